From an optimization exercise on the open Yosys and OpenROAD flow, aimed at small area, a short achievable clock period and few clock cycles per item; shortcuts taken in it are not production practice.
RTL that was checked went through simulation tests only; none was proved equivalent to the original.
The runs stand in the order in which they began. Some may have run side by side, so a run need not build on the results above it, and the first need not be the original design.
Some runs may be left out. An edit can pass the tests and still lose a function that they never use.
The RTL of runs 1, 2 and 4 was laid out without a check of its function.
Power and IR drop assume default switching activity.

### design/flow/design.v
module fac (
  input x,
  input y,
  input c_in,
  output z,
  output c_out
);
  assign z = x ^ y ^ c_in;
  assign c_out = x & y | x & c_in | y & c_in;
endmodule
module rca8 (
  input [7:0]x,
  input [7:0]y,
  input c_in,
  output [7:0]z,
  output c_out
);
  generate
    wire intern_carry[6:0];
    genvar i;
    for(i = 0 ; i < 8 ; i = i + 1) begin: instances
      if(i == 0)
        fac inst(.x(x[0]), .y(y[0]), .c_in(c_in), .z(z[0]), .c_out(intern_carry[0]));
      else if(i == 7)
        fac inst(.x(x[7]), .y(y[7]), .c_in(intern_carry[6]), .z(z[7]), .c_out(c_out));
      else
        fac inst(.x(x[i]), .y(y[i]), .c_in(intern_carry[i-1]), .z(z[i]), .c_out(intern_carry[i]));
    end
  endgenerate
endmodule
module csea_level (
  input [7:0]x,
  input [7:0]y,
  input previous_c_out,
  output [7:0]z,
  output next_c_out
);
  wire [7:0]z_0;
  wire [7:0]z_1;
  wire c_out_0;
  wire c_out_1;
  rca8 adder_0 (
    .x(x),
    .y(y),
    .c_in(1'b0),
    .z(z_0),
    .c_out(c_out_0)
  );
  rca8 adder_1 (
    .x(x),
    .y(y),
    .c_in(1'b1),
    .z(z_1),
    .c_out(c_out_1)
  );
  mux2to1 #(.w(8)) sum_mux (
    .in_0(z_0),
    .in_1(z_1),
    .sel(previous_c_out),
    .out(z)
  );
  mux2to1 #(.w(1)) carry_mux (
    .in_0(c_out_0),
    .in_1(c_out_1),
    .sel(previous_c_out),
    .out(next_c_out)
  );
endmodule
module ml_csea_8 #(parameter w = 64)(
  input [w-1:0]x,
  input [w-1:0]y,
  input c_in,
  output [w-1:0]z
);
  generate
    wire [((w-1)/8 - 1):0]intern_carry;
    genvar i;
    for(i = 0 ; i < (w-1)/8 ; i = i + 1) begin: instances
      if(i == 0)
        rca8 adder( .x(x[7:0]), .y(y[7:0]), .c_in(c_in), .z(z[7:0]), .c_out(intern_carry[0]) );
      else if(i == (w-1)/8 - 1)
      begin
        csea_level ml_adder( .x(x[w-2:w-9]), .y(y[w-2:w-9]), .previous_c_out(intern_carry[(w-1)/8 - 2]), .z(z[w-2:w-9]), .next_c_out(intern_carry[(w-1)/8 - 1]) );
        fac adder( .x(x[w-1]), .y(y[w-1]), .c_in(intern_carry[(w-1)/8 - 1]), .z(z[w-1]), .c_out() );
      end
      else
        csea_level ml_adder( .x(x[8*i+7:8*i]), .y(y[8*i+7:8*i]), .previous_c_out(intern_carry[i-1]), .z(z[8*i+7:8*i]), .next_c_out(intern_carry[i]) );
    end
  endgenerate
endmodule
module mux2to1 #(parameter w = 1)(
  input [w-1:0]in_0,
  input [w-1:0]in_1,
  input sel,
  output [w-1:0]out
);
  assign out = sel ? in_1 : in_0;
endmodule
module mux4to1 #(parameter w = 64)(
  input [w-1:0]in_0,
  input [w-1:0]in_1,
  input [w-1:0]in_2,
  input [w-1:0]in_3,
  input [1:0]sel,
  output reg [w-1:0]out
);
  always @(*) begin
    case(sel)
      2'b00: out = in_0;
      2'b01: out = in_1;
      2'b10: out = in_2;
      default: out = in_3;
    endcase
  end
endmodule
module mux8to1 #(parameter w = 64) ( 
  input [w-1:0]in_0,
  input [w-1:0]in_1,
  input [w-1:0]in_2,
  input [w-1:0]in_3,
  input [w-1:0]in_4,
  input [w-1:0]in_5,
  input [w-1:0]in_6,
  input [w-1:0]in_7,
  input [2:0]sel,
  output reg [w-1:0]out
);
  always @(*) begin
    case(sel)
      3'b000: out = in_0;
      3'b001: out = in_1;
      3'b010: out = in_2;
      3'b011: out = in_3;
      3'b100: out = in_4;
      3'b101: out = in_5;
      3'b110: out = in_6;
      default: out = in_7;
    endcase
  end
endmodule
module bitwise_and (
  input in_0,
  input in_1,
  output and_
);
  assign and_ = in_0 & in_1;
endmodule
module bitwise_nand (
  input in_0,
  input in_1,
  output nand_
);
  assign nand_ = ~(in_0 & in_1);
endmodule
module bitwise_or (
  input in_0,
  input in_1,
  output or_
);
  assign or_ = in_0 | in_1;
endmodule
module bitwise_nor (
  input in_0,
  input in_1,
  output nor_
);
  assign nor_ = ~(in_0 | in_1);
endmodule
module bitwise_xor (
  input in_0,
  input in_1,
  output xor_
);
  assign xor_ = in_0 ^ in_1;
endmodule
module bitwise_xnor (
  input in_0,
  input in_1,
  output xnor_
);
  assign xnor_ = ~(in_0 ^ in_1);
endmodule
module bitwise_not (
  input in,
  output not_
);
  assign not_ = ~in;
endmodule
module and_wordgate #(parameter w = 64)(
  input [w-1:0]in_0,
  input [w-1:0]in_1,
  output [w-1:0]AND
);
  generate
    genvar i;
    for(i = 0 ; i < w ; i = i + 1) begin: and_gates
      bitwise_and gate(.in_0(in_0[i]), .in_1(in_1[i]), .and_(AND[i]));
    end
  endgenerate
endmodule
module nand_wordgate #(parameter w = 64)(
  input [w-1:0]in_0,
  input [w-1:0]in_1,
  output [w-1:0]NAND
);
  generate
    genvar i;
    for(i = 0 ; i < w ; i = i + 1) begin: nand_gates
      bitwise_nand gate(.in_0(in_0[i]), .in_1(in_1[i]), .nand_(NAND[i]));
    end
  endgenerate
endmodule
module or_wordgate #(parameter w = 64)(
  input [w-1:0]in_0,
  input [w-1:0]in_1,
  output [w-1:0]OR
);
  generate
    genvar i;
    for(i = 0 ; i < w ; i = i + 1) begin: or_gates
      bitwise_or gate(.in_0(in_0[i]), .in_1(in_1[i]), .or_(OR[i]));
    end
  endgenerate
endmodule
module nor_wordgate #(parameter w = 64)(
  input [w-1:0]in_0,
  input [w-1:0]in_1,
  output [w-1:0]NOR
);
  generate
    genvar i;
    for(i = 0 ; i < w ; i = i + 1) begin: nor_gates
      bitwise_nor gate(.in_0(in_0[i]), .in_1(in_1[i]), .nor_(NOR[i]));
    end
  endgenerate
endmodule
module xor_wordgate #(parameter w = 64)(
  input [w-1:0]in_0,
  input [w-1:0]in_1,
  output [w-1:0]XOR
);
  generate
    genvar i;
    for(i = 0 ; i < w ; i = i + 1) begin: xor_gates
      bitwise_xor gate(.in_0(in_0[i]), .in_1(in_1[i]), .xor_(XOR[i]));
    end
  endgenerate
endmodule
module xnor_wordgate #(parameter w = 64)(
  input [w-1:0]in_0,
  input [w-1:0]in_1,
  output [w-1:0]XNOR
);
  generate
    genvar i;
    for(i = 0 ; i < w ; i = i + 1) begin: xnor_gates
      bitwise_xnor gate(.in_0(in_0[i]), .in_1(in_1[i]), .xnor_(XNOR[i]));
    end
  endgenerate
endmodule
module not_wordgate #(parameter w = 64)(
  input [w-1:0]in,
  output [w-1:0]NOT
);
  generate
    genvar i;
    for(i = 0 ; i < w ; i = i + 1) begin: not_gates
      bitwise_not gate(.in(in[i]), .not_(NOT[i]));
    end
  endgenerate
endmodule
module logic_unit (
  input [63:0]in_0,
  input [63:0]in_1,
  input [2:0]sel,
  output [63:0]out
);
  wire [63:0]and_out;
  wire [63:0]nand_out;
  wire [63:0]or_out;
  wire [63:0]nor_out;
  wire [63:0]xor_out;
  wire [63:0]xnor_out;
  wire [63:0]not_out;
  and_wordgate uut_and (
    .in_0(in_0),
    .in_1(in_1),
    .AND(and_out)
  );
  nand_wordgate uut_nand (
    .in_0(in_0),
    .in_1(in_1),
    .NAND(nand_out)
  );
  or_wordgate uut_or (
    .in_0(in_0),
    .in_1(in_1),
    .OR(or_out)
  );
  nor_wordgate uut_nor (
    .in_0(in_0),
    .in_1(in_1),
    .NOR(nor_out)
  );
  xor_wordgate uut_xor (
    .in_0(in_0),
    .in_1(in_1),
    .XOR(xor_out)
  );
  xnor_wordgate uut_xnor (
    .in_0(in_0),
    .in_1(in_1),
    .XNOR(xnor_out)
  );
  not_wordgate uut_not (
    .in(sel[0] ? in_1 : in_0),
    .NOT(not_out)
  );
  mux8to1 uut_mux (
    .in_0(and_out),
    .in_1(nand_out),
    .in_2(or_out),
    .in_3(nor_out),
    .in_4(xor_out),
    .in_5(xnor_out),
    .in_6(not_out),
    .in_7(not_out),
    .sel(sel),
    .out(out)
  );
endmodule
module sll (
  input [127:0]in,
  output [127:0]out
);
  assign out = {in[126:0], 1'b0};
endmodule
module srl (
  input [127:0]in,
  output [127:0]out
);
  assign out = {1'b0, in[127:1]};
endmodule
module sla (
  input [127:0]in,
  output [127:0]out
);
  assign out = {in[126:0], 1'b0};
endmodule
module sra (
  input [127:0]in,
  output [127:0]out
);
  assign out = {in[127], in[127:1]};
endmodule
module rotl (
  input [127:0]in,
  output [127:0]out
);
  assign out = {in[126:0], in[127]};
endmodule
module rotr (
  input [127:0]in,
  output [127:0]out
);
  assign out = {in[0], in[127:1]};
endmodule
module shift_rotate_unit (
  input [127:0]in,
  input [2:0]sel,
  output [127:0]out
);
  wire [127:0]sll_out;
  wire [127:0]srl_out;
  wire [127:0]sla_out;
  wire [127:0]sra_out;
  wire [127:0]rotl_out;
  wire [127:0]rotr_out;
  sll uut_sll (
    .in(in),
    .out(sll_out)
  );
  srl uut_srl (
    .in(in),
    .out(srl_out)
  );
  sla uut_sla (
    .in(in),
    .out(sla_out)
  );
  sra uut_sra (
    .in(in),
    .out(sra_out)
  );
  rotl uut_rotl (
    .in(in),
    .out(rotl_out)
  );
  rotr uut_rotr (
    .in(in),
    .out(rotr_out)
  );
  mux8to1 #(.w(128)) uut_mux (
    .in_0(sll_out),
    .in_1(srl_out),
    .in_2(sla_out),
    .in_3(sra_out),
    .in_4(rotl_out),
    .in_5(rotr_out),
    .in_6(128'b0),
    .in_7(128'b0),
    .sel(sel),
    .out(out)
  );
endmodule
module reg_M #(parameter w = 64)(
  input clk,
  input rst_b,
  input c0,
  input [w-1:0]inbus,
  output reg [w-1:0]q
);
  always@(posedge clk or negedge rst_b) begin
    if(!rst_b)
      q <= 0;
    else if(c0)
      q <= inbus;
  end
endmodule
module reg_A #(parameter w = 65)(
  input clk,
  input rst_b,
  input c0,
  input c2,
  input c10,
  input c5,
  input c8,
  input Q_msb,
  input [w-1:0]sum,
  output reg [w-2:0]outbus,
  output reg [w-1:0]q
);
  always@(posedge clk or negedge rst_b) begin
    if(!rst_b) 
      q <= 0;
    else if(c0)
      q <= 0;
    else if(c2)
      q <= sum;
    else if(c10)
      q <= {q[w-1], q[w-1:1]};
    else if(c8)
      q <= {q[w-2:0], Q_msb};
  end
  always @(*) begin
    if(c5) 
      outbus = q[w-2:0];
    else 
      outbus = {(w-1){1'b0}};
  end
endmodule
module reg_Q #(parameter w = 64)(
  input clk,
  input rst_b,
  input c1,
  input c10,
  input c6,
  input c8,
  input c9,
  input [w-1:0]inbus,
  input A_lsb,
  output reg [w-1:0]outbus,
  output reg [w-1:0]q
);
  always @(posedge clk or negedge rst_b) begin
    if(!rst_b)
      q <= 0;
    else if (c1)
      q <= inbus;
    else if(c10)
      q <= {A_lsb, q[w-1:1]};
    else if(c8)
      q <= {q[w-2:0], 1'b0};
    else if(c9)
      q[0] <= 1;
  end
  always @(*) begin
    if(c6) 
      outbus = q;
    else 
      outbus = {w{1'b0}};
  end
endmodule
module reg_Q_1(
  input clk,
  input rst_b,
  input c0,
  input c4,
  input Q_lsb,
  output reg q
);
  always @(posedge clk or negedge rst_b) begin
    if(!rst_b)
      q <= 0;
    else if(c0)
      q <= 0;
    else if(c4)
      q <= Q_lsb;
  end
endmodule
module counter (
  input clk,
  input rst_b,
  input c0,
  input c4,
  output count63
);
  reg [5:0]count;
  always@(posedge clk or negedge rst_b) begin
    if(!rst_b) 
      count <= 0;
    else if(c0)
      count <= 0;
    else if(c4)
      count <= count + 1;
  end
  assign count63 = count[0] & count[1] & count[2] & count[3] & count[4] & count[5];
endmodule
  module control_unit(
  input clk,
  input rst_b,
  input bgn,
  input [1:0]opcode,
  input q_1,
  input q0,
  input a64,
  input count63,
  output reg c0,
  output reg c1,
  output reg c2,
  output reg c3,
  output reg c4,
  output reg c5,
  output reg c6,
  output reg c7,
  output reg c8,
  output reg c9,
  output reg c10,
  output reg stop
);
  localparam ADDITION = 2'b00;
  localparam SUBSTRACTION = 2'b01;
  localparam MULTIPLICATION = 2'b10;
  localparam DIVISION = 2'b11;
  localparam S0 = 4'b0000;
  localparam S1_A = 4'b0001;
  localparam S2_A = 4'b0010;
  localparam S3_A = 4'b0011;
  localparam S4_A = 4'b0100;
  localparam S1_S = 4'b0001;
  localparam S2_S = 4'b0010;
  localparam S3_S = 4'b0011;
  localparam S4_S = 4'b0100;
  localparam S1_M = 4'b0001;
  localparam S2_M = 4'b0010;
  localparam S3_M = 4'b0011;
  localparam S4_M = 4'b0100;
  localparam S5_M = 4'b0101;
  localparam S6_M = 4'b0110;
  localparam S7_M = 4'b0111;
  localparam S8_M = 4'b1000;
  localparam S1_D = 4'b0001;
  localparam S2_D = 4'b0010;
  localparam S3_D = 4'b0011;
  localparam S4_D = 4'b0100;
  localparam S5_D = 4'b0101;
  localparam S7_D = 4'b0111;
  localparam S8_D = 4'b1000;
  reg [3:0] st;
  reg [3:0] st_nxt;
  always@(*) begin
    stop = 0;
    c0 = 0;
    c1 = 0;
    c2 = 0;
    c3 = 0;
    c4 = 0;
    c5 = 0;
    c6 = 0;
    c7 = 0;
    c8 = 0;
    c9 = 0;
    c10 = 0;
    st_nxt = S0;
    case(opcode)
      ADDITION:
      begin
        c7 = 1;
        case(st)
        S0: 
        begin 
          if(bgn) 
            st_nxt = S1_A;
          else 
            st_nxt = S0;
        end
        S1_A:
        begin
          c0 = 1;
          st_nxt = S2_A;
        end
        S2_A:
        begin
          c1 = 1;
          st_nxt = S3_A;
        end
        S3_A:
        begin
          c2 = 1;
          st_nxt = S4_A;
        end
        S4_A:
        begin
          c5 = 1;
          stop = 1;
          st_nxt = S0;
        end
        default:
          st_nxt = S0;
        endcase
      end
      SUBSTRACTION:
      begin
        c7 = 1;
        case(st)
        S0: 
        begin 
          if(bgn) 
            st_nxt = S1_S;
          else 
            st_nxt = S0;
        end
        S1_S:
        begin
          c0 = 1;
          st_nxt = S2_S;
        end
        S2_S:
        begin
          c1 = 1;
          st_nxt = S3_S;
        end
        S3_S:
        begin
          c2 = 1;
          c3 = 1;
          st_nxt = S4_S;
        end
        S4_S:
        begin
          c5 = 1;
          stop = 1;
          st_nxt = S0;
        end
        default:
          st_nxt = S0;
        endcase
      end
      MULTIPLICATION:
      begin
        case(st)
        S0: 
        begin 
          if(bgn) 
            st_nxt = S1_M;
          else 
            st_nxt = S0;
          end
        S1_M:
        begin
          c0 = 1;
          st_nxt = S2_M;
        end 
        S2_M: 
        begin 
          c1 = 1; 
          st_nxt = S8_M;
        end
        S8_M: 
        begin 
          if(q0 == 0 && q_1 == 1)
            st_nxt = S3_M;
          else if(q0 == 1 && q_1 == 0) 
            st_nxt = S4_M;
          else 
            st_nxt = S5_M;   
        end
        S3_M: 
        begin
          c2 = 1;
          st_nxt = S5_M;
        end
        S4_M: 
        begin
          c2 = 1;
          c3 = 1;
          st_nxt = S5_M;
        end
        S5_M:
        begin
          c4 = 1;
          c10 = 1;
          if(count63 == 0)
            st_nxt = S8_M;
          else 
            st_nxt = S6_M;
        end    
        S6_M: 
        begin
          c5 = 1;
          st_nxt = S7_M;
        end  
        S7_M:
        begin
          c6 = 1;
          stop = 1;
          st_nxt = S0;
        end
        default:
          st_nxt = S0;
        endcase
      end
      DIVISION:
      begin
        case(st)
        S0: 
        begin 
          if(bgn) 
            st_nxt = S1_D;
          else 
            st_nxt = S0;
        end
        S1_D:
        begin
          c0 = 1;
          st_nxt = S2_D;
        end
        S2_D:
        begin
          c1 = 1;
          st_nxt = S3_D;
        end
        S3_D:
        begin
          c8 = 1;
          st_nxt = S4_D;
        end
        S4_D:
        begin
          c2 = 1;
          c3 = 1;
          st_nxt = S5_D;
        end
        S5_D:
        begin
          c4 = 1;
          if(a64)
            c2 = 1;
          else
            c9 = 1;
          if(!count63)
            st_nxt = S3_D;
          else
            st_nxt = S7_D;
        end
        S7_D:
        begin
          c5 = 1;
          st_nxt = S8_D;
        end
        S8_D:
        begin
          c6 = 1;
          stop = 1;
          st_nxt = S0;
        end
        default:
          st_nxt = S0;
      endcase
    end
    endcase
  end
  always@(posedge clk or negedge rst_b) begin
    if(!rst_b)
      st <= S0;
    else 
      st <= st_nxt;
  end
endmodule
module arithmetic_unit (
  input clk,
  input bgn,
  input rst_b,
  input [1:0]opcode,  
  input [63:0]inbus,
  output stop, 
  output [63:0]outbus
);
  wire c0;
  wire c1;
  wire c2;
  wire c3;
  wire c4;
  wire c5;
  wire c6;
  wire c7;
  wire c8;
  wire c9;
  wire c10;
  wire q_1;
  wire count63;
  wire [63:0]M;
  wire [64:0]A;
  wire [63:0]Q;
  wire [64:0]M_ext;
  wire [64:0]out_parallel;
  wire [64:0]out_xor;
  wire [63:0]outbus_A;
  wire [63:0]outbus_Q;
  reg_M  uut_M (
    .clk(clk),
    .rst_b(rst_b),
    .c0(c0), 
    .inbus(inbus), 
    .q(M)
  );
  reg_A uut_A (
    .clk(clk), 
    .rst_b(rst_b), 
    .c0(c0), 
    .c2(c2), 
    .c10(c10), 
    .c5(c5), 
    .c8(c8),
    .sum(out_parallel), 
    .Q_msb(Q[63]),
    .q(A), 
    .outbus(outbus_A)
  );
  reg_Q uut_Q (
    .clk(clk), 
    .rst_b(rst_b), 
    .c1(c1), 
    .c10(c10), 
    .c6(c6), 
    .c8(c8),
    .c9(c9),
    .A_lsb(A[0]), 
    .inbus(inbus), 
    .q(Q),
    .outbus(outbus_Q)
  );
  reg_Q_1 uut_Q_1 (
    .clk(clk), 
    .rst_b(rst_b), 
    .c0(c0), 
    .c4(c4), 
    .Q_lsb(Q[0]), 
    .q(q_1)
  );
  counter uut_counter (
    .clk(clk), 
    .rst_b(rst_b), 
    .c0(c0), 
    .c4(c4), 
    .count63(count63)
  );
  control_unit uut_control_unit ( 
    .clk(clk), 
    .rst_b(rst_b), 
    .bgn(bgn), 
    .opcode(opcode),
    .q_1(q_1), 
    .q0(Q[0]), 
    .count63(count63),
    .a64(A[64]),
    .c0(c0), 
    .c1(c1), 
    .c2(c2), 
    .c3(c3), 
    .c4(c4), 
    .c5(c5), 
    .c6(c6), 
    .c7(c7),
    .c8(c8),
    .c9(c9),
    .c10(c10),
    .stop(stop)
  );
  assign M_ext = {~opcode[0] & M[63], M};
  xor_wordgate #(.w(65)) uut_xor (
    .in_0({65{c3}}), 
    .in_1(M_ext), 
    .XOR(out_xor)
  );
  ml_csea_8 #(.w(65)) uut_adder (
    .x(out_xor), 
    .y(c7 ? {1'b0, Q} : A), 
    .c_in(c3), 
    .z(out_parallel)
  );
  assign outbus = outbus_A | outbus_Q;
endmodule
module ALU_64 (
  input clk,
  input rst_b,
  input bgn,
  input [63:0]in_0,
  input [63:0]in_1,
  input [4:0]sel,
  output stop,
  output [63:0]out
);
  wire [63:0]out_arithmetic;
  wire [63:0]out_logic;
  wire [127:0]out_shift;
  arithmetic_unit uut_arithmetic (
    .clk(clk),
    .bgn(bgn),
    .rst_b(rst_b),
    .opcode(sel[1:0]),
    .inbus(in_0),
    .stop(stop),
    .outbus(out_arithmetic)
  );
  logic_unit uut_logic (
    .in_0(in_0),
    .in_1(in_1),
    .sel(sel[2:0]),
    .out(out_logic)
  );
  shift_rotate_unit uut_shift (
    .in({in_1, in_0}),
    .sel(sel[2:0]),
    .out(out_shift)
  );
  mux4to1 uut_mux (
    .in_0(out_arithmetic),
    .in_1(out_logic),
    .in_2(out_shift[63:0]),
    .in_3({64{1'b0}}),
    .sel(sel[4:3]),
    .out(out)
  );
endmodule
### design/flow/run.sh
#!/bin/bash
# synth_recipe.tcl (not shown) runs the flow's synth.tcl, then flattens the netlist and writes it again
# the make line also repeats each setting of config.mk as NAME=value (left out here)
make -C /OpenROAD-flow-scripts/flow DESIGN_CONFIG=/design/flow/config.mk WORK_HOME=/design/flow/orfs CLKGATE_MAP_FILE= SYNTH_SCRIPT=/design/flow/synth_recipe.tcl finish
### design/flow/config.mk
export PLATFORM = sky130hd
export DESIGN_NAME = ALU_64
export DESIGN_NICKNAME = ALU_64
export VERILOG_FILES = /design/flow/design.v
export SDC_FILE = /design/flow/constraint.sdc
export NUM_CORES = 4
export LEC_CHECK = 0
export CAP_MARGIN = 20
export CORE_MARGIN = 2
export CORE_UTILIZATION = 40
export PLACE_DENSITY = 0.6
export SLEW_MARGIN = 20
### design/flow/constraint.sdc
create_clock -name core_clock -period 7.0 [get_ports {clk}]
set_input_delay 1.4000 -clock core_clock [delete_from_list [all_inputs] [get_ports {clk}]]
set_output_delay 1.4000 -clock core_clock [all_outputs]
set_load 0.01 [all_outputs]
==> impl_metrics.toml, run 1 <==
[floorplanning]
design.die.area_um2 = 56400
top_level_port_count = 201
floorplan.die.height_um = 238
design.core.area_um2 = 53900
fp-row-count = 85
die_width_um = 238
start_util = 0.405

[global_route]
grt_pass1_wl_um = 109000
all_layer_global_routing_usage = 0.234
via_count_of_the_first_global_routing_pass = 20700
antenna_violations_before_repair = 0
overflow_left_after_global_routing = 0
grt_max_degree = 164

[sta]
slew-limit-headroom = 0.256
grt_setup_unrepaired = "no"
fmax_mhz = 150
fin_crit_sh = 0.954
final-setup-viol-count = 0
final_max_slew_viol_count = 0
fin_skew_ps = 13.8
timing.final.crit_period_ps = 6680
tns_ps = 0
timing_worst_slew_pin_value_ps = 1120
finalHoldViolCount = 0

[critical_path]
worst-endpoint-arrival_ps = 7110
worst_path_dominant_cell_family = "adder cells"
slowest_stage = "sky130_fd_sc_hd__fa_2"
reg2reg_from = "uut_arithmetic.uut_control_unit.st[1]"
worst-setup-path-type = "in2reg"
timing.critical_path.slowest_cell_delay_ps = 410
cp_startpoint_kind = "primary input"
critical_path_peak_fanout = 6
crit_top_cell = "sky130_fd_sc_hd__fa_2"
cp.buffers_inverters = 3
cp_data_required_time_ps = 7430
worst_setup_path_startpoint = "sel[1]"
setup_crit_end_kind = "register"

[final_layout]
finalCoreUtilization = 0.473
share_of_post_route_cells_with_drive_strength_above_1 = 0.0991
stdcell_area_um2 = 25500
final_net_count = 3124
filler_cells = 5102
syn2layout_area_growth_pct = 16.9
antenna_cells_inserted = 0
multi_input_area_um2 = 15200
sequential_cell_area_um2 = 5100

[logic_synthesis]
yosys_warnings = 10
summed_instance_area_of_the_synthesized_netlist_um2 = 21800
number_of_nets_in_the_synthesized_netlist = 3036
synth_largest_area_cell = "sky130_fd_sc_hd__dfrtp_1"
number_of_flops_mapped_to_enable_cells_by_yosys = 0
avgSynthCellArea_um2 = 8.08
ys_types = 70
yosys_most_used_dff = "sky130_fd_sc_hd__dfrtp_1"
synth_sequential_area_ratio = 0.234
synthDominantCellAreaShare = 0.234
yosys_register_bits = 204
ys_top_cells_by_area = "sky130_fd_sc_hd__dfrtp_1 23%, sky130_fd_sc_hd__ha_1 11%, sky130_fd_sc_hd__mux2i_1 7.2%"
synth_most_common_cell = "sky130_fd_sc_hd__nand2_1"
synth.top_cells.by_count = "372 x sky130_fd_sc_hd__nand2_1, 253 x sky130_fd_sc_hd__inv_1, 226 x sky130_fd_sc_hd__o21ai_0"
synthCells = 2700
postSynth.asyncResetShare = 1.00

[power_and_ir_drop]
power_mw = 8.91
combinational_group_share_of_total_power = 0.588
internal_power_mw = 4.96
power_density_nw_per_um2 = 349
sw_frac_of_total = 0.443
pwr-share-clk = 0.144
vdd.ir_drop.worst_v = 0.000209
p_leak_nw = 11.4
seqPwrFrac = 0.268
net-switching-power_mw = 3.95

[run]
max_cap_violations = 0

[drt]
ant_nets = 0
routed_vias_inst = 5.89
drt_iter0_markers = 1873
first_drt_pass_iteration_count = 10
drt-wirelength-per-cell_um = 19.4
route.detailed.drc = 0
total_length_of_routed_wires_um = 67900
dr_total_vias = 20600

[placed_design]
post-dp-hpwl_um = 46200
io_buffer_count = 200
dpl_cell_area_um2 = 24600
routabilityCongestion = 0.855

[clock_network]
cts_tree = "built"
sinks_on_clock_net = 204
clk_root_buffer_cell = "sky130_fd_sc_hd__clkbuf_16"
postCtsSetupRepairBufs = 0
quantity_of_gates_resized_following_cts = 0
post_cts_hold_buffer_count = 0
cts_htree_levels = 1
cts_inserted_buffers = 25
max-clock-path-buffers = 3
cts.reportedPaths.clkPinSlew_ps = 60
clock_latency_late_sink_ps = 550

[hold_path]
hp-class = "reg2reg"
worst_hold_startpoint = "uut_arithmetic.uut_M.q[41]"

[run_status]
outcome = "finished clean"
-- path summary, 6_finish.rpt --
kind | to | slack, ps | depth (start not counted)
min in group asynchronous | uut_arithmetic.uut_Q.q[35] | 790 | 1
hold reg to reg | uut_arithmetic.uut_M.q[41] | 530 | 1
hold / removal | uut_arithmetic.uut_M.q[41] | 530 | 1
setup reg to reg | uut_arithmetic.uut_A.q[47] | 520 | 24
max in group asynchronous | uut_arithmetic.uut_control_unit.st[2] | 4910 | 2
setup / recovery | uut_arithmetic.uut_A.q[47] | 320 | 25
-- cell usage in the layout, fill, tap and decap left out, types with 10 or more instances in the layout --
cell type,netlist,final
sky130_fd_sc_hd__nand2_1,372,372
sky130_fd_sc_hd__inv_1,253,253
sky130_fd_sc_hd__o21ai_0,226,218
sky130_fd_sc_hd__dfrtp_1,204,204
sky130_fd_sc_hd__clkdlybuf4s50_1,0,196
sky130_fd_sc_hd__ha_1,193,193
sky130_fd_sc_hd__mux2i_1,156,156
sky130_fd_sc_hd__xnor2_1,150,148
sky130_fd_sc_hd__a21oi_1,135,131
sky130_fd_sc_hd__mux2_2,103,101
sky130_fd_sc_hd__a222oi_1,90,90
sky130_fd_sc_hd__nor2_1,82,78
sky130_fd_sc_hd__nand2b_1,73,73
sky130_fd_sc_hd__o221ai_1,68,68
sky130_fd_sc_hd__a22oi_1,65,65
sky130_fd_sc_hd__and3_1,64,63
sky130_fd_sc_hd__buf_4,1,56
sky130_fd_sc_hd__xor2_1,35,35
sky130_fd_sc_hd__clkbuf_16,0,25
sky130_fd_sc_hd__a221o_1,24,24
sky130_fd_sc_hd__or2_2,20,19
sky130_fd_sc_hd__o22ai_1,19,19
sky130_fd_sc_hd__nand3_1,15,15
sky130_fd_sc_hd__clkbuf_8,0,10
-- area by class of cell --
class,count,share of cell area
Clock buffer,40,0.0303
Clock inverter,5,0.00123
Inverter,253,0.0372
Multi-Input combinational cell,2043,0.597
Sequential cell,204,0.200
Tap cell,696,0.0341
Timing Repair Buffer,261,0.0995
-- metal layers --
layer / part of all wire / vias up / global-route usage
li1: - / 9776 / -
met1: 0.45 / 10100 / 0.317
met2: 0.46 / 657 / 0.386
met3: 0.066 / 77 / 0.0345
met4: 0.020 / 0 / 0.0678
met5: 0 / - / 0
-- cell families (layout without fill, tap and decap cells) --
group           count (synthesis)  after routing  synth area share
compound gates                714            714             0.224
simple gates                  680            680             0.143
xor+xnor                      186            186            0.0750
mux                           263            263             0.128
fa+ha+maj                     200            200             0.117
buf+inv                       453            559            0.0793
flops                         204            204             0.234
-- stage by stage --
stage          hold WS [ps]  setup WS, ps  cells
2_1_floorplan           492         -1300   2700
3_3_place_gp            513          -228   3456
3_5_place_dp            518          -373   3456
4_1_cts                 534           167   3501
5_1_grt                 545          18.8   3502
6_report                531           325   3502
-- registers in the layout (all words and copies together) (netlist names) --
register                            flops
uut_arithmetic.uut_control_unit.st      4
uut_arithmetic.uut_Q_1.q                1
uut_arithmetic.uut_A.q                 65
uut_arithmetic.uut_M.q                 64
uut_arithmetic.uut_counter.count        6
uut_arithmetic.uut_Q.q                 64
-- worst reg2reg max path, stage by stage, from the launching register on --
cell                       delay (ps)
sky130_fd_sc_hd__dfrtp_1          380
sky130_fd_sc_hd__buf_4            190
sky130_fd_sc_hd__and3b_1          220
sky130_fd_sc_hd__a32oi_4          350
sky130_fd_sc_hd__xnor2_4          160
sky130_fd_sc_hd__fa_2             230
sky130_fd_sc_hd__fa_1             170
sky130_fd_sc_hd__inv_1             50
sky130_fd_sc_hd__fa_2             340
sky130_fd_sc_hd__fa_2             350
sky130_fd_sc_hd__fa_2             350
sky130_fd_sc_hd__fa_2             350
sky130_fd_sc_hd__fa_2             410
sky130_fd_sc_hd__a211oi_2         240
sky130_fd_sc_hd__a21oi_1          100
sky130_fd_sc_hd__a211o_2          330
sky130_fd_sc_hd__mux2i_4          260
sky130_fd_sc_hd__mux2i_4          310
sky130_fd_sc_hd__mux2_4           370
sky130_fd_sc_hd__a21boi_2         180
sky130_fd_sc_hd__o31ai_2          100
sky130_fd_sc_hd__a31oi_4          200
sky130_fd_sc_hd__o21bai_2          90
sky130_fd_sc_hd__or4_1            390
sky130_fd_sc_hd__a32o_1           270
-- power groups by stage --
stage	Sequential [mW]	Combinational, mW	Clock [mW]
6_report	2.39	5.23	1.29
3_5_place_dp	2.38	5.19	0
4_1_cts	2.37	5.23	1.30
2_1_floorplan	2.15	4.02	0
5_1_grt	2.46	5.85	1.35
3_3_place_gp	2.37	5.04	0
==> run 2: changes to the inputs <==
--- a/design/flow/design.v
+++ b/design/flow/design.v
@@ -921,35 +921,191 @@
   output stop,
   output [63:0]out
 );
-  wire [63:0]out_arithmetic;
-  wire [63:0]out_logic;
-  wire [127:0]out_shift;
-  arithmetic_unit uut_arithmetic (
-    .clk(clk),
-    .bgn(bgn),
-    .rst_b(rst_b),
-    .opcode(sel[1:0]),
-    .inbus(in_0),
-    .stop(stop),
-    .outbus(out_arithmetic)
-  );
-  logic_unit uut_logic (
-    .in_0(in_0),
-    .in_1(in_1),
-    .sel(sel[2:0]),
-    .out(out_logic)
-  );
-  shift_rotate_unit uut_shift (
-    .in({in_1, in_0}),
-    .sel(sel[2:0]),
-    .out(out_shift)
-  );
-  mux4to1 uut_mux (
-    .in_0(out_arithmetic),
-    .in_1(out_logic),
-    .in_2(out_shift[63:0]),
-    .in_3({64{1'b0}}),
-    .sel(sel[4:3]),
-    .out(out)
-  );
+  localparam S_IDLE = 3'd0;
+  localparam S_LDX  = 3'd1;
+  localparam S_LDY  = 3'd2;
+  localparam S_RUN  = 3'd3;    
+  localparam S_DIV  = 3'd4;    
+  localparam S_CORR = 3'd5;    
+  localparam S_HI   = 3'd6;
+  localparam S_LAST = 3'd7;
+  reg [2:0] st;
+  reg [1:0] op;        
+  reg [6:0] cnt_a;     
+  reg [6:0] cnt_b;     
+  reg       out_q;     
+  reg [6:0] lx;
+  reg [1:0] kx;
+  reg [63:0] M;
+  reg [64:0] A;
+  reg [63:0] Q;
+  reg        q1;
+  wire is_mul = (op == 2'b10);
+  wire is_div = (op == 2'b11);
+  wire [7:0]  g_nz;
+  wire [23:0] g_lz;
+  genvar g;
+  generate
+    for (g = 0; g < 8; g = g + 1) begin : lzg
+      wire [7:0] b = in_0[63-8*g -: 8];
+      assign g_nz[g] = |b;
+      assign g_lz[3*g +: 3] = b[7] ? 3'd0 : b[6] ? 3'd1 : b[5] ? 3'd2 : b[4] ? 3'd3 :
+                              b[3] ? 3'd4 : b[2] ? 3'd5 : b[1] ? 3'd6 : 3'd7;
+    end
+  endgenerate
+  reg [6:0] lz;
+  integer i;
+  always @(*) begin
+    lz = 7'd64;
+    for (i = 7; i >= 0; i = i - 1)
+      if (g_nz[i]) lz = {1'b0, i[2:0], g_lz[3*i +: 3]};
+  end
+  wire fit16 = (&in_0[63:15]) | ~(|in_0[63:15]);
+  wire fit32 = (&in_0[63:31]) | ~(|in_0[63:31]);
+  wire fit48 = (&in_0[63:47]) | ~(|in_0[63:47]);
+  wire [1:0] kz = fit16 ? 2'd0 : fit32 ? 2'd1 : fit48 ? 2'd2 : 2'd3;
+  wire       swap  = (kz < kx);                        
+  wire [1:0] kmin  = swap ? kz : kx;
+  wire [6:0] qb    = (lx == 7'd64) ? 7'd64 :
+                     (lx >= lz) ? (lx - lz + 7'd1) : 7'd0;
+  wire [6:0] r_div = (qb + 7'd1) & 7'b1111110;
+  wire [2:0] bd = {Q[1], Q[0], q1};
+  wire b_zero = (bd == 3'b000) | (bd == 3'b111);
+  wire b_neg  = Q[1];
+  wire b_two  = (bd == 3'b011) | (bd == 3'b100);
+  wire s_ldy  = (st == S_LDY);
+  wire s_run  = (st == S_RUN);
+  wire s_div  = (st == S_DIV);
+  wire s_corr = (st == S_CORR);
+  wire mul_fast = is_mul & (cnt_b == 7'd0);
+  wire div_fast = is_div & (cnt_b >= 7'd16);
+  wire fast     = s_run & (mul_fast | div_fast);
+  wire [65:0] add_p = s_ldy ? {2'b00, in_0 & {64{~is_mul}}} :
+                      s_div ? {A, Q[63]} :
+                              {A[64], A};
+  wire use_m  = s_ldy ? ~op[1] :
+                s_run ? (is_mul & ~b_zero) :
+                        1'b1;
+  wire use_2m = s_run & b_two;
+  wire [65:0] b_mag = ~use_m ? 66'd0 :
+                      use_2m ? {M[63], M, 1'b0} :
+                      is_mul ? {M[63], M[63], M} : {2'b00, M};
+  wire add_inv = s_ldy ? (~op[1] & op[0]) :
+                 s_run ? (b_neg & ~b_zero) :
+                 s_div ? ~A[64] :
+                         1'b0;
+  wire [66:0] sum_c = {add_p, 1'b1} + {b_mag ^ {66{add_inv}}, add_inv};
+  wire [65:0] sum = sum_c[66:1];
+  wire [6:0] dec_a = (s_run & fast & is_mul) ? 7'd8 : 7'd1;
+  wire [6:0] dec_b = div_fast ? 7'd16 : is_div ? 7'd2 : {6'd0, cnt_b != 7'd0};
+  always @(posedge clk or negedge rst_b) begin
+    if (!rst_b) begin
+      st    <= S_IDLE;
+      op    <= 2'b00;
+      out_q <= 1'b0;
+    end else begin
+      case (st)
+        S_IDLE: if (bgn) begin
+          st <= S_LDX;
+          op <= sel[1:0];
+        end
+        S_LDX: st <= S_LDY;
+        S_LDY: st <= ~op[1] ? S_LAST : (is_div & (r_div == 7'd0)) ? S_HI : S_RUN;
+        S_RUN: begin
+          if (is_mul) begin
+            if (cnt_a == dec_a) st <= S_HI;
+          end else begin
+            if (cnt_b == dec_b) st <= S_DIV;
+          end
+        end
+        S_DIV: if (cnt_a == 7'd1) st <= sum[65] ? S_CORR : S_HI;
+        S_CORR: st <= S_HI;
+        S_HI: begin
+          st    <= S_LAST;
+          out_q <= 1'b1;
+        end
+        default: begin
+          st    <= S_IDLE;
+          out_q <= 1'b0;
+        end
+      endcase
+    end
+  end
+  always @(posedge clk) begin
+    case (st)
+      S_LDX: begin
+        lx <= lz;
+        kx <= kz;
+      end
+      S_LDY: begin
+        cnt_a <= is_div ? r_div : 7'd32;
+        cnt_b <= is_div ? r_div : ({5'd0, kmin} + 7'd1) << 3;
+      end
+      S_RUN: begin
+        if (is_mul) cnt_a <= cnt_a - dec_a;
+        cnt_b <= cnt_b - dec_b;
+      end
+      S_DIV: cnt_a <= cnt_a - 7'd1;
+      default: ;
+    endcase
+  end
+  always @(posedge clk) begin
+    case (st)
+      S_LDX: M <= in_0;
+      S_LDY: begin
+        A  <= sum[64:0];
+        q1 <= 1'b0;
+        if (is_mul & ~swap) begin
+          Q <= M;
+          M <= in_0;
+        end else begin
+          Q <= in_0 & {64{~is_div}};
+        end
+      end
+      S_RUN: begin
+        if (fast) begin
+          A <= {{16{A[64]}}, A[64:16]};
+          Q <= {A[15:0], Q[63:16]};
+        end else begin
+          A  <= {sum[65], sum[65:2]};
+          Q  <= {sum[1:0], Q[63:2]};
+          q1 <= Q[1];
+        end
+      end
+      S_DIV: begin
+        A <= sum[64:0];
+        Q <= {Q[62:0], ~sum[65]};
+      end
+      S_CORR: A <= sum[64:0];
+      default: ;
+    endcase
+  end
+  assign stop = (st == S_LAST);
+  wire [63:0] out_arith = out_q ? Q : A[63:0];
+  reg [3:0] t;
+  always @(*) begin
+    case (sel[2:0])
+      3'd0: t = 4'b1000;
+      3'd1: t = 4'b0111;
+      3'd2: t = 4'b1110;
+      3'd3: t = 4'b0001;
+      3'd4: t = 4'b0110;
+      3'd5: t = 4'b1001;
+      3'd6: t = 4'b0011;
+      default: t = 4'b0101;
+    endcase
+  end
+  wire en_l  = (sel[4:3] == 2'b01);
+  wire en_sl = (sel[4:3] == 2'b10) & ~sel[0] & ~(sel[2] & sel[1]);
+  wire en_sr = (sel[4:3] == 2'b10) & sel[0] & ~(sel[2] & sel[1]);
+  wire en_ar = (sel[4:3] == 2'b00);
+  wire [3:0] te = t & {4{en_l}};
+  wire [63:0] sl_src = {in_0[62:0], sel[2] & in_1[63]};
+  wire [63:0] sr_src = {in_1[0], in_0[63:1]};
+  wire [63:0] lut = ( in_0 &  in_1 & {64{te[3]}}) |
+                    ( in_0 & ~in_1 & {64{te[2]}}) |
+                    (~in_0 &  in_1 & {64{te[1]}}) |
+                    (~in_0 & ~in_1 & {64{te[0]}});
+  assign out = lut | (sl_src & {64{en_sl}}) | (sr_src & {64{en_sr}}) |
+               (out_arith & {64{en_ar}});
 endmodule
==> impl_metrics.toml, run 2 <==
[clock_network]
clk_root_buffer_cell = "sky130_fd_sc_hd__clkbuf_16"
cts.reportedPaths.clkPinSlew_ps = 60
sinks_on_clock_net = 223
max-clock-path-buffers = 3
postCtsSetupRepairBufs = 0
cts_tree = "built"
cts_inserted_buffers = 31
cts_htree_levels = 1
clock_latency_late_sink_ps = 620

[logic_synthesis]
ys_types = 76
yosys_most_used_dff = "sky130_fd_sc_hd__edfxtp_1"
yosys_register_bits = 223
synth.area.mux_share = 0.0330
synthCells = 3187
number_of_flops_mapped_to_enable_cells_by_yosys = 217
synthDominantCellAreaShare = 0.280
avgSynthCellArea_um2 = 7.29
simple_gate_share_of_the_synthesized_area = 0.220
postSynth.asyncResetShare = 0.0269
yosys_warnings = 1
synth_most_common_cell = "sky130_fd_sc_hd__nand2_1"
yosys.area_share.xor_xnor = 0.0562
number_of_nets_in_the_synthesized_netlist = 3418
synth_sequential_area_ratio = 0.287
combinational_family_with_the_most_area_after_synthesis = "compound AO/OA/AOI/OAI gates"
ys_top_cells_by_area = "sky130_fd_sc_hd__edfxtp_1 28%, sky130_fd_sc_hd__nand2_1 9.7%, sky130_fd_sc_hd__a21oi_1 6.7%"
synth_largest_area_cell = "sky130_fd_sc_hd__edfxtp_1"
synth_compound_gate_area_share = 0.295
summed_instance_area_of_the_synthesized_netlist_um2 = 23200
synth_fa_ha_area_frac = 0.0525
synth.top_cells.by_count = "602 x sky130_fd_sc_hd__nand2_1, 400 x sky130_fd_sc_hd__nor2_1, 313 x sky130_fd_sc_hd__a21oi_1"

[final_layout]
biggestRegsByFlops = "A: 65 flops, M: 64 flops, Q: 64 flops"
max_flop_register = "A"
stdcell_area_um2 = 27500
layout.cells.most_common = "sky130_fd_sc_hd__nand2_1"
share_of_post_route_cells_with_drive_strength_above_1 = 0.0873
final_net_count = 3516
final_cell_count_no_fill = 4075
antenna_cells_inserted = 0
syn2layout_area_growth_pct = 18.4
max_reg_flops = 65
most-common-layout-cells = "595 x sky130_fd_sc_hd__nand2_1, 395 x sky130_fd_sc_hd__nor2_1, 312 x sky130_fd_sc_hd__a21oi_1"

[placed_design]
post-dp-hpwl_um = 83600
dpl_cell_area_um2 = 26500
routabilityCongestion = 1.04
dp_cells = 4017
io_buffer_count = 200

[sta]
fin_crit_sh = 0.938
fin_skew_ps = 24.7
timing.final.crit_period_ps = 6560
final_max_slew_viol_count = 0
fmax_mhz = 152
slew-limit-headroom = 0.281
finalHoldViolCount = 0
timing_worst_slew_pin_value_ps = 1080
grt_setup_unrepaired = "no"
final-setup-viol-count = 0

[global_route]
grt_max_degree = 82
via_count_of_the_first_global_routing_pass = 24600
all_layer_global_routing_usage = 0.365
overflow_left_after_global_routing = 0
antenna_violations_before_repair = 1
grt_pass1_wl_um = 165000

[floorplanning]
floorplan.die.height_um = 245
design.die.area_um2 = 60000
design.core.area_um2 = 57600
top_level_port_count = 201
start_util = 0.403
fp-row-count = 88
die_width_um = 245

[critical_path]
rrSetupSlack_ps = 940
worst-setup-path-type = "in2reg"
r2r_cells = 18
regToRegEndpoint = "A[64]"
reg2reg_from = "Q[0]"
worst-endpoint-arrival_ps = 7010
cp_startpoint_kind = "primary input"
setup_crit_end_kind = "register"
cp-endpoint = "st[0]"
critical_path_peak_fanout = 2
cp_data_required_time_ps = 7450
worst_setup_path_startpoint = "in_0[15]"
timing.critical_path.slowest_cell_delay_ps = 450
crit_top_cell = "sky130_fd_sc_hd__inv_1"
slowest_stage = "sky130_fd_sc_hd__clkdlybuf4s50_1"

[hold_path]
worst_hold_startpoint = "cnt_a[6]"
hp-class = "reg2reg"

[drt]
total_length_of_routed_wires_um = 113000
drt-wirelength-per-cell_um = 27.8
routed_vias_inst = 6.57
first_drt_pass_iteration_count = 9
drt_iter0_markers = 3827
route.detailed.drc = 0
ant_nets = 0
dr_total_vias = 26800

[run]
max_cap_violations = 0

[run_status]
outcome = "finished clean"
-- run 2: per-stage QoR --
step	setup slack (ps)	hold slack [ps]	utilization	setup TNS, ps
2_1_floorplan	1070	546	-	0
3_3_place_gp	-169	614	0.459	-416
3_5_place_dp	-287	602	0.459	-889
5_1_grt	18.0	651	0.478	0
6_report	436	610	0.478	0
4_1_cts	319	617	0.477	0
-- run 2: cell families after synthesis --
| family | Yosys count |
|---|---|
| AND/OR/NAND/NOR | 1230 |
| XOR/XNOR | 149 |
| multiplexers | 72 |
| buffers and inverters | 352 |
| AO/OA/AOI/OAI | 1066 |
| adder cells (fa/ha/maj) | 95 |
| flip-flops | 223 |
-- run 2: layer usage --
layer | vias up | track usage | share of wire
met4 | 2 | 0.202 | 0.067
met3 | 373 | 0.0576 | 0.10
met2 | 1918 | 0.583 | 0.45
li1 | 11800 | - | -
met5 | - | 0 | 0.000097
met1 | 12600 | 0.472 | 0.38
-- run 2: cell type report --
class / count / area, um2
fill: 5749 / 30100
inverter: 60 / 225
sequential: 223 / 6670
timing repair buffer: 357 / 3240
clock buffer: 42 / 857
clock inverter: 16 / 178
tap: 765 / 957
multi-input combinational: 2612 / 15400
-- run 2: timing repair --
item | CTS | global route
endpoints found under the hold margin | 0 | 0
resized for setup | 0 | 5
setup endpoints to repair | 0 | 4
hold buffers | 0 | 0
-- run 2: critical path: cells and delay by family --
kind	cells	cell delay, ps
compound gates	11	2100
buf+inv	5	830
simple gates	7	1370
fa+ha+maj	3	850
xor+xnor	3	450
-- run 2: worst min-delay path by stage --
| stage | to | slack (ps) | cells past startpoint |
|---|---|---|---|
| 2_1_floorplan | cnt_a[6] | 550 | 2 |
| 3_3_place_gp | cnt_a[6] | 610 | 2 |
| 3_5_place_dp | cnt_a[6] | 600 | 2 |
| 5_1_grt | cnt_a[6] | 650 | 2 |
| 6_report | cnt_a[6] | 610 | 2 |
| 4_1_cts | cnt_a[6] | 620 | 2 |
Power of run 2 is left out: the tool's default activity adds up to more than one toggle a clock period on the data nets, which glitch-free logic cannot reach.
==> run 3: changes to the inputs <==
--- a/design/flow/design.v
+++ b/design/flow/design.v
@@ -921,25 +921,25 @@
   output stop,
   output [63:0]out
 );
-  localparam S_IDLE = 3'd0;
-  localparam S_LDX  = 3'd1;
-  localparam S_LDY  = 3'd2;
-  localparam S_RUN  = 3'd3;    
-  localparam S_DIV  = 3'd4;    
-  localparam S_CORR = 3'd5;    
-  localparam S_HI   = 3'd6;
-  localparam S_LAST = 3'd7;
-  reg [2:0] st;
+  reg s_ldx, s_ldy, s_run, s_div, s_corr, s_hi, s_last;
+  wire s_idle = ~(s_ldx | s_ldy | s_run | s_div | s_corr | s_hi | s_last);
   reg [1:0] op;        
+  reg       out_q;     
   reg [6:0] cnt_a;     
   reg [6:0] cnt_b;     
-  reg       out_q;     
-  reg [6:0] lx;
-  reg [1:0] kx;
+  reg [5:0] lx;        
+  reg       xz;        
+  reg [1:0] kx;        
   reg [63:0] M;
   reg [64:0] A;
   reg [63:0] Q;
   reg        q1;
+  reg p_in;            
+  reg p_aq;            
+  reg p_a;             
+  reg b_m1;            
+  reg b_m2;            
+  reg b_inv;           
   wire is_mul = (op == 2'b10);
   wire is_div = (op == 2'b11);
   wire [7:0]  g_nz;
@@ -964,123 +964,110 @@
   wire fit32 = (&in_0[63:31]) | ~(|in_0[63:31]);
   wire fit48 = (&in_0[63:47]) | ~(|in_0[63:47]);
   wire [1:0] kz = fit16 ? 2'd0 : fit32 ? 2'd1 : fit48 ? 2'd2 : 2'd3;
-  wire       swap  = (kz < kx);                        
-  wire [1:0] kmin  = swap ? kz : kx;
-  wire [6:0] qb    = (lx == 7'd64) ? 7'd64 :
-                     (lx >= lz) ? (lx - lz + 7'd1) : 7'd0;
-  wire [6:0] r_div = (qb + 7'd1) & 7'b1111110;
-  wire [2:0] bd = {Q[1], Q[0], q1};
-  wire b_zero = (bd == 3'b000) | (bd == 3'b111);
-  wire b_neg  = Q[1];
-  wire b_two  = (bd == 3'b011) | (bd == 3'b100);
-  wire s_ldy  = (st == S_LDY);
-  wire s_run  = (st == S_RUN);
-  wire s_div  = (st == S_DIV);
-  wire s_corr = (st == S_CORR);
+  wire swap = (kz < kx);         
+  wire [1:0] kmin = swap ? kz : kx;
+  wire [7:0] d     = {2'b00, lx} - {1'b0, cnt_b};
+  wire d_neg       = d[7];
+  wire d_fast      = ~d_neg & (d[6:0] >= 7'd14);
+  wire d_last      = d_fast ? (d[6:1] == 6'd7) : (d[6:1] == 6'd0);
   wire mul_fast = is_mul & (cnt_b == 7'd0);
-  wire div_fast = is_div & (cnt_b >= 7'd16);
-  wire fast     = s_run & (mul_fast | div_fast);
-  wire [65:0] add_p = s_ldy ? {2'b00, in_0 & {64{~is_mul}}} :
-                      s_div ? {A, Q[63]} :
-                              {A[64], A};
-  wire use_m  = s_ldy ? ~op[1] :
-                s_run ? (is_mul & ~b_zero) :
-                        1'b1;
-  wire use_2m = s_run & b_two;
-  wire [65:0] b_mag = ~use_m ? 66'd0 :
-                      use_2m ? {M[63], M, 1'b0} :
-                      is_mul ? {M[63], M[63], M} : {2'b00, M};
-  wire add_inv = s_ldy ? (~op[1] & op[0]) :
-                 s_run ? (b_neg & ~b_zero) :
-                 s_div ? ~A[64] :
-                         1'b0;
+  wire fast     = mul_fast | (is_div & d_fast);
+  wire mul_end  = mul_fast ? (cnt_a == 7'd8) : (cnt_a == 7'd1);
+  wire [65:0] add_p = ({66{p_in}} & {2'b00, in_0}) |
+                      ({66{p_aq}} & {A, Q[63]}) |
+                      ({66{p_a}}  & {A[64], A});
+  wire [65:0] b_mag = ({66{b_m1}} & {{2{is_mul & M[63]}}, M}) |
+                      ({66{b_m2}} & {M[63], M, 1'b0});
+  wire add_inv = b_inv | (s_div & ~A[64]);
   wire [66:0] sum_c = {add_p, 1'b1} + {b_mag ^ {66{add_inv}}, add_inv};
   wire [65:0] sum = sum_c[66:1];
-  wire [6:0] dec_a = (s_run & fast & is_mul) ? 7'd8 : 7'd1;
-  wire [6:0] dec_b = div_fast ? 7'd16 : is_div ? 7'd2 : {6'd0, cnt_b != 7'd0};
+  wire run_to_hi  = is_mul ? mul_end : d_neg;
+  wire run_to_div = is_div & ~d_neg & d_last;
+  wire div_end    = (cnt_a == 7'd1);
+  wire n_ldx  = s_idle & bgn;
+  wire n_ldy  = s_ldx;
+  wire n_run  = (s_ldy & op[1]) | (s_run & ~run_to_hi & ~run_to_div);
+  wire n_div  = (s_run & run_to_div) | (s_div & ~div_end);
+  wire n_corr = s_div & div_end & sum[65];
+  wire n_hi   = (s_run & run_to_hi) | (s_div & div_end & ~sum[65]) | s_corr;
+  wire n_last = (s_ldy & ~op[1]) | s_hi;
+  wire [2:0] bd_nxt = s_ldy ? (swap ? {in_0[1:0], 1'b0} : {Q[1:0], 1'b0}) :
+                      fast  ? {Q[17:16], q1} : Q[3:1];
+  wire bd_zero = (bd_nxt == 3'b000) | (bd_nxt == 3'b111);
+  wire bd_two  = (bd_nxt == 3'b011) | (bd_nxt == 3'b100);
+  wire n_mstep = n_run & is_mul;
   always @(posedge clk or negedge rst_b) begin
     if (!rst_b) begin
-      st    <= S_IDLE;
-      op    <= 2'b00;
-      out_q <= 1'b0;
+      s_ldx  <= 1'b0;
+      s_ldy  <= 1'b0;
+      s_run  <= 1'b0;
+      s_div  <= 1'b0;
+      s_corr <= 1'b0;
+      s_hi   <= 1'b0;
+      s_last <= 1'b0;
+      op     <= 2'b00;
+      out_q  <= 1'b0;
     end else begin
-      case (st)
-        S_IDLE: if (bgn) begin
-          st <= S_LDX;
-          op <= sel[1:0];
-        end
-        S_LDX: st <= S_LDY;
-        S_LDY: st <= ~op[1] ? S_LAST : (is_div & (r_div == 7'd0)) ? S_HI : S_RUN;
-        S_RUN: begin
-          if (is_mul) begin
-            if (cnt_a == dec_a) st <= S_HI;
-          end else begin
-            if (cnt_b == dec_b) st <= S_DIV;
-          end
-        end
-        S_DIV: if (cnt_a == 7'd1) st <= sum[65] ? S_CORR : S_HI;
-        S_CORR: st <= S_HI;
-        S_HI: begin
-          st    <= S_LAST;
-          out_q <= 1'b1;
-        end
-        default: begin
-          st    <= S_IDLE;
-          out_q <= 1'b0;
-        end
-      endcase
+      s_ldx  <= n_ldx;
+      s_ldy  <= n_ldy;
+      s_run  <= n_run;
+      s_div  <= n_div;
+      s_corr <= n_corr;
+      s_hi   <= n_hi;
+      s_last <= n_last;
+      if (n_ldx) op <= sel[1:0];
+      out_q  <= s_hi;
     end
   end
   always @(posedge clk) begin
-    case (st)
-      S_LDX: begin
-        lx <= lz;
-        kx <= kz;
-      end
-      S_LDY: begin
-        cnt_a <= is_div ? r_div : 7'd32;
-        cnt_b <= is_div ? r_div : ({5'd0, kmin} + 7'd1) << 3;
-      end
-      S_RUN: begin
-        if (is_mul) cnt_a <= cnt_a - dec_a;
-        cnt_b <= cnt_b - dec_b;
+    p_in  <= n_ldy & ~is_mul;
+    p_aq  <= n_div;
+    p_a   <= n_run | n_corr;
+    b_m1  <= (n_ldy & ~op[1]) | (n_mstep & ~bd_zero & ~bd_two) | n_div | n_corr;
+    b_m2  <= n_mstep & bd_two;
+    b_inv <= (n_ldy & (op == 2'b01)) | (n_mstep & bd_nxt[2]);
+    if (s_ldx) begin
+      lx <= lz[6] ? 6'd63 : lz[5:0];
+      xz <= lz[6];
+      kx <= kz;
+    end
+    if (s_ldy) begin
+      cnt_a <= is_div ? 7'd0 : 7'd32;
+      cnt_b <= is_div ? (xz ? 7'd0 : lz) : ({5'd0, kmin} + 7'd1) << 3;
+    end
+    if (s_run) begin
+      if (is_mul) begin
+        cnt_a <= cnt_a - (mul_fast ? 7'd8 : 7'd1);
+        cnt_b <= cnt_b - {6'd0, ~mul_fast};
+      end else begin
+        cnt_a <= cnt_a + (d_fast ? 7'd16 : 7'd2);
+        cnt_b <= cnt_b + (d_fast ? 7'd16 : 7'd2);
       end
-      S_DIV: cnt_a <= cnt_a - 7'd1;
-      default: ;
-    endcase
+    end
+    if (s_div) cnt_a <= cnt_a - 7'd1;
   end
+  wire y_to_m = is_mul & ~swap;
   always @(posedge clk) begin
-    case (st)
-      S_LDX: M <= in_0;
-      S_LDY: begin
-        A  <= sum[64:0];
-        q1 <= 1'b0;
-        if (is_mul & ~swap) begin
-          Q <= M;
-          M <= in_0;
-        end else begin
-          Q <= in_0 & {64{~is_div}};
-        end
-      end
-      S_RUN: begin
-        if (fast) begin
-          A <= {{16{A[64]}}, A[64:16]};
-          Q <= {A[15:0], Q[63:16]};
-        end else begin
-          A  <= {sum[65], sum[65:2]};
-          Q  <= {sum[1:0], Q[63:2]};
-          q1 <= Q[1];
-        end
-      end
-      S_DIV: begin
-        A <= sum[64:0];
-        Q <= {Q[62:0], ~sum[65]};
-      end
-      S_CORR: A <= sum[64:0];
-      default: ;
-    endcase
+    if (s_ldx | (s_ldy & y_to_m)) M <= in_0;
+  end
+  wire a_fast = s_run & fast;
+  wire a_sh   = s_run & ~fast & ~(is_div & d_neg);
+  always @(posedge clk) begin
+    if (a_fast)    A <= {{16{A[64]}}, A[64:16]};
+    else if (a_sh) A <= {sum[65], sum[65:2]};
+    else           A <= sum[64:0];
+  end
+  always @(posedge clk) begin
+    if (s_ldx | (s_ldy & ~y_to_m)) Q <= in_0 & {64{~(s_ldy & is_div)}};
+    if (s_ldy) q1 <= 1'b0;
+    if (a_fast) Q <= {A[15:0], Q[63:16]};
+    if (a_sh) begin
+      Q  <= {sum[1:0], Q[63:2]};
+      q1 <= Q[1];
+    end
+    if (s_div) Q <= {Q[62:0], ~sum[65]};
   end
-  assign stop = (st == S_LAST);
+  assign stop = s_last;
   wire [63:0] out_arith = out_q ? Q : A[63:0];
   reg [3:0] t;
   always @(*) begin
@@ -1102,10 +1089,15 @@
   wire [3:0] te = t & {4{en_l}};
   wire [63:0] sl_src = {in_0[62:0], sel[2] & in_1[63]};
   wire [63:0] sr_src = {in_1[0], in_0[63:1]};
-  wire [63:0] lut = ( in_0 &  in_1 & {64{te[3]}}) |
-                    ( in_0 & ~in_1 & {64{te[2]}}) |
-                    (~in_0 &  in_1 & {64{te[1]}}) |
-                    (~in_0 & ~in_1 & {64{te[0]}});
+  wire [63:0] lut;
+  genvar k;
+  generate
+    for (k = 0; k < 64; k = k + 1) begin : lb
+      wire l0 = in_1[k] ? te[1] : te[0];
+      wire l1 = in_1[k] ? te[3] : te[2];
+      assign lut[k] = in_0[k] ? l1 : l0;
+    end
+  endgenerate
   assign out = lut | (sl_src & {64{en_sl}}) | (sr_src & {64{en_sr}}) |
                (out_arith & {64{en_ar}});
 endmodule
==> design/flow/flow/run.sh (new file) <==
#!/bin/bash
set -e
cd "$(dirname "$0")/.."
cp standard.sh flow_standard_copy.sh.log
echo "export BUFFER_PORTS_ARGS = -buffer_cell sky130_fd_sc_hd__buf_2" >> config.mk
bash standard.sh > standard_sh.log 2>&1
==> design/flow/standard.sh (new file) <==
#!/bin/bash
# synth_recipe.tcl (not shown) runs the flow's synth.tcl, then flattens the netlist and writes it again
# the make line also repeats each setting of config.mk as NAME=value (left out here)
make -C /OpenROAD-flow-scripts/flow DESIGN_CONFIG=/design/flow/config.mk WORK_HOME=/design/flow/orfs CLKGATE_MAP_FILE= SYNTH_SCRIPT=/design/flow/synth_recipe.tcl "${@:-finish}"
--- a/design/flow/config.mk
+++ b/design/flow/config.mk
@@ -9,4 +9,6 @@
 export CORE_MARGIN = 2
 export CORE_UTILIZATION = 40
 export PLACE_DENSITY = 0.6
+export SETUP_SLACK_MARGIN = 2.5
 export SLEW_MARGIN = 20
+export BUFFER_PORTS_ARGS = -buffer_cell sky130_fd_sc_hd__buf_2
removed: design/flow/run.sh
==> impl_metrics.toml, run 3 <==
[run_status]
outcome = "finished clean"

[clock_network]
max-clock-path-buffers = 3
sinks_on_clock_net = 233
cts.reportedPaths.clkPinSlew_ps = 60
cts_inserted_buffers = 30
post_cts_hold_buffer_count = 0
clk_root_buffer_cell = "sky130_fd_sc_hd__clkbuf_16"
clock_latency_late_sink_ps = 610
cts_tree = "built"
cts_htree_levels = 1

[final_layout]
finalCoreUtilization = 0.477
final_net_count = 3042
max_flop_register = "A"
max_reg_flops = 65
stdcell_area_um2 = 25600
most-common-layout-cells = "348 x sky130_fd_sc_hd__nand2_1, 237 x sky130_fd_sc_hd__nor2_1, 209 x sky130_fd_sc_hd__o21ai_0"
layout.cells.most_common = "sky130_fd_sc_hd__nand2_1"
syn2layout_area_growth_pct = 18.3
biggestRegsByFlops = "A: 65 flops, M: 64 flops, Q: 64 flops"
share_of_post_route_cells_with_drive_strength_above_1 = 0.177

[drt]
ant_nets = 0
total_length_of_routed_wires_um = 108000
routed_vias_inst = 6.79
dr_total_vias = 24100
drt_iter0_markers = 3516
route.detailed.drc = 0
first_drt_pass_iteration_count = 8
drt-wirelength-per-cell_um = 30.4

[logic_synthesis]
summed_instance_area_of_the_synthesized_netlist_um2 = 21600
synth_sequential_area_ratio = 0.289
ys_top_cells_by_area = "sky130_fd_sc_hd__edfxtp_1 21%, sky130_fd_sc_hd__dfxtp_1 6.5%, sky130_fd_sc_hd__nand2_1 6.1%"
synth_largest_area_cell = "sky130_fd_sc_hd__edfxtp_1"
yosys_warnings = 1
synthDominantCellAreaShare = 0.213
postSynth.asyncResetShare = 0.0429
yosys_most_used_dff = "sky130_fd_sc_hd__edfxtp_1"
yosys_register_bits = 233
synthCells = 2748
avgSynthCellArea_um2 = 7.87
ys_types = 99
synth.top_cells.by_count = "352 x sky130_fd_sc_hd__nand2_1, 250 x sky130_fd_sc_hd__nor2_1, 227 x sky130_fd_sc_hd__o21ai_0"
synth_most_common_cell = "sky130_fd_sc_hd__nand2_1"
number_of_nets_in_the_synthesized_netlist = 2976
number_of_flops_mapped_to_enable_cells_by_yosys = 153

[floorplanning]
fp-row-count = 85
floorplan.die.height_um = 236
design.die.area_um2 = 55900
design.core.area_um2 = 53600
die_width_um = 236
start_util = 0.403
top_level_port_count = 201

[global_route]
all_layer_global_routing_usage = 0.356
grt_util_met2 = 0.551
grt_pass1_wl_um = 150000
antenna_violations_before_repair = 7
grt_max_degree = 95
use_met1 = 0.471
via_count_of_the_first_global_routing_pass = 22300
grt_use_met3 = 0.0681
overflow_left_after_global_routing = 0
grt.busiest_layer = "met2"

[run]
max_cap_violations = 0

[critical_path]
worst-endpoint-arrival_ps = 3140
critical_path_peak_fanout = 9
worst-setup-path-type = "in2out"
cp_startpoint_kind = "primary input"
r2r_cells = 17
regToRegEndpoint = "A[64]"
rrSetupSlack_ps = 2540
setup_crit_end_kind = "primary output"
cp_data_required_time_ps = 5600
reg2reg_from = "A[64]"

[placed_design]
dpl_cell_area_um2 = 22800
post-dp-hpwl_um = 69500
routabilityCongestion = 0.990
io_buffer_count = 200

[sta]
slew-limit-headroom = 0.249
grt_setup_unrepaired = "yes"
fin_crit_sh = 0.648
finalHoldViolCount = 0
holdWs_ps = 412
tns_ps = 0
fin_skew_ps = 25.5
final_max_slew_viol_count = 0
timing.final.crit_period_ps = 4540
timing_worst_slew_pin_value_ps = 1110
final-setup-viol-count = 0
fmax_mhz = 220

[hold_path]
worst_hold_endpoint = "out_q"
worst_hold_startpoint = "s_hi"
hp-class = "reg2reg"
cell_depth_of_the_worst_min_delay_path = 0

[power_and_ir_drop]
power_density_nw_per_um2 = 476
p_leak_nw = 10.1
vdd.ir_drop.worst_v = 0.000230
[run 3: report_power, final]
group	internal, mW	leakage (nW)	switching, mW
combinational	2.74	7.44	4.31
clock	0.995	0.518	0.710
sequential	2.34	2.17	1.06
total	6.08	10.1	6.08
[run 3: worst max path at each step]
stage,start,endpoint,slack (ps),depth (start not counted)
finish,sel[0],out[37],2460,8
global route,in_0[6],A[64],2350,17
CTS,in_0[23],b_m1,2410,15
detailed placement,in_0[31],A[64],1470,14
global placement,in_0[31],A[64],1460,14
floorplan,in_0[63],Q[0],840,11
[run 3: layer usage]
layer | vias up | share of wire
met1 | 11700 | 0.39
met4 | 6 | 0.066
met5 | - | 0.0017
met2 | 1614 | 0.43
li1 | 10400 | -
met3 | 332 | 0.11
[run 3: what timing repair did]
action,4_1_cts,5_1_grt
pin swaps,39,32
resized for setup,110,91
endpoints found under the setup margin,157,217
buffers inserted,43,11
cloned,9,6
[run 3: layout make-up]
cell class,instances,area (um2)
Fill cell,5384,28000
Multi-Input combinational cell,2135,14700
Sequential cell,233,6270
Timing Repair Buffer,294,2220
Clock buffer,39,877
Tap cell,696,871
Inverter,120,450
Clock inverter,17,186
Antenna cell,7,17.5
[run 3: cells by family after synthesis]
group	count (synthesis)	synth area share
AO/OA/AOI/OAI	1018	0.329
XOR/XNOR	151	0.0612
adder cells (fa/ha/maj)	92	0.0543
buffers and inverters	386	0.0705
flip-flops	233	0.289
multiplexers	71	0.0332
AND/OR/NAND/NOR	797	0.163
[run 3: through the flow]
| stage | worst slack [ps] | std cells | power (mW) |
|---|---|---|---|
| floorplan | 836 | 2748 | 7.68 |
| global placement | 1460 | 3407 | 9.64 |
| detailed placement | 1470 | 3408 | 9.69 |
| CTS | 2410 | 3516 | 11.7 |
| global route | 2350 | 3537 | 12.8 |
| finish | 2460 | 3541 | 12.2 |
[run 3: worst max-delay path, cell delays in order]
cell                      delay, ps
sky130_fd_sc_hd__buf_4          170
sky130_fd_sc_hd__or3_4          480
sky130_fd_sc_hd__and3_4         300
sky130_fd_sc_hd__nand2_1        100
sky130_fd_sc_hd__o21ai_0         90
sky130_fd_sc_hd__o21ai_2        240
sky130_fd_sc_hd__nand2_1        160
sky130_fd_sc_hd__buf_2          170
Testbench counts for the RTL of run 3, summed over its fixed seeds: cycles 25,744, ops 2,048.
==> run 4: changes to the inputs <==
--- a/design/flow/design.v
+++ b/design/flow/design.v
@@ -940,6 +940,9 @@
   reg b_m1;            
   reg b_m2;            
   reg b_inv;           
+  reg c_m1;            
+  reg c_m2;            
+  reg c_inv;           
   wire is_mul = (op == 2'b10);
   wire is_div = (op == 2'b11);
   wire [7:0]  g_nz;
@@ -968,19 +971,26 @@
   wire [1:0] kmin = swap ? kz : kx;
   wire [7:0] d     = {2'b00, lx} - {1'b0, cnt_b};
   wire d_neg       = d[7];
-  wire d_fast      = ~d_neg & (d[6:0] >= 7'd14);
-  wire d_last      = d_fast ? (d[6:1] == 6'd7) : (d[6:1] == 6'd0);
+  wire d_fast      = ~d_neg & (d[6:0] >= 7'd12);
+  wire d_last      = d_fast ? (d[6:2] == 5'd3) : (d[6:2] == 5'd0);
   wire mul_fast = is_mul & (cnt_b == 7'd0);
   wire fast     = mul_fast | (is_div & d_fast);
-  wire mul_end  = mul_fast ? (cnt_a == 7'd8) : (cnt_a == 7'd1);
-  wire [65:0] add_p = ({66{p_in}} & {2'b00, in_0}) |
-                      ({66{p_aq}} & {A, Q[63]}) |
-                      ({66{p_a}}  & {A[64], A});
-  wire [65:0] b_mag = ({66{b_m1}} & {{2{is_mul & M[63]}}, M}) |
-                      ({66{b_m2}} & {M[63], M, 1'b0});
+  wire mul_end  = mul_fast ? (cnt_a == 7'd8) : (cnt_a == 7'd2);
+  wire [67:0] add_p = ({68{p_aq}} & {{2{A[64]}}, A, Q[63]}) |
+                      ({68{p_a}}  & {{3{A[64]}}, A});
+  wire [67:0] b_mag = ({68{b_m1}} & {{4{is_mul & M[63]}}, M}) |
+                      ({68{b_m2}} & {{3{M[63]}}, M, 1'b0});
+  wire [67:0] c_mag = ({68{c_m1}} & {{2{M[63]}}, M, 2'b00}) |
+                      ({68{c_m2}} & {M[63], M, 3'b000});
   wire add_inv = b_inv | (s_div & ~A[64]);
-  wire [66:0] sum_c = {add_p, 1'b1} + {b_mag ^ {66{add_inv}}, add_inv};
-  wire [65:0] sum = sum_c[66:1];
+  wire [67:0] b_op = b_mag ^ {68{add_inv}};
+  wire [67:0] c_op = c_mag ^ {68{c_inv}};
+  wire [67:0] cs_s = add_p ^ b_op ^ c_op;
+  wire [67:0] cs_c = p_in ? {4'b0000, in_0} :
+                     {(add_p[66:0] & b_op[66:0]) | (add_p[66:0] & c_op[66:0]) |
+                      (b_op[66:0] & c_op[66:0]), c_inv};
+  wire [68:0] sum_c = {cs_s, 1'b1} + {cs_c, add_inv};
+  wire [67:0] sum = sum_c[68:1];
   wire run_to_hi  = is_mul ? mul_end : d_neg;
   wire run_to_div = is_div & ~d_neg & d_last;
   wire div_end    = (cnt_a == 7'd1);
@@ -988,13 +998,15 @@
   wire n_ldy  = s_ldx;
   wire n_run  = (s_ldy & op[1]) | (s_run & ~run_to_hi & ~run_to_div);
   wire n_div  = (s_run & run_to_div) | (s_div & ~div_end);
-  wire n_corr = s_div & div_end & sum[65];
-  wire n_hi   = (s_run & run_to_hi) | (s_div & div_end & ~sum[65]) | s_corr;
+  wire n_corr = s_div & div_end & sum[67];
+  wire n_hi   = (s_run & run_to_hi) | (s_div & div_end & ~sum[67]) | s_corr;
   wire n_last = (s_ldy & ~op[1]) | s_hi;
-  wire [2:0] bd_nxt = s_ldy ? (swap ? {in_0[1:0], 1'b0} : {Q[1:0], 1'b0}) :
-                      fast  ? {Q[17:16], q1} : Q[3:1];
-  wire bd_zero = (bd_nxt == 3'b000) | (bd_nxt == 3'b111);
-  wire bd_two  = (bd_nxt == 3'b011) | (bd_nxt == 3'b100);
+  wire [4:0] bd_nxt = s_ldy ? (swap ? {in_0[3:0], 1'b0} : {Q[3:0], 1'b0}) :
+                      fast  ? {Q[19:16], q1} : Q[7:3];
+  wire bd_zero = (bd_nxt[2:0] == 3'b000) | (bd_nxt[2:0] == 3'b111);
+  wire bd_two  = (bd_nxt[2:0] == 3'b011) | (bd_nxt[2:0] == 3'b100);
+  wire cd_zero = (bd_nxt[4:2] == 3'b000) | (bd_nxt[4:2] == 3'b111);
+  wire cd_two  = (bd_nxt[4:2] == 3'b011) | (bd_nxt[4:2] == 3'b100);
   wire n_mstep = n_run & is_mul;
   always @(posedge clk or negedge rst_b) begin
     if (!rst_b) begin
@@ -1026,6 +1038,9 @@
     b_m1  <= (n_ldy & ~op[1]) | (n_mstep & ~bd_zero & ~bd_two) | n_div | n_corr;
     b_m2  <= n_mstep & bd_two;
     b_inv <= (n_ldy & (op == 2'b01)) | (n_mstep & bd_nxt[2]);
+    c_m1  <= n_mstep & ~cd_zero & ~cd_two;
+    c_m2  <= n_mstep & cd_two;
+    c_inv <= n_mstep & bd_nxt[4];
     if (s_ldx) begin
       lx <= lz[6] ? 6'd63 : lz[5:0];
       xz <= lz[6];
@@ -1037,11 +1052,11 @@
     end
     if (s_run) begin
       if (is_mul) begin
-        cnt_a <= cnt_a - (mul_fast ? 7'd8 : 7'd1);
-        cnt_b <= cnt_b - {6'd0, ~mul_fast};
+        cnt_a <= cnt_a - (mul_fast ? 7'd8 : 7'd2);
+        cnt_b <= cnt_b - {5'd0, ~mul_fast, 1'b0};
       end else begin
-        cnt_a <= cnt_a + (d_fast ? 7'd16 : 7'd2);
-        cnt_b <= cnt_b + (d_fast ? 7'd16 : 7'd2);
+        cnt_a <= cnt_a + (d_fast ? 7'd16 : 7'd4);
+        cnt_b <= cnt_b + (d_fast ? 7'd16 : 7'd4);
       end
     end
     if (s_div) cnt_a <= cnt_a - 7'd1;
@@ -1054,7 +1069,7 @@
   wire a_sh   = s_run & ~fast & ~(is_div & d_neg);
   always @(posedge clk) begin
     if (a_fast)    A <= {{16{A[64]}}, A[64:16]};
-    else if (a_sh) A <= {sum[65], sum[65:2]};
+    else if (a_sh) A <= {sum[67], sum[67:4]};
     else           A <= sum[64:0];
   end
   always @(posedge clk) begin
@@ -1062,10 +1077,10 @@
     if (s_ldy) q1 <= 1'b0;
     if (a_fast) Q <= {A[15:0], Q[63:16]};
     if (a_sh) begin
-      Q  <= {sum[1:0], Q[63:2]};
-      q1 <= Q[1];
+      Q  <= {sum[3:0], Q[63:4]};
+      q1 <= Q[3];
     end
-    if (s_div) Q <= {Q[62:0], ~sum[65]};
+    if (s_div) Q <= {Q[62:0], ~sum[67]};
   end
   assign stop = s_last;
   wire [63:0] out_arith = out_q ? Q : A[63:0];
==> impl_metrics.toml, run 4 <==
[global_route]
grt_max_degree = 103
antenna_violations_before_repair = 4
overflow_left_after_global_routing = 0
via_count_of_the_first_global_routing_pass = 25300
all_layer_global_routing_usage = 0.341
grt_pass1_wl_um = 170000

[logic_synthesis]
synth.top_cells.by_count = "421 x sky130_fd_sc_hd__nand2_1, 311 x sky130_fd_sc_hd__a21oi_1, 222 x sky130_fd_sc_hd__o21ai_0"
yosys_register_bits = 236
number_of_nets_in_the_synthesized_netlist = 3527
synthCells = 3234
postSynth.asyncResetShare = 0.0424
synth_largest_area_cell = "sky130_fd_sc_hd__edfxtp_1"
ys_top_cells_by_area = "sky130_fd_sc_hd__edfxtp_1 18%, sky130_fd_sc_hd__xnor2_1 6.6%, sky130_fd_sc_hd__nand2_1 6.2%"
yosys_most_used_dff = "sky130_fd_sc_hd__edfxtp_1"
combinational_family_with_the_most_area_after_synthesis = "compound AO/OA/AOI/OAI gates"
number_of_flops_mapped_to_enable_cells_by_yosys = 153
yosys_warnings = 1
summed_instance_area_of_the_synthesized_netlist_um2 = 25300
synth_fa_ha_area_frac = 0.0978
synth_compound_gate_area_share = 0.288
simple_gate_share_of_the_synthesized_area = 0.160
synth_sequential_area_ratio = 0.249
synth_most_common_cell = "sky130_fd_sc_hd__nand2_1"
synth.area.mux_share = 0.0599
yosys.area_share.xor_xnor = 0.0740
avgSynthCellArea_um2 = 7.83
synthDominantCellAreaShare = 0.182
ys_types = 82

[critical_path]
worst_path_dominant_cell_family = "compound AO/OA/AOI/OAI gates"
worst-endpoint-arrival_ps = 5060
r2r_cells = 14
setup_crit_end_kind = "register"
reg2reg_from = "lx[0]"
critical_path_peak_fanout = 59
worst-setup-path-type = "reg2reg"
slowest_stage = "sky130_fd_sc_hd__a311oi_4"
cp_startpoint_kind = "register"
timing.critical_path.slowest_cell_delay_ps = 650
timing.critical_path.cells = "inv_1, ha_1, inv_1, fa_1, a211oi_1, o21bai_1, a21oi_1, xnor2_1, a311oi_4, o21a_4, buf_8, nand2_1, a311oi_1, a21o_1"
rrSetupSlack_ps = 2440
crit_top_cell = "sky130_fd_sc_hd__inv_1"
regToRegEndpoint = "Q[0]"
cp.buffers_inverters = 3
cp_data_required_time_ps = 7500

[floorplanning]
start_util = 0.403
design.die.area_um2 = 65300
top_level_port_count = 201
design.core.area_um2 = 62900
fp-row-count = 92
die_width_um = 256
floorplan.die.height_um = 256

[placed_design]
io_buffer_count = 200
post-dp-hpwl_um = 82600
routabilityCongestion = 1.02
dpl_cell_area_um2 = 26600

[run]
max_cap_violations = 0

[sta]
finalHoldViolCount = 0
grt_setup_unrepaired = "yes"
final_max_slew_viol_count = 0
tns_ps = 0
slew-limit-headroom = 0.353
fin_skew_ps = 13.0
fin_crit_sh = 0.651
final-setup-viol-count = 0
timing.final.crit_period_ps = 4560
timing_worst_slew_pin_value_ps = 970
fmax_mhz = 220

[drt]
routed_vias_inst = 6.47
drt_iter0_markers = 3649
drt-wirelength-per-cell_um = 28.4
ant_nets = 0
route.detailed.drc = 0
first_drt_pass_iteration_count = 7
total_length_of_routed_wires_um = 118000
dr_total_vias = 27000

[final_layout]
biggestRegsByFlops = "A: 65 flops, M: 64 flops, Q: 64 flops"
stdcell_area_um2 = 29800
max_reg_flops = 65
syn2layout_area_growth_pct = 17.6
max_flop_register = "A"
most-common-layout-cells = "415 x sky130_fd_sc_hd__nand2_1, 290 x sky130_fd_sc_hd__a21oi_1, 209 x sky130_fd_sc_hd__nor2_1"
final_net_count = 3592
share_of_post_route_cells_with_drive_strength_above_1 = 0.183
finalCoreUtilization = 0.474
layout.cells.most_common = "sky130_fd_sc_hd__nand2_1"

[power_and_ir_drop]
pwr-share-clk = 0.129
seqPwrFrac = 0.253
p_leak_nw = 11.2
power_density_nw_per_um2 = 459
vdd.ir_drop.worst_v = 0.000276
combinational_group_share_of_total_power = 0.618
sw_frac_of_total = 0.511
internal_power_mw = 6.69
net-switching-power_mw = 6.98

[hold_path]
worst_hold_startpoint = "s_hi"
cell_depth_of_the_worst_min_delay_path = 0
hp-class = "reg2reg"
worst_hold_endpoint = "out_q"

[clock_network]
cts_tree = "built"
max-clock-path-buffers = 3
sinks_on_clock_net = 236
clk_root_buffer_cell = "sky130_fd_sc_hd__clkbuf_16"
cts_inserted_buffers = 31
cts.reportedPaths.clkPinSlew_ps = 60
post_cts_hold_buffer_count = 0
cts_htree_levels = 1
clock_latency_late_sink_ps = 640

[run_status]
outcome = "finished clean"
[run 4: changes by cell type after synthesis, sizes merged, moves of 66 or more]
cell   change
a21oi    +152
a22oi    +125
nand2     +66
xnor2    +142
xor2      -79
[run 4: stage by stage]
stage               power (mW)  hold WS, ps  setup slack [ps]  std cells
finish                    13.7          458              2440       4173
global route              14.4          474              2420       4170
CTS                       12.8          460              2390       4125
detailed placement        10.7          445              1410       4029
global placement          10.7          463              1460       4029
floorplan                 8.29          377              2510       3234
[run 4: worst max-delay path by stage]
| stage | from | end | slack (ps) | cells past startpoint |
|---|---|---|---|---|
| after floorplan | A[64] | A[53] | 2510 | 18 |
| after global placement | s_div | A[64] | 1460 | 17 |
| after detailed placement | s_div | A[64] | 1410 | 16 |
| after CTS | lx[0] | Q[0] | 2390 | 14 |
| after global routing | lx[0] | Q[0] | 2420 | 14 |
| final | lx[0] | Q[0] | 2440 | 14 |
[run 4: power groups by stage]
stage                     registers, mW  clock network, mW  logic (mW)
after global placement             3.44                  0        7.28
after CTS                          3.39               1.76        7.65
after detailed placement           3.43                  0        7.26
final                              3.46               1.76        8.46
after floorplan                    2.71                  0        5.57
after global routing               3.46               1.81        9.13
[run 4: logic make-up (layout without fill, tap and decap cells)]
kind of cell,count (synthesis),after routing
adder cells (fa/ha/maj),157,157
AND/OR/NAND/NOR,896,902
XOR/XNOR,214,214
buffers and inverters,456,538
other,0,3
multiplexers,146,146
AO/OA/AOI/OAI,1129,1131
flip-flops,236,236
[run 4: area by class of cell]
class	count	area, um2
clock buffer	46	966
multi-input combinational	2550	18400
fill	6220	33100
antenna	3	7.51
inverter	164	637
clock inverter	12	131
sequential	236	6340
tap	846	1060
timing repair buffer	316	2280
[run 4: timing repair]
| action | 4_1_cts | 5_1_grt |
|---|---|---|
| gates resized for setup | 107 | 163 |
| pin swaps | 25 | 61 |
| cloned | 6 | 4 |
| hold endpoints to repair | 0 | 0 |
| setup buffers | 32 | 41 |
| endpoints found under the setup margin | 229 | 196 |
[run 4: worst reg2reg max path, delay by kind of cell, from the launching register on]
| family | cells | cell delay [ps] |
|---|---|---|
| buf+inv | 3 | 610 |
| compound gates | 7 | 2570 |
| flops | 1 | 380 |
| simple gates | 1 | 120 |
| xor+xnor | 1 | 160 |
| fa+ha+maj | 2 | 590 |
[run 4: per-layer routing]
layer / up-vias / global-route usage / share of wire
li1: 12000 / - / -
met1: 12800 / 0.440 / 0.39
met2: 1775 / 0.526 / 0.43
met3: 457 / 0.0786 / 0.11
met4: 6 / 0.188 / 0.067
met5: - / 0 / 0.00040
==> run 5: changes to the inputs <==
--- a/design/flow/design.v
+++ b/design/flow/design.v
@@ -930,6 +930,7 @@
   reg [5:0] lx;        
   reg       xz;        
   reg [1:0] kx;        
+  reg       x_mul;     
   reg [63:0] M;
   reg [64:0] A;
   reg [63:0] Q;
@@ -967,8 +968,8 @@
   wire fit32 = (&in_0[63:31]) | ~(|in_0[63:31]);
   wire fit48 = (&in_0[63:47]) | ~(|in_0[63:47]);
   wire [1:0] kz = fit16 ? 2'd0 : fit32 ? 2'd1 : fit48 ? 2'd2 : 2'd3;
-  wire swap = (kz < kx);         
-  wire [1:0] kmin = swap ? kz : kx;
+  wire swap = ~x_mul;            
+  wire [1:0] kmin = x_mul ? kx : kz;
   wire [7:0] d     = {2'b00, lx} - {1'b0, cnt_b};
   wire d_neg       = d[7];
   wire d_fast      = ~d_neg & (d[6:0] >= 7'd12);
@@ -982,7 +983,7 @@
                       ({68{b_m2}} & {{3{M[63]}}, M, 1'b0});
   wire [67:0] c_mag = ({68{c_m1}} & {{2{M[63]}}, M, 2'b00}) |
                       ({68{c_m2}} & {M[63], M, 3'b000});
-  wire add_inv = b_inv | (s_div & ~A[64]);
+  wire add_inv = b_inv;
   wire [67:0] b_op = b_mag ^ {68{add_inv}};
   wire [67:0] c_op = c_mag ^ {68{c_inv}};
   wire [67:0] cs_s = add_p ^ b_op ^ c_op;
@@ -1037,7 +1038,8 @@
     p_a   <= n_run | n_corr;
     b_m1  <= (n_ldy & ~op[1]) | (n_mstep & ~bd_zero & ~bd_two) | n_div | n_corr;
     b_m2  <= n_mstep & bd_two;
-    b_inv <= (n_ldy & (op == 2'b01)) | (n_mstep & bd_nxt[2]);
+    b_inv <= (n_ldy & (op == 2'b01)) | (n_mstep & bd_nxt[2]) |
+             (n_div & ~(s_div & sum[67]));
     c_m1  <= n_mstep & ~cd_zero & ~cd_two;
     c_m2  <= n_mstep & cd_two;
     c_inv <= n_mstep & bd_nxt[4];
@@ -1045,6 +1047,7 @@
       lx <= lz[6] ? 6'd63 : lz[5:0];
       xz <= lz[6];
       kx <= kz;
+      x_mul <= ~kz[1];
     end
     if (s_ldy) begin
       cnt_a <= is_div ? 7'd0 : 7'd32;
==> impl_metrics.toml, run 5 <==
[sta]
slew-limit-headroom = 0.194
fin_crit_sh = 0.672
final_max_slew_viol_count = 0
finalHoldViolCount = 0
fmax_mhz = 213
timing_worst_slew_pin_value_ps = 1200
grt_setup_unrepaired = "yes"
holdWs_ps = 439
fin_skew_ps = 28.1
tns_ps = 0
final-setup-viol-count = 0
timing.final.crit_period_ps = 4700

[drt]
routed_vias_inst = 6.67
drt-wirelength-per-cell_um = 30.4
dr_total_vias = 27000
ant_nets = 0
drt_iter0_markers = 3882
route.detailed.drc = 0
total_length_of_routed_wires_um = 123000
first_drt_pass_iteration_count = 8

[placed_design]
post-dp-hpwl_um = 86400
dp_cells = 3917
io_buffer_count = 200
routabilityCongestion = 1.02

[logic_synthesis]
yosys_register_bits = 237
yosys_most_used_dff = "sky130_fd_sc_hd__edfxtp_1"
summed_instance_area_of_the_synthesized_netlist_um2 = 24800
ys_types = 80
number_of_flops_mapped_to_enable_cells_by_yosys = 154
avgSynthCellArea_um2 = 7.82
synthCells = 3170
postSynth.asyncResetShare = 0.0422
synth_largest_area_cell = "sky130_fd_sc_hd__edfxtp_1"
synth.top_cells.by_count = "402 x sky130_fd_sc_hd__nand2_1, 305 x sky130_fd_sc_hd__a21oi_1, 234 x sky130_fd_sc_hd__clkbuf_1"
synth_most_common_cell = "sky130_fd_sc_hd__nand2_1"
synth_sequential_area_ratio = 0.256
yosys_warnings = 1
synthDominantCellAreaShare = 0.187
number_of_nets_in_the_synthesized_netlist = 3462
ys_top_cells_by_area = "sky130_fd_sc_hd__edfxtp_1 19%, sky130_fd_sc_hd__a21oi_1 6.2%, sky130_fd_sc_hd__nand2_1 6.1%"

[global_route]
all_layer_global_routing_usage = 0.372
antenna_violations_before_repair = 1
overflow_left_after_global_routing = 0
via_count_of_the_first_global_routing_pass = 25900
grt_max_degree = 114
grt_pass1_wl_um = 176000

[final_layout]
share_of_post_route_cells_with_drive_strength_above_1 = 0.182
max_reg_flops = 65
max_flop_register = "A"
antenna_cells_inserted = 0
layout.cells.most_common = "sky130_fd_sc_hd__nand2_1"
final_cell_count_no_fill = 4047
final_net_count = 3523
biggestRegsByFlops = "A: 65 flops, M: 64 flops, Q: 64 flops"
most-common-layout-cells = "395 x sky130_fd_sc_hd__nand2_1, 284 x sky130_fd_sc_hd__a21oi_1, 216 x sky130_fd_sc_hd__o21ai_0"
syn2layout_area_growth_pct = 17.7

[critical_path]
cp_startpoint_kind = "primary input"
r2r_cells = 17
reg2reg_from = "b_m1"
worst-endpoint-arrival_ps = 3300
regToRegEndpoint = "s_hi"
setup_crit_end_kind = "primary output"
rrSetupSlack_ps = 2520
cp_data_required_time_ps = 5600
critical_path_peak_fanout = 30
worst-setup-path-type = "in2out"

[floorplanning]
design.core.area_um2 = 61500
floorplan.die.height_um = 253
die_width_um = 253
top_level_port_count = 201
start_util = 0.403
fp-row-count = 91
design.die.area_um2 = 64000

[clock_network]
cts_htree_levels = 2
max-clock-path-buffers = 3
clock_latency_late_sink_ps = 590
clk_root_buffer_cell = "sky130_fd_sc_hd__clkbuf_16"
cts.reportedPaths.clkPinSlew_ps = 60
cts_tree = "built"
sinks_on_clock_net = 237
cts_inserted_buffers = 34

[run_status]
outcome = "finished clean"

[hold_path]
worst_hold_startpoint = "s_hi"
cell_depth_of_the_worst_min_delay_path = 0
hp-class = "reg2reg"
worst_hold_endpoint = "out_q"

[power_and_ir_drop]
vdd.ir_drop.worst_v = 0.000378
power_density_nw_per_um2 = 488
power_mw = 14.2
p_leak_nw = 10.8

[run]
max_cap_violations = 0
==> run 5: cell count changes after synthesis, moves of 12 or more <==
cell and change:
sky130_fd_sc_hd__xnor2_1 -67, sky130_fd_sc_hd__o22ai_1 +14, sky130_fd_sc_hd__xor2_1 +66, sky130_fd_sc_hd__clkbuf_1 +13
sky130_fd_sc_hd__a21o_1 -14, sky130_fd_sc_hd__nand2_1 -19, sky130_fd_sc_hd__buf_2 -17, sky130_fd_sc_hd__a31oi_1 -12
==> run 5: layout make-up <==
class                   count  area (um2)
clock buffers              44         960
clock inverters            18         211
fillers                  6077       32300
inverters                 163         629
multi-input cells        2488       17800
flip-flops and latches    237        6380
well taps                 790         988
repair buffers            307        2270
==> run 5: worst max-delay path, cell delays in order <==
cell and delay, ps:
sky130_fd_sc_hd__buf_4 150, sky130_fd_sc_hd__a21o_1 170, sky130_fd_sc_hd__nor3b_2 80, sky130_fd_sc_hd__buf_12 170, sky130_fd_sc_hd__a222oi_1 870, sky130_fd_sc_hd__o211ai_1 220
sky130_fd_sc_hd__buf_2 210
==> run 5: worst max path at each step <==
stage	cells past startpoint	end	slack, ps	start
final	7	out[44]	2300	sel[1]
after global routing	7	out[44]	2380	sel[1]
after CTS	7	out[44]	2410	sel[1]
after detailed placement	14	A[63]	1110	in_0[0]
after global placement	14	A[63]	1040	in_0[0]
after floorplan	18	A[54]	2540	c_m1
==> run 5: report_power, final <==
part | total [mW] | switching, mW | internal (mW) | leakage, nW
registers | 3.65 | 1.24 | 2.42 | 2.21
logic | 8.68 | 5.40 | 3.28 | 7.98
clock network | 1.90 | 0.776 | 1.12 | 0.577
==> run 5: kinds of logic after synthesis <==
| logic type | share of synthesized area |
|---|---|
| simple gates | 0.154 |
| flops | 0.256 |
| fa+ha+maj | 0.0996 |
| buf+inv | 0.0683 |
| compound gates | 0.289 |
| mux | 0.0581 |
| xor+xnor | 0.0759 |
==> run 5: layer usage <==
layer / vias to the layer above / GRT usage / routed length [um]
met3: 324 / 0.0619 / 12200
met5: - / 0 / 0
met4: 0 / 0.178 / 6600
met2: 1732 / 0.599 / 55500
met1: 13200 / 0.486 / 48800
li1: 11700 / - / -
==> run 5: repair_timing <==
item	in CTS	in global routing
pin swaps	14	28
endpoints found under the setup margin	121	108
cloned	2	1
gates resized for setup	102	143
hold buffers	0	0
buffers inserted	37	28
==> run 5: metrics by stage <==
stage	cell area, um2	util	worst slack [ps]
after global routing	29200	0.475	2380
final	29200	0.475	2300
after detailed placement	26200	0.425	1110
after global placement	26200	0.425	1040
after CTS	28300	0.460	2410
after floorplan	24800	-	2540
Testbench counts for the RTL of run 5, summed over its fixed seeds: cycles 21,768, ops 2,048.
==> run 6: changes to the inputs <==
--- a/design/flow/design.v
+++ b/design/flow/design.v
@@ -987,7 +987,7 @@
   wire [67:0] b_op = b_mag ^ {68{add_inv}};
   wire [67:0] c_op = c_mag ^ {68{c_inv}};
   wire [67:0] cs_s = add_p ^ b_op ^ c_op;
-  wire [67:0] cs_c = p_in ? {4'b0000, in_0} :
+  wire [67:0] cs_c = {4'b0000, in_0 & {64{p_in}}} |
                      {(add_p[66:0] & b_op[66:0]) | (add_p[66:0] & c_op[66:0]) |
                       (b_op[66:0] & c_op[66:0]), c_inv};
   wire [68:0] sum_c = {cs_s, 1'b1} + {cs_c, add_inv};
@@ -1070,23 +1070,23 @@
   end
   wire a_fast = s_run & fast;
   wire a_sh   = s_run & ~fast & ~(is_div & d_neg);
+  wire a_sum  = ~a_fast & ~a_sh;
+  always @(posedge clk)
+    A <= ({65{a_fast}} & {{16{A[64]}}, A[64:16]}) |
+         ({65{a_sh}}   & {sum[67], sum[67:4]}) |
+         ({65{a_sum}}  & sum[64:0]);
+  wire q_ld = s_ldx | (s_ldy & ~y_to_m);
+  wire q_en = q_ld | a_fast | a_sh | s_div;
   always @(posedge clk) begin
-    if (a_fast)    A <= {{16{A[64]}}, A[64:16]};
-    else if (a_sh) A <= {sum[67], sum[67:4]};
-    else           A <= sum[64:0];
-  end
-  always @(posedge clk) begin
-    if (s_ldx | (s_ldy & ~y_to_m)) Q <= in_0 & {64{~(s_ldy & is_div)}};
+    if (q_en)
+      Q <= ({64{q_ld & ~(s_ldy & is_div)}} & in_0) |
+           ({64{a_fast}} & {A[15:0], Q[63:16]}) |
+           ({64{a_sh}}   & {sum[3:0], Q[63:4]}) |
+           ({64{s_div}}  & {Q[62:0], ~sum[67]});
     if (s_ldy) q1 <= 1'b0;
-    if (a_fast) Q <= {A[15:0], Q[63:16]};
-    if (a_sh) begin
-      Q  <= {sum[3:0], Q[63:4]};
-      q1 <= Q[3];
-    end
-    if (s_div) Q <= {Q[62:0], ~sum[67]};
+    if (a_sh)  q1 <= Q[3];
   end
   assign stop = s_last;
-  wire [63:0] out_arith = out_q ? Q : A[63:0];
   reg [3:0] t;
   always @(*) begin
     case (sel[2:0])
@@ -1116,6 +1116,8 @@
       assign lut[k] = in_0[k] ? l1 : l0;
     end
   endgenerate
+  wire en_a = en_ar & ~out_q;
+  wire en_q = en_ar & out_q;
   assign out = lut | (sl_src & {64{en_sl}}) | (sr_src & {64{en_sr}}) |
-               (out_arith & {64{en_ar}});
+               (A[63:0] & {64{en_a}}) | (Q & {64{en_q}});
 endmodule
==> impl_metrics.toml, run 6 <==
[clock_network]
sinks_on_clock_net = 237
clock_latency_late_sink_ps = 630
cts_inserted_buffers = 31
cts_htree_levels = 1
clk_root_buffer_cell = "sky130_fd_sc_hd__clkbuf_16"
cts_tree = "built"
cts.reportedPaths.clkPinSlew_ps = 70
max-clock-path-buffers = 3

[drt]
route.detailed.drc = 0
drt-wirelength-per-cell_um = 29.5
ant_nets = 0
first_drt_pass_iteration_count = 15
routed_vias_inst = 6.67
total_length_of_routed_wires_um = 112000
dr_total_vias = 25400
drt_iter0_markers = 3951

[critical_path]
cp_startpoint_kind = "register"
timing.critical_path.cells = "buf_6, a22oi_1, xnor2_1, fa_1, a21o_1, ha_4, a21o_1, a221o_2, buf_4, o211ai_4, a2111oi_4, nor2_4, o21ai_4, a21oi_4, o22ai_1, a31oi_1, xnor2_1, a221o_1"
worst-endpoint-arrival_ps = 5060
critical_path_peak_fanout = 6
reg2reg_from = "b_m1"
timing.critical_path.slowest_cell_delay_ps = 450
worst_setup_path_startpoint = "b_m1"
worst-setup-path-type = "reg2reg"
cp_data_required_time_ps = 7520
rrSetupSlack_ps = 2460
cp.buffers_inverters = 2
worst_path_dominant_cell_family = "compound AO/OA/AOI/OAI gates"
slowest_stage = "sky130_fd_sc_hd__a221o_2"
setup_crit_end_kind = "register"

[placed_design]
dpl_cell_area_um2 = 24500
routabilityCongestion = 0.992
dp_cells = 3640
io_buffer_count = 200
post-dp-hpwl_um = 73900

[floorplanning]
top_level_port_count = 201
fp-row-count = 88
die_width_um = 245
design.die.area_um2 = 60000
start_util = 0.403
floorplan.die.height_um = 245
design.core.area_um2 = 57600

[hold_path]
worst_hold_startpoint = "s_hi"
hp-class = "reg2reg"

[global_route]
grt_max_degree = 81
antenna_violations_before_repair = 1
overflow_left_after_global_routing = 0
via_count_of_the_first_global_routing_pass = 23500
grt_pass1_wl_um = 159000
all_layer_global_routing_usage = 0.350

[logic_synthesis]
synth.top_cells.by_count = "586 x sky130_fd_sc_hd__nand2_1, 214 x sky130_fd_sc_hd__clkbuf_1, 210 x sky130_fd_sc_hd__o21ai_0"
number_of_nets_in_the_synthesized_netlist = 3193
postSynth.asyncResetShare = 0.0422
yosys.area_share.xor_xnor = 0.0829
synth_compound_gate_area_share = 0.293
simple_gate_share_of_the_synthesized_area = 0.175
synthCells = 2901
yosys_warnings = 1
synth_largest_area_cell = "sky130_fd_sc_hd__edfxtp_1"
synth.area.mux_share = 0.00496
number_of_flops_mapped_to_enable_cells_by_yosys = 153
summed_instance_area_of_the_synthesized_netlist_um2 = 23200
avgSynthCellArea_um2 = 8.00
ys_top_cells_by_area = "sky130_fd_sc_hd__edfxtp_1 20%, sky130_fd_sc_hd__nand2_1 9.5%, sky130_fd_sc_hd__dfxtp_1 6.4%"
combinational_family_with_the_most_area_after_synthesis = "compound AO/OA/AOI/OAI gates"
synth_sequential_area_ratio = 0.272
synth_fa_ha_area_frac = 0.106
synth_most_common_cell = "sky130_fd_sc_hd__nand2_1"
ys_types = 87
synthDominantCellAreaShare = 0.198
yosys_register_bits = 237
yosys_most_used_dff = "sky130_fd_sc_hd__edfxtp_1"

[power_and_ir_drop]
p_leak_nw = 10.8
vdd.ir_drop.worst_v = 0.000332
power_density_nw_per_um2 = 498
power_mw = 14.0

[final_layout]
syn2layout_area_growth_pct = 21.0
final_cell_count_no_fill = 3806
biggestRegsByFlops = "A: 65 flops, M: 64 flops, Q: 64 flops"
max_flop_register = "A"
stdcell_area_um2 = 28100
most-common-layout-cells = "579 x sky130_fd_sc_hd__nand2_1, 197 x sky130_fd_sc_hd__buf_2, 196 x sky130_fd_sc_hd__o21ai_0"
max_reg_flops = 65
share_of_post_route_cells_with_drive_strength_above_1 = 0.195
final_net_count = 3306
layout.cells.most_common = "sky130_fd_sc_hd__nand2_1"

[sta]
fin_crit_sh = 0.648
final-setup-viol-count = 0
holdWs_ps = 455
final_max_slew_viol_count = 0
finalHoldViolCount = 0
fmax_mhz = 220
fin_skew_ps = 32.1
slew-limit-headroom = 0.272
timing_worst_slew_pin_value_ps = 1090
grt_setup_unrepaired = "yes"
timing.final.crit_period_ps = 4540
tns_ps = 0

[run]
max_cap_violations = 0

[run_status]
outcome = "finished clean"
-- run 6: kinds of logic after synthesis --
kind of cell / Yosys count
buffers and inverters: 386
and+or+nand+nor: 949
muxes: 11
xor gates and xnor gates: 219
adders and majority gates: 156
DFF: 237
AOI/OAI and AO/OA: 943
-- run 6: final cells by class --
cell class                      count  area [um2]
Fill cell                        5508       29500
Multi-Input combinational cell   2283       16600
Clock buffer                       37         851
Antenna cell                        2        5.00
Tap cell                          765         957
Clock inverter                     21         206
Inverter                          126         478
Sequential cell                   237        6360
Timing Repair Buffer              335        2640
-- run 6: power by group --
part           leakage (nW)  internal, mW  switching [mW]
sequential             2.23          2.37            1.20
combinational          8.07          3.39            5.32
clock                 0.517         0.981           0.739
total                  10.8          6.74            7.26
-- run 6: final timing paths --
path	cells after the start	end
min reg2reg	0	out_q
max reg2reg	18	A[57]
max	18	A[57]
min	0	out_q
min in group asynchronous	1	op[0]
max in group asynchronous	1	s_div
-- run 6: layer usage --
metal  GRT usage  routed length, um  vias up
li1            -                  -    11000
met1       0.480              44800    12400
met2       0.540              49100     1701
met3      0.0659              12700      301
met4       0.144               5910        0
met5           0                  0        -
-- run 6: through the flow --
| step | utilization | worst slack [ps] |
|---|---|---|
| finish | 0.488 | 2460 |
| floorplan | - | 2540 |
| CTS | 0.462 | 2480 |
| global route | 0.488 | 2340 |
| detailed placement | 0.425 | 1220 |
| global placement | 0.425 | 1150 |
-- run 6: timing repair --
item,4_1_cts,5_1_grt
setup endpoints to repair,116,124
hold buffers,0,0
hold endpoints to repair,0,0
pin swaps,21,57
buffers inserted,51,40
resized for setup,102,179
gates cloned,6,9
Testbench counts for the RTL of run 6, summed over its fixed seeds: cycles 21,768, ops 2,048.
==> run 7: changes to the inputs <==
--- a/design/flow/design.v
+++ b/design/flow/design.v
@@ -992,16 +992,17 @@
                       (b_op[66:0] & c_op[66:0]), c_inv};
   wire [68:0] sum_c = {cs_s, 1'b1} + {cs_c, add_inv};
   wire [67:0] sum = sum_c[68:1];
-  wire run_to_hi  = is_mul ? mul_end : d_neg;
+  wire div_q0     = is_div & d_neg;
+  wire run_to_hi  = is_mul & mul_end;
   wire run_to_div = is_div & ~d_neg & d_last;
   wire div_end    = (cnt_a == 7'd1);
   wire n_ldx  = s_idle & bgn;
   wire n_ldy  = s_ldx;
-  wire n_run  = (s_ldy & op[1]) | (s_run & ~run_to_hi & ~run_to_div);
+  wire n_run  = (s_ldy & op[1]) | (s_run & ~run_to_hi & ~run_to_div & ~div_q0);
   wire n_div  = (s_run & run_to_div) | (s_div & ~div_end);
   wire n_corr = s_div & div_end & sum[67];
   wire n_hi   = (s_run & run_to_hi) | (s_div & div_end & ~sum[67]) | s_corr;
-  wire n_last = (s_ldy & ~op[1]) | s_hi;
+  wire n_last = (s_ldy & ~op[1]) | s_hi | (s_run & div_q0);
   wire [4:0] bd_nxt = s_ldy ? (swap ? {in_0[3:0], 1'b0} : {Q[3:0], 1'b0}) :
                       fast  ? {Q[19:16], q1} : Q[7:3];
   wire bd_zero = (bd_nxt[2:0] == 3'b000) | (bd_nxt[2:0] == 3'b111);
@@ -1029,14 +1030,14 @@
       s_hi   <= n_hi;
       s_last <= n_last;
       if (n_ldx) op <= sel[1:0];
-      out_q  <= s_hi;
+      out_q  <= s_hi | (s_run & div_q0);
     end
   end
   always @(posedge clk) begin
     p_in  <= n_ldy & ~is_mul;
     p_aq  <= n_div;
-    p_a   <= n_run | n_corr;
-    b_m1  <= (n_ldy & ~op[1]) | (n_mstep & ~bd_zero & ~bd_two) | n_div | n_corr;
+    p_a   <= n_run | (s_div & div_end);
+    b_m1  <= (n_ldy & ~op[1]) | (n_mstep & ~bd_zero & ~bd_two) | n_div | (s_div & div_end);
     b_m2  <= n_mstep & bd_two;
     b_inv <= (n_ldy & (op == 2'b01)) | (n_mstep & bd_nxt[2]) |
              (n_div & ~(s_div & sum[67]));
==> impl_metrics.toml, run 7 <==
[global_route]
via_count_of_the_first_global_routing_pass = 23700
all_layer_global_routing_usage = 0.339
antenna_violations_before_repair = 1
grt_pass1_wl_um = 155000
grt_max_degree = 75
overflow_left_after_global_routing = 0

[final_layout]
syn2layout_area_growth_pct = 17.5
biggestRegsByFlops = "A: 65 flops, M: 64 flops, Q: 64 flops"
max_reg_flops = 65
layout.cells.most_common = "sky130_fd_sc_hd__nand2_1"
max_flop_register = "A"
most-common-layout-cells = "564 x sky130_fd_sc_hd__nand2_1, 220 x sky130_fd_sc_hd__o21ai_0, 210 x sky130_fd_sc_hd__a22oi_1"
final_net_count = 3295
share_of_post_route_cells_with_drive_strength_above_1 = 0.166

[logic_synthesis]
synth_sequential_area_ratio = 0.271
synthCells = 2931
number_of_flops_mapped_to_enable_cells_by_yosys = 153
yosys_warnings = 1
synthDominantCellAreaShare = 0.197
postSynth.asyncResetShare = 0.0422
yosys_most_used_dff = "sky130_fd_sc_hd__edfxtp_1"
ys_types = 84
ys_top_cells_by_area = "sky130_fd_sc_hd__edfxtp_1 20%, sky130_fd_sc_hd__nand2_1 9.1%, sky130_fd_sc_hd__a22oi_1 6.9%"
synth_most_common_cell = "sky130_fd_sc_hd__nand2_1"
synth_largest_area_cell = "sky130_fd_sc_hd__edfxtp_1"
yosys_register_bits = 237
number_of_nets_in_the_synthesized_netlist = 3223
summed_instance_area_of_the_synthesized_netlist_um2 = 23300
avgSynthCellArea_um2 = 7.97
synth.top_cells.by_count = "569 x sky130_fd_sc_hd__nand2_1, 243 x sky130_fd_sc_hd__o21ai_0, 217 x sky130_fd_sc_hd__clkbuf_1"

[placed_design]
preCtsSetupSlack_ps = 1400
routabilityCongestion = 0.976
io_buffer_count = 200
post-dp-hpwl_um = 74700

[sta]
grt_setup_unrepaired = "yes"
fin_skew_ps = 20.7
finalHoldViolCount = 0
final-setup-viol-count = 0
tns_ps = 0
timing_worst_slew_pin_value_ps = 1170
holdWs_ps = 487
slew-limit-headroom = 0.219
fmax_mhz = 217
final_max_slew_viol_count = 0
timing.final.crit_period_ps = 4600
final_critical_path_setup_slack_ps = 2400
fin_crit_sh = 0.657

[clock_network]
max-clock-path-buffers = 3
clock_latency_late_sink_ps = 610
sinks_on_clock_net = 237
clk_root_buffer_cell = "sky130_fd_sc_hd__clkbuf_16"
cts.reportedPaths.clkPinSlew_ps = 60
cts_htree_levels = 1
cts_inserted_buffers = 30
cts_tree = "built"

[hold_path]
worst_hold_endpoint = "s_hi"
cell_depth_of_the_worst_min_delay_path = 2
hp-class = "reg2reg"
worst_hold_startpoint = "s_corr"

[critical_path]
worst_setup_path_startpoint = "sel[1]"
reg2reg_from = "c_m1"
setup_crit_end_kind = "primary output"
regToRegEndpoint = "A[61]"
rrSetupSlack_ps = 2490
cp_startpoint_kind = "primary input"
worst-endpoint-arrival_ps = 3200
r2r_cells = 17
cp_data_required_time_ps = 5600
critical_path_peak_fanout = 36
worst-setup-path-type = "in2out"

[drt]
total_length_of_routed_wires_um = 108000
drt-wirelength-per-cell_um = 28.5
ant_nets = 0
first_drt_pass_iteration_count = 14
routed_vias_inst = 6.61
route.detailed.drc = 0
dr_total_vias = 25100
drt_iter0_markers = 4246

[run]
max_cap_violations = 0

[floorplanning]
start_util = 0.405
die_width_um = 246
floorplan.die.height_um = 246
design.core.area_um2 = 57700
fp-row-count = 88
top_level_port_count = 201
design.die.area_um2 = 60300

[run_status]
outcome = "finished clean"
## run 7: timing repair
| item | CTS | global route |
|---|---|---|
| endpoints found under the setup margin | 108 | 175 |
| hold buffers | 0 | 0 |
| gates cloned | 5 | 7 |
| endpoints found under the hold margin | 0 | 0 |
| setup buffers | 37 | 20 |
| pin swaps | 12 | 24 |
| gates resized for setup | 94 | 119 |
## run 7: area by class of cell
type,instances,area (um2)
Antenna cell,1,2.50
Clock buffer,36,783
Clock inverter,20,219
Fill cell,5687,30200
Inverter,115,448
Multi-Input combinational cell,2318,16400
Sequential cell,237,6360
Tap cell,765,957
Timing Repair Buffer,301,2310
## run 7: worst max-delay path: stages
cell                       delay, ps
sky130_fd_sc_hd__clkbuf_4        160
sky130_fd_sc_hd__and2_4          180
sky130_fd_sc_hd__buf_4           120
sky130_fd_sc_hd__nor4bb_4         50
sky130_fd_sc_hd__buf_12          190
sky130_fd_sc_hd__a222oi_1        730
sky130_fd_sc_hd__nand3_1         140
sky130_fd_sc_hd__buf_2           180
## run 7: kinds of logic after synthesis
| group | count (synthesis) | share of synthesized area |
|---|---|---|
| XOR/XNOR | 217 | 0.0814 |
| multiplexers | 12 | 0.00547 |
| AND/OR/NAND/NOR | 954 | 0.180 |
| adder cells (fa/ha/maj) | 156 | 0.106 |
| buffers and inverters | 380 | 0.0620 |
| AO/OA/AOI/OAI | 975 | 0.294 |
| flip-flops | 237 | 0.271 |
## run 7: worst max path at each step
stage,endpoint
2_1_floorplan,A[64]
3_3_place_gp,A[60]
3_5_place_dp,A[60]
4_1_cts,A[47]
5_1_grt,A[61]
6_report,out[49]
## run 7: through the flow
step	cell area, um2	cells	utilization
after floorplan	23400	2931	-
after global placement	24700	3667	0.428
after detailed placement	24700	3667	0.428
after CTS	26600	3765	0.461
after global routing	27400	3792	0.476
final	27400	3793	0.476
## run 7: per-layer routing
layer  GRT usage  routed length [um]
met2       0.535               48500
met1       0.461               43100
met3      0.0577               11700
met4       0.130                4770
met5           0                   7
Testbench counts for the RTL of run 7, summed over its fixed seeds: cycles 21,554, ops 2,048.
Power of run 7 is not shown: the default activity estimate is doubtful for this run.
==> run 8: changes to the inputs <==
--- a/design/flow/config.mk
+++ b/design/flow/config.mk
@@ -8,6 +8,9 @@
 export CAP_MARGIN = 20
 export CORE_MARGIN = 2
 export CORE_UTILIZATION = 40
+export CTS_BUF_LIST = sky130_fd_sc_hd__clkbuf_16
+export CTS_CLUSTER_DIAMETER = 80
+export CTS_CLUSTER_SIZE = 24
 export PLACE_DENSITY = 0.6
 export SETUP_SLACK_MARGIN = 2.5
 export SLEW_MARGIN = 20
==> impl_metrics.toml, run 8 <==
[clock_network]
clock_latency_late_sink_ps = 580
sinks_on_clock_net = 237
cts_inserted_buffers = 22
clk_root_buffer_cell = "sky130_fd_sc_hd__clkbuf_16"
max-clock-path-buffers = 3
cts_htree_levels = 1
cts_tree = "built"
cts.reportedPaths.clkPinSlew_ps = 80

[sta]
fmax_mhz = 219
grt_setup_unrepaired = "yes"
finalHoldViolCount = 0
fin_crit_sh = 0.652
slew-limit-headroom = 0.206
fin_skew_ps = 19.0
timing_worst_slew_pin_value_ps = 1190
final_max_slew_viol_count = 0
final-setup-viol-count = 0
timing.final.crit_period_ps = 4560
tns_ps = 0

[critical_path]
cp_startpoint_kind = "primary input"
setup_crit_end_kind = "primary output"
cp_data_required_time_ps = 5600
worst-setup-path-type = "in2out"
rrSetupSlack_ps = 2510
critical_path_peak_fanout = 8
worst-endpoint-arrival_ps = 3160

[global_route]
overflow_left_after_global_routing = 0
antenna_violations_before_repair = 0
all_layer_global_routing_usage = 0.337
via_count_of_the_first_global_routing_pass = 23500
grt_max_degree = 75
grt_pass1_wl_um = 154000

[final_layout]
most-common-layout-cells = "565 x sky130_fd_sc_hd__nand2_1, 221 x sky130_fd_sc_hd__o21ai_0, 202 x sky130_fd_sc_hd__a22oi_1"
biggestRegsByFlops = "A: 65 flops, M: 64 flops, Q: 64 flops"
stdcell_area_um2 = 27200
final_net_count = 3279
share_of_post_route_cells_with_drive_strength_above_1 = 0.162
syn2layout_area_growth_pct = 16.6
antenna_cells_inserted = 0
max_flop_register = "A"
max_reg_flops = 65
final_cell_count_no_fill = 3768
finalCoreUtilization = 0.472
layout.cells.most_common = "sky130_fd_sc_hd__nand2_1"

[logic_synthesis]
number_of_flops_mapped_to_enable_cells_by_yosys = 153
avgSynthCellArea_um2 = 7.97
synth_compound_gate_area_share = 0.294
simple_gate_share_of_the_synthesized_area = 0.180
yosys_warnings = 1
number_of_nets_in_the_synthesized_netlist = 3223
synthCells = 2931
yosys_register_bits = 237
synth_fa_ha_area_frac = 0.106
synth.top_cells.by_count = "569 x sky130_fd_sc_hd__nand2_1, 243 x sky130_fd_sc_hd__o21ai_0, 217 x sky130_fd_sc_hd__clkbuf_1"
ys_types = 84
yosys_most_used_dff = "sky130_fd_sc_hd__edfxtp_1"
synth_sequential_area_ratio = 0.271
ys_top_cells_by_area = "sky130_fd_sc_hd__edfxtp_1 20%, sky130_fd_sc_hd__nand2_1 9.1%, sky130_fd_sc_hd__a22oi_1 6.9%"
synth_largest_area_cell = "sky130_fd_sc_hd__edfxtp_1"
summed_instance_area_of_the_synthesized_netlist_um2 = 23300
yosys.area_share.xor_xnor = 0.0814
postSynth.asyncResetShare = 0.0422
synth_most_common_cell = "sky130_fd_sc_hd__nand2_1"
synthDominantCellAreaShare = 0.197
combinational_family_with_the_most_area_after_synthesis = "compound AO/OA/AOI/OAI gates"
synth.area.mux_share = 0.00547

[placed_design]
post-dp-hpwl_um = 74700
routabilityCongestion = 0.976
dpl_cell_area_um2 = 24700
dp_cells = 3667
io_buffer_count = 200

[drt]
route.detailed.drc = 0
dr_total_vias = 24900
ant_nets = 0
drt_iter0_markers = 3813
first_drt_pass_iteration_count = 12
total_length_of_routed_wires_um = 107000
drt-wirelength-per-cell_um = 28.3
routed_vias_inst = 6.61

[floorplanning]
design.die.area_um2 = 60300
fp-row-count = 88
start_util = 0.405
die_width_um = 246
design.core.area_um2 = 57700
top_level_port_count = 201
floorplan.die.height_um = 246

[run_status]
outcome = "finished clean"

[hold_path]
hp-class = "reg2reg"

[run]
max_cap_violations = 0
==> run 8: cell counts after synthesis <==
Identical to the previous run, type by type.
==> run 8: worst max-delay path: stages <==
cell                        delay, ps
sky130_fd_sc_hd__buf_6            100
sky130_fd_sc_hd__and2_4           180
sky130_fd_sc_hd__nor4b_4           60
sky130_fd_sc_hd__buf_4            150
sky130_fd_sc_hd__clkbuf_16        160
sky130_fd_sc_hd__buf_4            190
sky130_fd_sc_hd__a222oi_1         590
sky130_fd_sc_hd__nand3_1          150
sky130_fd_sc_hd__buf_2            170
==> run 8: cell type report <==
cell class | instances | area, um2
repair buffers | 293 | 2180
well taps | 765 | 957
flip-flops and latches | 237 | 6360
clock buffers | 23 | 576
fillers | 5681 | 30500
inverters | 115 | 448
clock inverters | 17 | 219
multi-input cells | 2318 | 16500
==> run 8: what timing repair did <==
action | CTS | global route
cloned | 5 | 3
endpoints found under the setup margin | 109 | 166
hold buffers | 0 | 0
setup buffers | 32 | 21
resized for setup | 88 | 136
pin swaps | 11 | 28
==> run 8: worst paths after layout <==
path / startpoint / end / depth (start not counted)
min in group asynchronous: rst_b / s_div / 1
max: sel[1] / out[52] / 9
min: s_corr / s_hi / 2
min reg2reg: s_corr / s_hi / 2
max reg2reg: c_m1 / A[54] / 17
max in group asynchronous: rst_b / s_div / 1
==> run 8: cell families (layout without fill, tap and decap cells) <==
kind of cell	after synthesis	after routing
fa+ha+maj	156	156
buf+inv	380	448
mux	12	12
compound gates	975	976
flops	237	237
xor+xnor	217	217
simple gates	954	957
==> run 8: per-stage QoR <==
step	hold slack, ps	setup WS [ps]
2_1_floorplan	444	2510
3_3_place_gp	473	1510
3_5_place_dp	474	1400
4_1_cts	498	2460
5_1_grt	524	2380
6_report	501	2440
==> run 8: metal layers <==
metal / vias up / GRT usage / part of all wire
li1: 11000 / - / -
met1: 12000 / 0.455 / 0.40
met2: 1576 / 0.532 / 0.45
met3: 292 / 0.0633 / 0.11
met4: 0 / 0.131 / 0.047
met5: - / 0 / 0
Power of run 8 is not shown: the default activity estimate is doubtful for this run.

re-timing with driven ports:
The results above use ideal ports. As a check the final layouts listed here were re-extracted and re-timed, cells and wires unchanged. Step 1: set_driving_cell puts a clkbuf_16 on clk and a buf_2 on each other input, an assumption about the parent block. Step 2 times the ports against the registers' clock, not the clock port: input delays grow and output delays shrink by t, the midpoint of the rising clock arrivals with the driver on. a / b / c = ideal ports / drivers / drivers and shift; a / b = the first two.
| run | shift t [ns] | setup WS [ns] | worst hold slack (ns) | worst setup path at the end | clock arrival spread, ns |
|---|---|---|---|---|---|
| run 1 | 0.598 | 0.325 / 0.283 / -0.285 | 0.531 / 0.531 / 0.531 | input to register | 0.014 / 0.014 |
| run 2 | 0.669 | 0.436 / 0.475 / -0.193 | 0.610 / 0.610 / 0.610 | input to register | 0.024 / 0.025 |
| run 3 | 0.647 | 2.463 / 2.441 / 1.870 | 0.412 / 0.412 / 0.412 | input to register | 0.027 / 0.027 |
| run 4 | 0.692 | 2.444 / 2.423 / 1.889 | 0.458 / 0.458 / 0.458 | input to register | 0.015 / 0.015 |
| run 5 | 0.634 | 2.298 / 2.260 / 1.912 | 0.439 / 0.439 / 0.439 | input to register | 0.030 / 0.030 |
| run 6 | 0.678 | 2.461 / 2.461 / 2.041 | 0.455 / 0.455 / 0.455 | input to register | 0.032 / 0.032 |
| run 7 | 0.661 | 2.398 / 2.366 / 2.173 | 0.487 / 0.487 / 0.487 | input to register | 0.021 / 0.021 |
| run 8 | 0.629 | 2.436 / 2.391 / 2.133 | 0.501 / 0.501 / 0.501 | input to register | 0.019 / 0.019 |
Met with ideal ports but missed after step 2: setup timing in run 1 and run 2. For run 2, which loses most, drivers alone change the setup slack by +0.039 ns; drivers and shift together by -0.629 ns.
